This design comes from an exercise in tuning for small area, a short achievable clock period and few clock cycles on the open sky130 flow, not from production work. Function was checked by simulation only, so behaviour that the tests miss may differ from the original. Runs are listed by start time; runs that overlapped did not see each other's results, and the first one shown may already differ from the original design. The series may have gaps, and a smaller design here may also do less where the tests do not look. Power figures rest on the tool's default switching activity, not on a simulated workload.

==> design/flow/design.v <==
module DecodeExecute(
    output [31:0] oldIR, oldA, oldB, oldPC,
    input [31:0] newIR, newA, newB, newPC,
    input clock, stall, reset);
    register_32 reg1(oldIR, newIR, clock, ~stall, reset);
    register_32 reg2(oldA, newA, clock, ~stall, reset);
    register_32 reg3(oldB, newB, clock, ~stall, reset);
    ProgramCounter programCounter(oldPC, newPC, clock, stall, reset);
endmodule
module FetchDecode(
    output [31:0] oldIR, oldPC,
    input [31:0] newIR, newPC,
    input clock, stall, reset);
    register_32 reg1(oldIR, newIR, clock, ~stall, reset);
    ProgramCounter programCounter(oldPC, newPC, clock, stall, reset);
endmodule
module MemoryWriteback(
    output [31:0] oldIR, oldO, oldD,
    output errorOut,
    input [31:0] newIR, newO, newD,
    input errorIn,
    input clock, stall, reset);
    register_32 regIR(oldIR, newIR, clock, ~stall, reset);
    register_32 regO(oldO, newO, clock, ~stall, reset);
    register_32 regD(oldD, newD, clock, ~stall, reset);
    dffe_ref regError(errorOut, errorIn, clock, ~stall, reset);
endmodule
module ProgramCounter(
    output [31:0] oldPC,
    input [31:0] newPC,
    input clock, stall, reset);
    register_32 reg1(oldPC, newPC, clock, ~stall, reset);
endmodule
module PCControl(
    output [31:0] nextPC,
    output branch,
    input [31:0] PCPlusOne, executePC, executeT, executeA, executeImmediate,
    input [4:0] executeOpcode,
    input neq, lt);
    wire [31:0] branchAddr, executePCPlusImmediate;
    wire adderOverflow;
    adder_32 adder(executePCPlusImmediate, adderOverflow, executePC, executeImmediate, 1'b0);
    assign nextPC = branch ? branchAddr : PCPlusOne;
    assign branchAddr = (executeOpcode == 5'b00001) || (executeOpcode == 5'b00011) || (executeOpcode == 5'b10110 && neq) ? executeT :
                        (executeOpcode == 5'b00010 && neq) || (executeOpcode == 5'b00110 && lt) ? executePCPlusImmediate :
                        (executeOpcode == 5'b00100) ? executeA :
                        32'd0;
    assign branch = (executeOpcode == 5'b00001) ||
                    (executeOpcode == 5'b00011) ||
                    (executeOpcode == 5'b00100) ||
                    (executeOpcode == 5'b10110 && neq) ||
                    (executeOpcode == 5'b00010 && neq) ||
                    (executeOpcode == 5'b00110 && lt);
endmodule
module ExecuteMemory(
    output [31:0] oldIR, oldO, oldB,
    output errorOut,
    input [31:0] newIR, newO, newB,
    input errorIn,
    input clock, stall, reset);
    register_32 regIR(oldIR, newIR, clock, ~stall, reset);
    register_32 regO(oldO, newO, clock, ~stall, reset);
    register_32 regB(oldB, newB, clock, ~stall, reset);
    dffe_ref regError(errorOut, errorIn, clock, ~stall, reset);
endmodule
module adder_32(
    output [31:0] sum,
    output overflow,
    input [31:0] A, B,
    input sub);
    wire [31:0] adderArgB, b_inverted;
    wire [3:0] carry;
    wire [3:0] PG, GG;
    wire [3:0] overflowBus;
    not_32 invertB(b_inverted, B);
    mux_2 add_sub_selector(adderArgB, sub, B, b_inverted);
    assign overflow = overflowBus[3];
    assign carry[0] = sub;
    adder_8 adder0(sum[7:0], PG[0], GG[0], overflowBus[0], A[7:0], adderArgB[7:0], carry[0]);
    adder_8 adder1(sum[15:8], PG[1], GG[1], overflowBus[1], A[15:8], adderArgB[15:8], carry[1]);
    adder_8 adder2(sum[23:16], PG[2], GG[2], overflowBus[2], A[23:16], adderArgB[23:16], carry[2]);
    adder_8 adder3(sum[31:24], PG[3], GG[3], overflowBus[3], A[31:24], adderArgB[31:24], carry[3]);
    cla_32 cla_32(carry, PG, GG);
endmodule
module adder_8(
    output [7:0] S,
    output PG, GG, overflow,
    input [7:0] a, b,
    input Cin);
    wire [7:0] carryWire;
    wire [7:0] P, G;
    xor carryOutXOR(overflow, carryWire[7], carryWire[6]);
    full_adder adder0(S[0], P[0], G[0], a[0], b[0], Cin);
    genvar i;
    for(i = 1; i < 8; i = i + 1) begin : adder_loop
        full_adder adder(S[i], P[i], G[i], a[i], b[i], carryWire[i - 1]);
    end
    cla_8 cla(PG, GG, carryWire, P, G, Cin);
endmodule
module alu(
    input [31:0] data_operandA, data_operandB,
    input [4:0] ctrl_ALUopcode, ctrl_shiftamt,
    output [31:0] data_result,
    output isNotEqual, isLessThan, overflow);
    wire [31:0] andWire, orWire, addWire, SLWire, SRWire, multWire, divWire;
    wire eq, multDone, divDone, startMult, startDiv;
    and_32 and_32(andWire, data_operandA, data_operandB);
    or_32 or_32(orWire, data_operandA, data_operandB);
    comparator_32 comparator_32(isLessThan, eq, data_operandA, data_operandB);
    not NEQNot(isNotEqual, eq);
    adder_32 adder_32(addWire, overflow, data_operandA, data_operandB, ctrl_ALUopcode[0]);
    shift_left SLL(SLWire, ctrl_shiftamt, data_operandA);
    shift_right SRA(SRWire, ctrl_shiftamt, data_operandA);
    alu_op alu_op(data_result, ctrl_ALUopcode[2:0], andWire, orWire, addWire, addWire, SLWire, SRWire);
endmodule
module alu_op(
    output [31:0] out,
    input [2:0] opcode,
    input [31:0] andData, orData, addData, subData, SLLData, SRAData);
    mux_8 mux(out, opcode, addData, subData, andData, orData, SLLData, SRAData, 32'b0, 32'b0);
endmodule
module and_32(
    output [31:0] result,
    input [31:0] a, b);
    genvar i;
    for(i = 0; i < 32; i = i + 1) begin : andGates
        and(result[i], a[i], b[i]);
    end
endmodule
module shift_left_1(
    output [31:0] out,
    input shift,
    input [31:0] in);
    wire [31:0] shifted;
    assign shifted[31:1] = in[30:0];
    assign shifted[0] = 1'b0;
    mux_2 mux(out, shift, in, shifted);
endmodule
module shift_left_16(
    output [31:0] out,
    input shift,
    input [31:0] in);
    wire [31:0] shifted;
    assign shifted[31:16] = in[15:0];
    assign shifted[15:0] = 1'b0;
    mux_2 mux(out, shift, in, shifted);
endmodule
module shift_left_2(
    output [31:0] out,
    input shift,
    input [31:0] in);
    wire [31:0] shifted;
    assign shifted[31:2] = in[29:0];
    assign shifted[1:0] = 1'b0;
    mux_2 mux(out, shift, in, shifted);
endmodule
module shift_left_4(
    output [31:0] out,
    input shift,
    input [31:0] in);
    wire [31:0] shifted;
    assign shifted[31:4] = in[27:0];
    assign shifted[3:0] = 1'b0;
    mux_2 mux(out, shift, in, shifted);
endmodule
module shift_left_8(
    output [31:0] out,
    input shift,
    input [31:0] in);
    wire [31:0] shifted;
    assign shifted[31:8] = in[23:0];
    assign shifted[7:0] = 1'b0;
    mux_2 mux(out, shift, in, shifted);
endmodule
module shift_right_1(
    output [31:0] out,
    input shift,
    input [31:0] in);
    wire [31:0] shifted;
    assign shifted[30:0] = in[31:1];
    assign shifted[31] = in[31];
    mux_2 mux(out, shift, in, shifted);
endmodule
module shift_right_16(
    output [31:0] out,
    input shift,
    input [31:0] in);
    wire [31:0] shifted;
    assign shifted[15:0] = in[31:16];
    genvar i;
    for(i = 16; i < 32; i = i + 1) begin
        assign shifted[i] = in[31];
    end
    mux_2 mux(out, shift, in, shifted);
endmodule
module shift_right_2(
    output [31:0] out,
    input shift,
    input [31:0] in);
    wire [31:0] shifted;
    assign shifted[29:0] = in[31:2];
    genvar i;
    for(i = 30; i < 32; i = i + 1) begin
        assign shifted[i] = in[31];
    end
    mux_2 mux(out, shift, in, shifted);
endmodule
module shift_right_4(
    output [31:0] out,
    input shift,
    input [31:0] in);
    wire [31:0] shifted;
    assign shifted[27:0] = in[31:4];
    genvar i;
    for(i = 28; i < 32; i = i + 1) begin
        assign shifted[i] = in[31];
    end
    mux_2 mux(out, shift, in, shifted);
endmodule
module shift_right_8(
    output [31:0] out,
    input shift,
    input [31:0] in);
    wire [31:0] shifted;
    assign shifted[23:0] = in[31:8];
    genvar i;
    for(i = 24; i < 32; i = i + 1) begin
        assign shifted[i] = in[31];
    end
    mux_2 mux(out, shift, in, shifted);
endmodule
module Bypass(
    output [1:0] ALU_A_bypass, ALU_B_bypass,
    output dmem_bypass,
    input [31:0] executeIR, memoryIR, writebackIR,
    input memoryException, writebackException);
    wire [4:0] executeRS1, executeRS2, memoryRD, writebackRD, memoryOpcode, writebackOpcode;
    wire [1:0] executeInsType;
    wire [31:0] executeT;
    wire memoryWrites, writebackWrites;
    DecodeControl executeSources(executeInsType, executeT, executeRS1, executeRS2, executeIR);
    assign memoryOpcode = memoryIR[31:27];
    assign writebackOpcode = writebackIR[31:27];
    assign memoryWrites = memoryException || memoryOpcode == 5'b00000 || memoryOpcode == 5'b00101 ||
                          memoryOpcode == 5'b01000 || memoryOpcode == 5'b00011 || memoryOpcode == 5'b10101;
    assign writebackWrites = writebackException || writebackOpcode == 5'b00000 || writebackOpcode == 5'b00101 ||
                             writebackOpcode == 5'b01000 || writebackOpcode == 5'b00011 || writebackOpcode == 5'b10101;
    assign memoryRD = memoryException ? 5'd30 : memoryOpcode == 5'b00011 ? 5'd31 : memoryOpcode == 5'b10101 ? 5'd30 : memoryIR[26:22];
    assign writebackRD = writebackException ? 5'd30 : writebackOpcode == 5'b00011 ? 5'd31 : writebackOpcode == 5'b10101 ? 5'd30 : writebackIR[26:22];
    assign ALU_A_bypass = (executeRS1 != 5'b0 && memoryWrites && executeRS1 == memoryRD) ? 2'b00 :
                          (executeRS1 != 5'b0 && writebackWrites && executeRS1 == writebackRD) ? 2'b01 : 2'b10;
    assign ALU_B_bypass = (executeRS2 != 5'b0 && memoryWrites && executeRS2 == memoryRD) ? 2'b00 :
                          (executeRS2 != 5'b0 && writebackWrites && executeRS2 == writebackRD) ? 2'b01 : 2'b10;
    assign dmem_bypass = memoryOpcode == 5'b00111 && memoryIR[26:22] != 5'b0 && writebackWrites && memoryIR[26:22] == writebackRD;
endmodule
module cla_32(
    output [3:0] carry,
    input [3:0] PG, GG);
    wire w1_0, w2_0, w2_1, w3_0, w3_1, w3_2, w4_0, w4_1, w4_2, w4_3;
    and andCarry1_0(w1_0, PG[0], carry[0]);
    or orCarry1_0(carry[1], GG[0], w1_0);
    and andCarry2_0(w2_0, PG[0], PG[1], carry[0]);
    and andCarry2_1(w2_1, GG[0], PG[1]);
    or orCarry2(carry[2], GG[1], w2_0, w2_1);
    and andCarry3_0(w3_0, PG[0], PG[1], PG[2], carry[0]);
    and andCarry3_1(w3_1, GG[0], PG[1], PG[2]);
    and andCarry3_2(w3_2, GG[1], PG[2]);
    or orCarry3(carry[3], GG[2], w3_0, w3_1, w3_2);
endmodule
module cla_8(
    output PG, GG,
    output [7:0] Cout,
    input [7:0] P, G,
    input Cin);
    wire w0_0, w1_0, w1_1, w2_0, w2_1, w2_2, w3_0, w3_1, w3_2, w3_3,
         w4_0, w4_1, w4_2, w4_3, w4_4, w5_0, w5_1, w5_2, w5_3, w5_4, w5_5,
         w6_0, w6_1, w6_2, w6_3, w6_4, w6_5, w6_6, w7_0, g0, g1, g2, g3,
         g4, g5, g6, wCout7;
    and andCOut0_0(w0_0, P[0], Cin);
    or orCOut0(Cout[0], G[0], w0_0);
    and andCOut1_0(w1_0, G[0], P[1]);
    and andCOut1_1(w1_1, P[0], P[1], Cin);
    or orCOut1(Cout[1], G[1], w1_0, w1_1);
    and andCOut2_0(w2_0, G[1], P[2]);
    and andCOut2_1(w2_1, G[0], P[1], P[2]);
    and andCOut2_2(w2_2, Cin, P[0], P[1], P[2]);
    or orCOut2(Cout[2], G[2], w2_0, w2_1, w2_2);
    and andCOut3_0(w3_0, G[2], P[3]);
    and andCOut3_1(w3_1, G[1], P[2], P[3]);
    and andCOut3_2(w3_2, G[0], P[1], P[2], P[3]);
    and andCOut3_3(w3_3, Cin, P[0], P[1], P[2], P[3]);
    or orCOut3(Cout[3], G[3], w3_0, w3_1, w3_2, w3_3);
    and andCOut4_0(w4_0, G[3], P[4]);
    and andCOut4_1(w4_1, G[2], P[3], P[4]);
    and andCOut4_2(w4_2, G[1], P[2], P[3], P[4]);
    and andCOut4_3(w4_3, G[0], P[1], P[2], P[3], P[4]);
    and andCOut4_4(w4_4, Cin, P[0], P[1], P[2], P[3], P[4]);
    or orCOut4(Cout[4], G[4], w4_0, w4_1, w4_2, w4_3, w4_4);
    and andCOut5_0(w5_0, G[4], P[5]);
    and andCOut5_1(w5_1, G[3], P[4], P[5]);
    and andCOut5_2(w5_2, G[2], P[3], P[4], P[5]);
    and andCOut5_3(w5_3, G[1], P[2], P[3], P[4], P[5]);
    and andCOut5_4(w5_4, G[0], P[1], P[2], P[3], P[4], P[5]);
    and andCOut5_5(w5_5, Cin, P[0], P[1], P[2], P[3], P[4], P[5]);
    or orCOut5(Cout[5], G[5], w5_0, w5_1, w5_2, w5_3, w5_4, w5_5);
    and andCOut6_0(w6_0, G[5], P[6]);
    and andCOut6_1(w6_1, G[4], P[5], P[6]);
    and andCOut6_2(w6_2, G[3], P[4], P[5], P[6]);
    and andCOut6_3(w6_3, G[2], P[3], P[4], P[5], P[6]);
    and andCOut6_4(w6_4, G[1], P[2], P[3], P[4], P[5], P[6]);
    and andCOut6_5(w6_5, G[0], P[1], P[2], P[3], P[4], P[5], P[6]);
    and andCOut6_6(w6_6, Cin, P[0], P[1], P[2], P[3], P[4], P[5], P[6]);
    or orCOut6(Cout[6], G[6], w6_0, w6_1, w6_2, w6_3, w6_4, w6_5, w6_6);
    and andCOut7_0(wCout7, Cin, PG);
    or orCOut7(Cout[7], GG, wCout7);
    and andPG(PG, P[7], P[6], P[5], P[4], P[3], P[2], P[1], P[0]);
    and andGG1(g6, G[6], P[7]);
    and andGG2(g5, G[5], P[6], P[7]);
    and andGG3(g4, G[4], P[5], P[6], P[7]);
    and andGG4(g3, G[3], P[4], P[5], P[6], P[7]);
    and andGG5(g2, G[2], P[3], P[4], P[5], P[6], P[7]);
    and andGG6(g1, G[1], P[2], P[3], P[4], P[5], P[6], P[7]);
    and andGG7(g0, G[0], P[1], P[2], P[3], P[4], P[5], P[6], P[7]);
    or combinedGG(GG, G[7], g0, g1, g2, g3, g4, g5, g6);
endmodule
module comparator_2(
    output LT, EQ,
    input LT_in, EQ_in,
    input [1:0] a, b);
    wire eq0, eq1, eq2, lt0, lt1, lt2, lt3, lt4;
    wire notA1Wire, notA0Wire, notB1Wire, notB0Wire;
    not notA1(notA1Wire, a[1]);
    not notA0(notA0Wire, a[0]);
    not notB1(notB1Wire, b[1]);
    not notB0(notB0Wire, b[0]);
    xnor xnor0(eq0, a[0], b[0]);
    xnor xnor1(eq1, a[1], b[1]);
    and EQAnd(EQ, eq0, eq1, EQ_in);
    and and0(lt0, notA1Wire, notA0Wire, notB1Wire, b[0]);
    and and1(lt1, notA1Wire, b[1]);
    and and2(lt2, a[1], notA0Wire, b[1], b[0]);
    or LTOr(lt3, lt0, lt1, lt2);
    and LTAnd(lt4, lt3, EQ_in);
    or LTOr2(LT, lt4, LT_in);
endmodule
module comparator_32(
    output LT, EQ,
    input [31:0] a, b);
    wire LT3, EQ3, LT2, EQ2, LT1, EQ1, LT_in, LT_chain_output, EQ_in, a32InverseWire, b32InverseWire, forceGTWire;
    not a32Inverse(a32InverseWire, a[31]);
    not b32Inverse(b32InverseWire, b[31]);
    and forceLT(LT_in, a[31], b32InverseWire);
    and forceGT(forceGTWire, b[31], a32InverseWire);
    assign EQ_in = 1;
    comparator_8 comp3(LT3, EQ3, LT_in, EQ_in, a[31:24], b[31:24]);
    comparator_8 comp2(LT2, EQ2, LT3, EQ3, a[23:16], b[23:16]);
    comparator_8 comp1(LT1, EQ1, LT2, EQ2, a[15:8], b[15:8]);
    comparator_8 comp0(LT_chain_output, EQ, LT1, EQ1, a[7:0], b[7:0]);
    mux_2_1 mux(LT, forceGTWire, LT_chain_output, 1'b0);
endmodule
module comparator_8(
    output LT, EQ,
    input LT_in, EQ_in,
    input [7:0] a, b);
    wire LT3, EQ3, LT2, EQ2, LT1, EQ1;
    comparator_2 comp3(LT3, EQ3, LT_in, EQ_in, a[7:6], b[7:6]);
    comparator_2 comp2(LT2, EQ2, LT3, EQ3, a[5:4], b[5:4]);
    comparator_2 comp1(LT1, EQ1, LT2, EQ2, a[3:2], b[3:2]);
    comparator_2 comp0(LT, EQ, LT1, EQ1, a[1:0], b[1:0]);
endmodule
module DecodeControl(
    output [1:0] insType,
    output [31:0] decodeT,
    output [4:0] ctrl_readRegA, ctrl_readRegB,
    input [31:0] ins);
    wire [4:0] rs1, rs2;
    TypeDetector typeDetector(insType, ins);
    assign decodeT[26:0] = insType == 2'b10 ? ins[26:0] : 27'b0;
    assign decodeT[31:27] = 5'b0;
    mux_4_5 select_rs1(rs1, insType, ins[21:17], ins[21:17], 5'b0, ins[26:22]);
    mux_4_5 select_rs2(rs2, insType, ins[16:12], ins[26:22], 5'b0, 5'b0);
    assign ctrl_readRegA = ins[31:27] == 5'b10101 ? 5'b0 : ins[31:27] == 5'b10110 ? 5'd30 : ins[31:27] == 5'b00110 || ins[31:27] == 5'b00010 ? rs2 : rs1;
    assign ctrl_readRegB = ins[31:27] == 5'b10110 ? 5'b0 : ins[31:27] == 5'b00110 || ins[31:27] == 5'b00010 ? rs1 : rs2;
endmodule
module decoder_32(
    output [31:0] out,
    input enable,
    input [4:0] select);
    assign out = enable << select;
endmodule
module dffe_ref(q, d, clk, en, clr);
   input d, clk, en, clr;
   wire clr;
   output q;
   reg q;
   always @(posedge clk or posedge clr) begin
       if (clr) begin
           q <= 1'b0;
       end else if (en) begin
           q <= d;
       end
   end
endmodule
module Exception(
    output [31:0] exceptionData,
    input [31:0] ins,
    input error);
    wire [4:0] op, aluOp;
    wire [1:0] insType;
    TypeDetector typeDetector(insType, ins);
    assign aluOp = ins[6:2];
    assign op = ins[31:27];
    assign exceptionData = error ? insType == 2'd0 && aluOp == 5'b00000 ? 32'd1 :
                                   insType == 2'd0 && aluOp == 5'b00001 ? 32'd3 :
                                   insType == 2'd0 && aluOp == 5'b00110 ? 32'd4 :
                                   insType == 2'd0 && aluOp == 5'b00111 ? 32'd5 :
                                   op == 5'b00101 ? 32'd2 :
                                   32'd0 : 32'd0;
endmodule
module ExecuteControl(
    output [1:0] insType,
    output [4:0] aluOpCode, shiftAmt,
    output aluBSelector0, aluBSelector1, startMult, startDiv,
    input [31:0] ins,
    input clock, multDivDone);
    TypeDetector typeDetector(insType, ins);
    assign aluOpCode = insType == 2'b00 ? ins[6:2] : 5'b0;
    assign aluBSelector0 = (insType == 2'b01) && (ins[31:27] != 5'b00010 && ins[31:27] != 5'b00110);
    assign aluBSelector1 = ins[31:27] == 5'b10101;
    assign shiftAmt = ins[11:7];
    assign startMult = insType == 2'b00 && aluOpCode == 5'b00110;
    assign startDiv = insType == 2'b00 && aluOpCode == 5'b00111;
endmodule
module SignExtender_16(
    output [31:0] out,
    input [16:0] in);
    assign out[31:17] = in[16] ? {15{1'b1}} : 15'b0;
    assign out[16:0] = in;
endmodule
module full_adder(
    output S, P, G,
    input A, B, Cin);
    wire w1, w2, w3;
    xor sumOut(S, A, B, Cin);
    and AND1(w1, A, B);
    and AND2(w2, A, Cin);
    and AND3(w3, B, Cin);
    and gen(G, A, B);
    or prop(P, A, B);
endmodule
module Interlock(
    output stall,
    input [31:0] decodeIR, executeIR);
    wire [4:0] decodeRS1, decodeRS2, executeRD, decodeOpcode, executeOpcode;
    wire [1:0] decodeInsType;
    wire [31:0] decodeT;
    DecodeControl decodeSources(decodeInsType, decodeT, decodeRS1, decodeRS2, decodeIR);
    assign executeRD = executeIR[26:22];
    assign decodeOpcode = decodeIR[31:27];
    assign executeOpcode = executeIR[31:27];
    assign stall = (executeOpcode == 5'b01000) && (executeRD != 5'b0) &&
                   ((decodeRS1 == executeRD) || ((decodeRS2 == executeRD) && decodeOpcode != 5'b00111));
endmodule
module MemoryControl(
    output [1:0] insType,
    output writeEnable,
    input [31:0] ins);
    wire [4:0] opcode;
    TypeDetector typeDetector(insType, ins);
    assign opcode = ins[31:27];
    assign writeEnable = opcode == 5'b00111;
endmodule
module MultDivStall(
    output stall,
    input [31:0] ins,
    input operationDone);
    wire [4:0] aluOpCode;
    wire [1:0] insType;
    TypeDetector insTypeDetector(insType, ins);
    assign aluOpCode = ins[6:2];
    assign stall = (insType == 2'b00) && (aluOpCode[4:1] == 4'b0011) && ~operationDone;
endmodule
module multdiv(
	data_operandA, data_operandB,
	ctrl_MULT, ctrl_DIV,
	clock, reset,
	data_result, data_exception, data_resultRDY);
    input [31:0] data_operandA, data_operandB;
    input ctrl_MULT, ctrl_DIV, clock, reset;
    output [31:0] data_result;
    output data_exception, data_resultRDY;
    reg busy, done, isDiv, negate;
    reg [5:0] count;
    reg [31:0] divisorReg;      
    reg [63:0] acc;             
    reg [31:0] resultReg;
    reg exceptionReg;
    wire [31:0] absA = data_operandA[31] ? (~data_operandA + 32'd1) : data_operandA;
    wire [31:0] absB = data_operandB[31] ? (~data_operandB + 32'd1) : data_operandB;
    wire [32:0] multSum = {1'b0, acc[63:32]} + (acc[0] ? {1'b0, divisorReg} : 33'd0);
    wire [63:0] divShift = {acc[62:0], 1'b0};
    wire [32:0] divDiff = {1'b0, divShift[63:32]} - {1'b0, divisorReg};
    wire [63:0] magProduct = acc;
    wire [63:0] signedProduct = negate ? (~magProduct + 64'd1) : magProduct;
    wire [31:0] quotient = negate ? (~acc[31:0] + 32'd1) : acc[31:0];
    wire multOverflow = (signedProduct[63:31] != {33{1'b0}}) && (signedProduct[63:31] != {33{1'b1}});
    always @(posedge clock or posedge reset) begin
        if (reset) begin
            busy <= 1'b0;
            done <= 1'b0;
            isDiv <= 1'b0;
            negate <= 1'b0;
            count <= 6'd0;
            divisorReg <= 32'd0;
            acc <= 64'd0;
            resultReg <= 32'd0;
            exceptionReg <= 1'b0;
        end else if (done) begin
            done <= 1'b0;
        end else if (busy) begin
            if (count == 6'd32) begin
                busy <= 1'b0;
                done <= 1'b1;
                if (isDiv) begin
                    resultReg <= (divisorReg == 32'd0) ? 32'd0 : quotient;
                    exceptionReg <= divisorReg == 32'd0;
                end else begin
                    resultReg <= signedProduct[31:0];
                    exceptionReg <= multOverflow;
                end
            end else begin
                count <= count + 6'd1;
                if (isDiv) begin
                    if (!divDiff[32])
                        acc <= {divDiff[31:0], divShift[31:1], 1'b1};
                    else
                        acc <= divShift;
                end else begin
                    acc <= {multSum, acc[31:1]};
                end
            end
        end else if (ctrl_MULT | ctrl_DIV) begin
            busy <= 1'b1;
            isDiv <= ctrl_DIV;
            negate <= data_operandA[31] ^ data_operandB[31];
            count <= 6'd0;
            divisorReg <= absB;
            acc <= {32'd0, absA};
        end
    end
    assign data_result = resultReg;
    assign data_exception = exceptionReg;
    assign data_resultRDY = done;
endmodule
module mux_2(out, select, in0, in1);
    output [31:0] out;
    input select;
    input [31:0] in0, in1;
    assign out = select ? in1 : in0;
endmodule
module mux_2_1(out, select, in0, in1);
    output out;
    input select;
    input in0, in1;
    assign out = select ? in1 : in0;
endmodule
module mux_2_5(out, select, in0, in1);
    output [4:0] out;
    input select;
    input [4:0] in0, in1;
    assign out = select ? in1 : in0;
endmodule
module mux_4(out, select, in0, in1, in2, in3);
    output [31:0] out;
    input [1:0] select;
    input [31:0] in0, in1, in2, in3;
    wire [31:0] w1, w2;
    mux_2 mux0_top(.out(w1), .select(select[0]), .in0(in0), .in1(in1));
    mux_2 mux0_bot(.out(w2), .select(select[0]), .in0(in2), .in1(in3));
    mux_2 mux1(.out(out), .select(select[1]), .in0(w1), .in1(w2));
endmodule
module mux_4_5(out, select, in0, in1, in2, in3);
    output [4:0] out;
    input [1:0] select;
    input [4:0] in0, in1, in2, in3;
    wire [4:0] w1, w2;
    mux_2_5 mux0_top(.out(w1), .select(select[0]), .in0(in0), .in1(in1));
    mux_2_5 mux0_bot(.out(w2), .select(select[0]), .in0(in2), .in1(in3));
    mux_2_5 mux1(.out(out), .select(select[1]), .in0(w1), .in1(w2));
endmodule
module mux_8(out, select, in0, in1, in2, in3, in4, in5, in6, in7);
    input [2:0] select;
    input [31:0] in0, in1, in2, in3, in4, in5, in6, in7;
    output [31:0] out;
    wire [31:0] w1, w2;
    mux_4 mux0_top(w1, select[1:0], in0, in1, in2, in3);
    mux_4 mux0_bottom(w2, select[1:0], in4, in5, in6, in7);
    mux_2 mux1(out, select[2], w1, w2);
endmodule
module not_32(
    output [31:0] result,
    input [31:0] in);
    genvar i;
    for(i = 0; i < 32; i = i + 1) begin : gen_loop
        not(result[i], in[i]);
    end
endmodule
module or_32(
    output [31:0] result,
    input [31:0] a, b);
    genvar i;
    for(i = 0; i < 32; i = i + 1) begin : gen_loop
        or(result[i], a[i], b[i]);
    end
endmodule
module processor(
    clock,                           
    reset,                           
    address_imem,                    
    q_imem,                          
    address_dmem,                    
    data,                            
    wren,                            
    q_dmem,                          
    ctrl_writeEnable,                
    ctrl_writeReg,                   
    ctrl_readRegA,                   
    ctrl_readRegB,                   
    data_writeReg,                   
    data_readRegA,                   
    data_readRegB                    
    );
	input clock, reset;
    output [31:0] address_imem;
	input [31:0] q_imem;
	output [31:0] address_dmem, data;
	output wren;
	input [31:0] q_dmem;
	output ctrl_writeEnable;
	output [4:0] ctrl_writeReg, ctrl_readRegA, ctrl_readRegB;
	output [31:0] data_writeReg;
	input [31:0] data_readRegA, data_readRegB;
    wire overflow1, multDivStall, stallPC, stallFD, stallDX, stallXM, stallMW;
    wire interlockStall;
    MultDivStall multDivStallModule(multDivStall, executeIR, multDivDone);
    assign stallPC = multDivStall || interlockStall;
    assign stallFD = multDivStall || interlockStall;
    assign stallDX = multDivStall;
    assign stallXM = multDivStall;
    assign stallMW = multDivStall;
    Interlock interlock(interlockStall, decodeIR, executeIR);
    wire [1:0] ALU_A_bypass, ALU_B_bypass;
    wire dmem_bypass;
    Bypass bypass(ALU_A_bypass, ALU_B_bypass, dmem_bypass, executeIR, memoryIR, writebackIR, memoryErrorOut, writebackErrorOut);
    wire [31:0] PC, nextPC, PCPlusOne;
    wire branch, PCOverflow;
    ProgramCounter programCounter(PC, nextPC, clock, stallPC, reset);
    PCControl programCountController(nextPC, branch, PCPlusOne, executePC, executeT, aluAInput, executeImmediate, executeOpcode, aluNEQ, aluLT);
    adder_32 PCAdder(PCPlusOne, PCOverflow, PC, 32'd1, 1'b0);
    assign address_imem = PC;
    wire [31:0] decodeIR, decodePC, decodeIRIn, decodeT;
    wire [1:0] decodeInsType;
    assign decodeIRIn = branch ? 32'b0 : q_imem;
    FetchDecode fetchDecodeLatch(decodeIR, decodePC, decodeIRIn, PCPlusOne, clock, stallFD, reset);
    DecodeControl decodeController(decodeInsType, decodeT, ctrl_readRegA, ctrl_readRegB, decodeIR);
    wire [31:0] executeIR, executeA, executeB, executePC, aluBInput, executeImmediate, aluOut, executeIRIn, executeT;
    wire [4:0] aluOpCode, shiftAmt, executeOpcode;
    wire [1:0] executeInsType;
    wire aluBSelector0, aluBSelector1, aluOverflow, aluNEQ, aluLT;
    assign executeT[26:0] = executeIR[26:0];
    assign executeT[31:27] = 5'b0;
    assign executeOpcode = executeIR[31:27];
    assign executeIRIn = interlockStall || branch ? 32'b0 : decodeIR;
    DecodeExecute decodeExecuteLatch(executeIR, executeA, executeB, executePC, executeIRIn, data_readRegA, data_readRegB, decodePC, clock, stallDX, reset);
    ExecuteControl executeController(executeInsType, aluOpCode, shiftAmt, aluBSelector0, aluBSelector1, startMult, startDiv, executeIR, clock, multDivDone);
    SignExtender_16 signExtenderExecuteImm(executeImmediate, executeIR[16:0]);
    wire [31:0] aluAInput, aluB;
    assign aluAInput = ALU_A_bypass[1] ? executeA : ALU_A_bypass[0] ? data_writeReg : memoryO;
    assign aluB = ALU_B_bypass[1] ? executeB : ALU_B_bypass[0] ? data_writeReg : memoryO;
    assign aluBInput = aluBSelector1 ? executeT : aluBSelector0 ? executeImmediate : aluB;
    alu mainALU(aluAInput, aluBInput, aluOpCode, shiftAmt, aluOut, aluNEQ, aluLT, aluOverflow);
    wire [31:0] memoryIn, multDivResult;
    wire startMult, startDiv, multDivError, multDivDone;
    multdiv mainMultDiv(aluAInput, aluB, startMult, startDiv, clock, reset, multDivResult, multDivError, multDivDone);
    wire [31:0] memoryIR, memoryO, memoryB;
    wire memoryErrorIn, memoryErrorOut;
    wire [1:0] memoryInsType;
    ExecuteMemory executeMemoryLatch(memoryIR, memoryO, memoryB, memoryErrorOut, executeIR, memoryIn, aluB, memoryErrorIn, clock, stallXM, reset);
    MemoryControl memoryController(memoryInsType, wren, memoryIR);
    assign address_dmem = memoryO;
    assign data = dmem_bypass ? data_writeReg : memoryB;
    assign memoryErrorIn = (multDivError && multDivDone) | (aluOverflow && executeIR != 32'd0 && ((executeInsType == 2'b00 && aluOpCode[4:1] == 4'b0000) || executeOpcode == 5'b00101));
    assign memoryIn = memoryErrorIn ? exceptionData : (executeInsType == 2'b00 && aluOpCode[4:1] == 4'b0011) ? multDivResult : executeOpcode == 5'b00011 ? executePC : aluOut;
    wire [31:0] exceptionData;
    Exception exceptionLogic(exceptionData, executeIR, memoryErrorIn);
    wire [31:0] writebackIR, writebackO, writebackD, writebackData;
    wire [4:0] rd, j1WriteReg;
    wire [1:0] writebackInsType;
    wire writebackDataSelector, writebackErrorOut;
    MemoryWriteback memoryWritebackLatch(writebackIR, writebackO, writebackD, writebackErrorOut, memoryIR, memoryO, q_dmem, memoryErrorOut, clock, stallMW, reset);
    WritebackControl writebackController(writebackInsType, writebackDataSelector, ctrl_writeEnable, writebackIR, 1'b0, 1'b0);
    assign j1WriteReg = writebackIR[31:27] == 5'b00011 ? 5'd31 : 5'd30;
    mux_4_5 select_rd(rd, writebackInsType, writebackIR[26:22], writebackIR[26:22], j1WriteReg, writebackIR[26:22]);
    assign data_writeReg = writebackDataSelector ? writebackD : writebackO;
    assign ctrl_writeReg = writebackErrorOut ? 5'd30 : rd;
endmodule
module regfile (
	clock,
	ctrl_writeEnable, ctrl_reset, ctrl_writeReg,
	ctrl_readRegA, ctrl_readRegB, data_writeReg,
	data_readRegA, data_readRegB);
	input clock, ctrl_writeEnable, ctrl_reset;
	input [4:0] ctrl_writeReg, ctrl_readRegA, ctrl_readRegB;
	input [31:0] data_writeReg;
	output [31:0] data_readRegA, data_readRegB;
    wire [31:0] regOut[31:0];
    wire [31:0] selectWriteRegDecoded;
    wire [31:0] storedA, storedB;
    decoder_32 selectWriteReg(selectWriteRegDecoded, ctrl_writeEnable, ctrl_writeReg);
    genvar i;
    for (i = 0; i < 32; i = i + 1) begin : registers
        if(i == 0) begin
            assign regOut[i] = 32'd0;
        end else begin
            register_32 reg32(regOut[i], data_writeReg, clock, selectWriteRegDecoded[i], ctrl_reset);
        end
    end
    assign storedA = regOut[ctrl_readRegA];
    assign storedB = regOut[ctrl_readRegB];
    assign data_readRegA = (ctrl_writeEnable && ctrl_writeReg != 5'd0 && ctrl_writeReg == ctrl_readRegA) ? data_writeReg : storedA;
    assign data_readRegB = (ctrl_writeEnable && ctrl_writeReg != 5'd0 && ctrl_writeReg == ctrl_readRegB) ? data_writeReg : storedB;
endmodule
    module register_32(
        output [31:0] out,
        input [31:0] data,
        input clock, enable, reset);
        dffe_ref dffe_reg[31:0] (out, data, clock, enable, reset);
    endmodule
module shift_left(
    output [31:0] out,
    input [4:0] shiftAmt,
    input [31:0] in);
    wire [31:0] shifted_16, shifted_8, shifted_4, shifted_2;
    shift_left_16 shift16(shifted_16, shiftAmt[4], in);
    shift_left_8 shift8(shifted_8, shiftAmt[3], shifted_16);
    shift_left_4 shift4(shifted_4, shiftAmt[2], shifted_8);
    shift_left_2 shift2(shifted_2, shiftAmt[1], shifted_4);
    shift_left_1 shift1(out, shiftAmt[0], shifted_2);
endmodule
module shift_right(
    output [31:0] out,
    input [4:0] shiftAmt,
    input [31:0] in);
    wire [31:0] shifted_16, shifted_8, shifted_4, shifted_2;
    shift_right_16 shift16(shifted_16, shiftAmt[4], in);
    shift_right_8 shift8(shifted_8, shiftAmt[3], shifted_16);
    shift_right_4 shift4(shifted_4, shiftAmt[2], shifted_8);
    shift_right_2 shift2(shifted_2, shiftAmt[1], shifted_4);
    shift_right_1 shift1(out, shiftAmt[0], shifted_2);
endmodule
module TypeDetector(
    output [1:0] insType,
    input [31:0] ins);
    wire [4:0] opcode;
    wire r_type, i_type, j1_type, j2_type;
    assign opcode = ins[31:27];
    assign insType = r_type ? 2'b00 : i_type ? 2'b01 : j1_type ? 2'b10 : j2_type ? 2'b11 : 2'b00;
    assign r_type = opcode == 5'b00000;
    assign i_type = opcode == 5'b00101 || opcode == 5'b00111 ||
                        opcode == 5'b01000 || opcode == 5'b00010 ||
                        opcode == 5'b00110 || opcode == 5'b10001;
    assign j1_type = opcode == 5'b00001 || opcode == 5'b00011 ||
                     opcode == 5'b10110 || opcode == 5'b10101;
    assign j2_type = opcode == 5'b00100;
endmodule
module WritebackControl(
    output [1:0] insType,
    output dataSelector, writeEnable,
    input [31:0] ins,
    input swStall, timeWriteEnable);
    wire [4:0] op;
    TypeDetector typeDetector(insType, ins);
    assign op = ins[31:27];
    assign dataSelector = op == 5'b01000;
    assign writeEnable = op == 5'b00000 || op == 5'b00101 ||
                         op == 5'b01000 || op == 5'b00011 ||
                         op == 5'b10101 || swStall || timeWriteEnable;
endmodule
module ece350_cpu(
    input         clock,
    input         reset,
    output [31:0] address_imem,
    input  [31:0] q_imem,
    output [31:0] address_dmem,
    output [31:0] data,
    output        wren,
    input  [31:0] q_dmem);
    wire rwe;
    wire [4:0] rd, rs1, rs2;
    wire [31:0] rData, regA, regB;
    processor CPU(.clock(clock), .reset(reset),
        .address_imem(address_imem), .q_imem(q_imem),
        .ctrl_writeEnable(rwe), .ctrl_writeReg(rd),
        .ctrl_readRegA(rs1), .ctrl_readRegB(rs2),
        .data_writeReg(rData), .data_readRegA(regA), .data_readRegB(regB),
        .wren(wren), .address_dmem(address_dmem),
        .data(data), .q_dmem(q_dmem));
    regfile RegisterFile(.clock(clock),
        .ctrl_writeEnable(rwe), .ctrl_reset(reset),
        .ctrl_writeReg(rd),
        .ctrl_readRegA(rs1), .ctrl_readRegB(rs2),
        .data_writeReg(rData), .data_readRegA(regA), .data_readRegB(regB));
endmodule
==> design/flow/run.sh <==
#!/bin/bash
# synth_recipe.tcl (not shown) runs the flow's synth.tcl, then flattens the netlist and writes it again
# the make line also repeats each setting of config.mk as NAME=value (left out here)
make -C /OpenROAD-flow-scripts/flow DESIGN_CONFIG=/design/flow/config.mk WORK_HOME=/design/flow/orfs CLKGATE_MAP_FILE= SYNTH_SCRIPT=/design/flow/synth_recipe.tcl finish
==> design/flow/config.mk <==
export PLATFORM = sky130hd
export DESIGN_NAME = ece350_cpu
export DESIGN_NICKNAME = ece350_cpu
export VERILOG_FILES = /design/flow/design.v
export SDC_FILE = /design/flow/constraint.sdc
export NUM_CORES = 4
export LEC_CHECK = 0
export CAP_MARGIN = 20
export CORE_MARGIN = 2
export CORE_UTILIZATION = 40
export SLEW_MARGIN = 20
==> design/flow/constraint.sdc <==
create_clock -name core_clock -period 11.0 [get_ports {clock}]
set_input_delay 2.2000 -clock core_clock [delete_from_list [all_inputs] [get_ports {clock}]]
set_output_delay 2.2000 -clock core_clock [all_outputs]
set_load 0.01 [all_outputs]
==> results.py, run 1 <==
metrics = {
    "route": {
        "firstDrtPassIters": 9,
        "wl_um": 491000,
        "antenna_left": 0,
        "viasPerCell": 6.83,
        "wl_per_cell_um": 37.4,
        "first_iter_violations": 14500,
        "drc": 0,
        "vias": 89600,
    },
    "sta": {
        "finalClockSkew_ps": 101,
        "tns_ps": 0,
        "rsz0062_at_grt": "no",
        "period_share_pct": 94.0,
        "drv_slew": 0,
        "max_freq_mhz": 96.7,
        "setup_viol_count_final": 0,
        "period_needed_ps": 10340,
        "hold_viol": 0,
        "relSlewSlack_pct": 15.3,
        "tightest_slew_ps": 1260,
    },
    "floorplan": {
        "die-area_um2": 227000,
        "die-height_um": 477,
        "placementRows": 173,
        "core_area_um2": 222000,
        "ios": 163,
        "die_x_um": 477,
        "initial_utilization_pct": 40.2,
    },
    "cells_and_area": {
        "num-nets-final": 10400,
        "mostFrequentLayoutCells": "1,682 x nand2_1, 1,500 x dfrtp_1, 1,369 x o21ai_0",
        "syn_to_final_growth_pct": 12.8,
        "layout_commonest_cell": "nand2_1",
        "layout-drive-gt1-share_pct": 10.1,
        "instances_no_fill": 13100,
    },
    "worst_setup_path": {
        "slowest_delay_ps": 730,
        "crit_family": "simple AND/OR/NAND/NOR gates",
        "worst_setup_path_start_kind": "flop",
        "arrival_ps": 11140,
        "cp_slowest_cell": "a311o_1",
        "cp-end-kind": "flop",
        "critPathBufInv": 1,
        "cp.required_ps": 11810,
        "critPathMaxFanout": 58,
        "path_class": "reg2reg",
    },
    "cts": {
        "post-cts-setup-buffers": 0,
        "cts_buffers": 173,
        "ctsHoldBuffers": 0,
        "insertion_delay_ps": 880,
        "max-clock-path-buffers": 3,
        "cts_tree": "built",
        "post_cts_resized": 0,
        "h-tree-depth": 4,
        "cts_root_buf": "clkbuf_16",
        "cts_sinks": 1505,
        "path_clk_slew_ps": 60,
    },
    "global_route": {
        "grt_usage_pct": 41.8,
        "antenna_found_initial": 53,
        "grt_pass1_vias": 85000,
        "grt_max_degree": 170,
        "grt-ovfl-total": 0,
        "grt_first_pass_wirelength_um": 678000,
    },
    "logic_synthesis": {
        "synthSimpleGateAreaFrac_pct": 15.2,
        "synth-xor-area-share_pct": 2.92,
        "ys_seq_area_share_pct": 42.1,
        "syn_inst": 10200,
        "synth_edf_count": 0,
        "synth_compound_area_share_pct": 26.8,
        "yosys_warnings": 3,
        "synthAdderAreaFrac_pct": 4.40,
        "yosysUniqueCellTypes": 121,
        "syn_area_um2": 89400,
        "yosys_register_bits": 1505,
        "avgSynthCellArea_um2": 8.75,
        "synth_top_family_by_area": "compound AO/OA/AOI/OAI gates",
        "synthArstFlopShare_pct": 100,
        "synth.mux.area_fraction_pct": 3.02,
        "synthFlopType": "dfrtp_1",
    },
    "placed_design": {
        "portBuffers": 162,
        "post-place-cells": 12800,
        "place.gp.congestion": 1.02,
        "dp_hpwl_um": 326000,
    },
    "flow_run": {
        "cap_violations": 0,
    },
    "power": {
        "p_leak_nw": 42.9,
        "peakVddDrop_v": 0.000199,
        "power-per-cell-area_nw_per_um2": 387,
    },
    "run_status": {
        "status": "no timing/DRC/antenna violations",
    },
    "hold_path": {
        "hold_class": "reg2reg",
    },
}
==> state kept, by name, summed over array words and instances (netlist names), 6 cells and up <==
| name | flops |
|---|---|
| RegisterFile.registers.genblk1.reg32.dffe.q | 992 |
| CPU.mainMultDiv.acc | 64 |
| CPU.decodeExecuteLatch.programCounter.reg1.dffe.q | 32 |
| CPU.decodeExecuteLatch.reg1.dffe.q | 32 |
| CPU.decodeExecuteLatch.reg2.dffe.q | 32 |
| CPU.decodeExecuteLatch.reg3.dffe.q | 32 |
| CPU.executeMemoryLatch.regB.dffe.q | 32 |
| CPU.executeMemoryLatch.regO.dffe.q | 32 |
| CPU.fetchDecodeLatch.programCounter.reg1.dffe.q | 32 |
| CPU.fetchDecodeLatch.reg1.dffe.q | 32 |
| CPU.mainMultDiv.divisorReg | 32 |
| CPU.mainMultDiv.resultReg | 32 |
| CPU.memoryWritebackLatch.regD.dffe.q | 32 |
| CPU.memoryWritebackLatch.regO.dffe.q | 32 |
| CPU.programCounter.reg1.dffe.q | 32 |
| CPU.executeMemoryLatch.regIR.dffe.q | 10 |
| CPU.memoryWritebackLatch.regIR.dffe.q | 10 |
| CPU.mainMultDiv.count | 6 |
==> final timing paths <==
path | start | end | slack, ps | cells after the start
worst max register to register | CPU.decodeExecuteLatch.reg1.dffe_reg[29].q$_DFFE_PP0N_ | CPU.programCounter.reg1.dffe_reg[25].q$_DFFE_PP0N_ | 660 | 30
worst max-delay path | CPU.decodeExecuteLatch.reg1.dffe_reg[29].q$_DFFE_PP0N_ | CPU.programCounter.reg1.dffe_reg[25].q$_DFFE_PP0N_ | 660 | 30
max in group asynchronous | reset | async pin | 6950 | 4
worst min-delay path | flop | flop | 470 | 2
min in group asynchronous | reset | CPU.mainMultDiv.acc[56]$_DFFE_PP0P_ | 1820 | 2
worst min register to register | flop | flop | 470 | 2
==> routing by layer <==
layer  part of all wire [%]  GRT usage, %  vias to the layer above
met5                  0.066         0.336                        -
met4                    8.9          29.6                       38
met3                     12          13.4                     2187
met2                     40          59.0                     6637
met1                     38          53.8                    43900
li1                       -             -                    36800
==> Yosys cell counts (39+ instances only) <==
cell type | number | area share [%]
o211ai_1 | 50 | 0.42
o21a_1 | 55 | 0.46
ha_1 | 300 | 4.2
a21oi_1 | 378 | 2.1
a221oi_1 | 345 | 3.4
nand3_1 | 203 | 1.1
a22o_1 | 365 | 3.6
nand2_1 | 1714 | 7.2
nor4_1 | 73 | 0.51
nand4_1 | 141 | 0.99
a222oi_1 | 91 | 1.0
xnor2_1 | 201 | 2.0
o221ai_1 | 54 | 0.53
clkbuf_1 | 715 | 3.0
buf_1 | 66 | 0.28
a22oi_1 | 323 | 2.7
xor2_1 | 97 | 0.95
nor2_1 | 582 | 2.4
dfrtp_1 | 1505 | 42
o31ai_1 | 39 | 0.33
nor3_1 | 112 | 0.63
o21ai_0 | 1370 | 7.7
mux2_2 | 93 | 1.2
buf_4 | 78 | 0.66
mux2i_1 | 114 | 1.3
inv_1 | 274 | 1.2
a31oi_1 | 99 | 0.69
a211oi_1 | 41 | 0.34
==> metrics by stage <==
| step | power [mW] | util, % | cell area (um^2) | hold slack, ps | setup WS [ps] |
|---|---|---|---|---|---|
| 6_report | 39.0 | 45.4 | 101000 | 473 | 664 |
| 5_1_grt | 40.2 | 45.4 | 101000 | 476 | 157 |
| 4_1_cts | 37.9 | 45.3 | 101000 | 474 | 803 |
| 3_5_place_dp | 31.7 | 42.6 | 94700 | 460 | 851 |
| 3_3_place_gp | 31.5 | 42.6 | 94700 | 453 | 922 |
| 2_1_floorplan | 21.6 | - | 89400 | 438 | -12040 |
==> power breakdown <==
group          internal, mW  leakage [nW]  switching, mW
registers              7.52          20.1           2.45
logic                  6.71          19.9           16.1
clock network          3.56          2.93           2.65
==> worst register-to-register path: cells and delay by family, from the launching register on <==
family	cells	cell delay, ps
buf+inv	1	690
simple gates	15	4590
compound gates	13	4000
flops	1	670
fa+ha+maj	1	350
==> final cells by class <==
type                            count  area, um^2
Fill cell                       21700      121000
Multi-Input combinational cell   7508       48000
Sequential cell                  1505       37700
Clock buffer                      256        5080
Timing Repair Buffer              506        4350
Tap cell                         2975        3720
Inverter                          285        1070
Clock inverter                     61         937
Antenna cell                       15        37.5
==> kinds of logic after synthesis <==
| group | count (synthesis) |
|---|---|
| AOI/OAI and AO/OA | 3553 |
| xor gates and xnor gates | 298 |
| adders and majority gates | 309 |
| buffers and inverters | 1197 |
| DFF | 1505 |
| muxes | 231 |
| and+or+nand+nor | 3117 |
Testbench counts, summed over its fixed seeds: cycles 121,605.
==> run 2, diff against run 1 <==
==> design/flow/design.v (replaced) <==
module ece350_cpu(
    input         clock,
    input         reset,
    output [31:0] address_imem,
    input  [31:0] q_imem,
    output [31:0] address_dmem,
    output [31:0] data,
    output        wren,
    input  [31:0] q_dmem);
    reg  [31:0] pc;
    reg         xAdd, xSub, xAnd, xOr, xSll, xSra, xMul, xDiv;
    reg         xLw, xSw, xBne, xBlt, xBex, xPassB, xOvfEn, xAddi, xPred, xWen;
    reg  [4:0]  xRd, xSh;
    reg  [31:0] xA, xB, xC;
    reg  [32*32-1:0] rf;      
    reg  [31:1] valid;
    wire [31:0] bOp   = xSub ? ~xB : xB;
    wire [31:0] sum   = xA + bOp + {31'd0, xSub};
    wire        ovf   = xOvfEn & (xA[31] == bOp[31]) & (sum[31] != xA[31]);
    wire [31:0] shl   = xA << xSh;
    wire [63:0] shr64 = {{32{xA[31]}}, xA} >> xSh;
    wire [31:0] shr   = shr64[31:0];
    wire [31:0] alu   = xAnd ? (xA & xB) :
                        xOr  ? (xA | xB) :
                        xSll ? shl :
                        xSra ? shr : sum;
    wire        neq   = xA != xB;
    wire        lt    = (xB[31] != xA[31]) ? xB[31] : (xB[30:0] < xA[30:0]);    
    wire        taken = (xBne & neq) | (xBlt & lt) | (xBex & (xB != 32'd0));
    wire        mispred = (xBne | xBlt | xBex) & (taken ^ xPred);
    wire        mdRun;             
    wire        mdDone;            
    wire [31:0] mdRes;
    wire        mdExc;
    muldiv MD(.clock(clock), .reset(reset), .mul(xMul), .div(xDiv),
        .a(xA), .b(xB), .run(mdRun), .done(mdDone), .result(mdRes), .exc(mdExc));
    wire        stall = mdRun;
    wire        exc   = ovf | mdExc;
    wire [31:0] excCode = xMul ? 32'd4 : xDiv ? 32'd5 : xAddi ? 32'd2 : xSub ? 32'd3 : 32'd1;
    wire [31:0] res   = exc ? excCode :
                        xLw ? q_dmem :
                        xPassB ? xB :
                        (xMul | xDiv) ? mdRes : alu;
    wire        wen   = ~stall & (exc | xWen);
    wire [4:0]  waddr = exc ? 5'd30 : xRd;
    assign address_dmem = sum;
    assign data = xC;
    assign wren = xSw;
    genvar i;
    generate
        for (i = 1; i < 32; i = i + 1) begin : regs
            always @(posedge clock)
                if (wen && waddr == i)
                    rf[32*i +: 32] <= res;
        end
    endgenerate
    always @(posedge clock or posedge reset)
        if (reset)
            valid <= 31'd0;
        else if (wen && waddr != 5'd0)
            valid[waddr] <= 1'b1;
    wire [31:0] ins = q_imem;
    wire [4:0]  op  = ins[31:27];
    wire isR    = op == 5'b00000;
    wire isJ    = op == 5'b00001;
    wire isBne  = op == 5'b00010;
    wire isJal  = op == 5'b00011;
    wire isJr   = op == 5'b00100;
    wire isAddi = op == 5'b00101;
    wire isBlt  = op == 5'b00110;
    wire isSw   = op == 5'b00111;
    wire isLw   = op == 5'b01000;
    wire isSetx = op == 5'b10101;
    wire isBex  = op == 5'b10110;
    wire [4:0] aluop = ins[6:2];
    wire [31:0] imm = {{15{ins[16]}}, ins[16:0]};
    wire [31:0] T   = {5'd0, ins[26:0]};
    wire [4:0] aP = ins[21:17];
    wire [4:0] aQ = isR ? ins[16:12] : isBex ? 5'd30 : ins[26:22];
    reg  [31:0] rfP, rfQ;
    integer k;
    always @(*) begin
        rfP = 32'd0;
        rfQ = 32'd0;
        for (k = 1; k < 32; k = k + 1) begin
            rfP = rfP | ({32{valid[k] && aP == k}} & rf[32*k +: 32]);
            rfQ = rfQ | ({32{valid[k] && aQ == k}} & rf[32*k +: 32]);
        end
    end
    wire byP = exc ? (aP == 5'd30) : (xWen && aP == xRd);
    wire byQ = exc ? (aQ == 5'd30) : (xWen && aQ == xRd);
    wire [31:0] valP = byP ? res : rfP;
    wire [31:0] valQ = byQ ? res : rfQ;
    wire [31:0] pcp1 = pc + 32'd1;
    wire [31:0] tgt  = pcp1 + imm;
    wire        cond = isBne | isBlt;
    wire        pred = (cond & ins[16]) | isBex;
    wire [31:0] altPC = (cond & ~ins[16]) ? tgt : pcp1;
    wire [31:0] nextPC = mispred ? xC :
                         (isJ | isJal | isBex) ? T :
                         isJr ? valQ :
                         (cond & ins[16]) ? tgt : pcp1;
    wire useImm = isAddi | isLw | isSw;
    wire [31:0] bIn = useImm ? imm : isJal ? pcp1 : isSetx ? T : valQ;
    wire [31:0] cIn = isSw ? valQ : altPC;
    wire [4:0] rdIn = isJal ? 5'd31 : isSetx ? 5'd30 : ins[26:22];
    wire wenIn = (isR | isAddi | isLw | isJal | isSetx) && rdIn != 5'd0;
    always @(posedge clock or posedge reset) begin
        if (reset)
            pc <= 32'd0;
        else if (!stall)
            pc <= nextPC;
    end
    always @(posedge clock or posedge reset) begin
        if (reset) begin
            {xAdd, xSub, xAnd, xOr, xSll, xSra, xMul, xDiv} <= 8'd0;
            {xLw, xSw, xBne, xBlt, xBex, xPassB, xOvfEn, xAddi, xPred, xWen} <= 10'd0;
        end else if (!stall) begin
            if (mispred) begin
                {xAdd, xSub, xAnd, xOr, xSll, xSra, xMul, xDiv} <= 8'd0;
                {xLw, xSw, xBne, xBlt, xBex, xPassB, xOvfEn, xAddi, xPred, xWen} <= 10'd0;
            end else begin
                xAdd   <= (isR & aluop == 5'd0) | useImm;
                xSub   <= isR & aluop == 5'd1;
                xAnd   <= isR & aluop == 5'd2;
                xOr    <= isR & aluop == 5'd3;
                xSll   <= isR & aluop == 5'd4;
                xSra   <= isR & aluop == 5'd5;
                xMul   <= isR & aluop == 5'd6;
                xDiv   <= isR & aluop == 5'd7;
                xLw    <= isLw;
                xSw    <= isSw;
                xBne   <= isBne;
                xBlt   <= isBlt;
                xBex   <= isBex;
                xPassB <= isJal | isSetx;
                xOvfEn <= (isR & (aluop == 5'd0 | aluop == 5'd1)) | isAddi;
                xAddi  <= isAddi;
                xPred  <= pred;
                xWen   <= wenIn;
            end
        end
    end
    always @(posedge clock)
        if (!stall)
            xRd <= rdIn;
    always @(posedge clock) begin
        xSh <= ins[11:7];
        xA  <= valP;
        xB  <= bIn;
        xC  <= cIn;
    end
    assign address_imem = pc;
endmodule
module muldiv(
    input         clock, reset,
    input         mul, div,
    input  [31:0] a, b,
    output        run, done,
    output [31:0] result,
    output        exc);
    localparam IDLE = 3'd0, SETUP = 3'd1, MUL = 3'd2, DIVA = 3'd3, DIVB = 3'd4, DONE = 3'd5;
    reg  [2:0]  state;
    reg  [31:0] R, Q;
    reg  [32:0] D;
    reg         neg, isDiv, big, dbig;
    reg  [5:0]  cnt;
    wire [31:0] absA = a[31] ? -a : a;
    wire [31:0] absB = b[31] ? -b : b;
    wire        aZero = a == 32'd0;
    wire        bZero = b == 32'd0;
    wire        start = (mul | div) & (state == IDLE);
    wire        trivial = aZero | bZero;
    wire [31:0] tr, td;
    assign tr[31] = R[31];
    assign td[31] = D[31];
    genvar t;
    generate
        for (t = 0; t < 31; t = t + 1) begin : therm
            assign tr[t] = tr[t+1] | R[t];
            assign td[t] = td[t+1] | D[t];
        end
    endgenerate
    wire        rLtD = |(td & ~tr);    
    wire [30:0] ovfPair;
    generate
        for (t = 1; t < 32; t = t + 1) begin : pairs
            assign ovfPair[t-1] = tr[t] & td[32-t];
        end
    endgenerate
    wire        setupDone = (state == SETUP) & (|ovfPair);
    wire [32:0] dOp = (state == DIVB) ? {1'b0, D[32:1]} : D;
    wire        sub = (state != MUL);
    wire [33:0] addRes = {2'b0, R} + {1'b0, sub ? ~dOp : dOp} + {33'd0, sub};
    wire        geq = sub & addRes[33];    
    wire [31:0] v    = isDiv ? Q : R;
    wire [31:0] vNeg = neg ? -v : v;
    wire        mulOvf = big | (R[31] & ~(neg & R[30:0] == 31'd0));
    wire        divZero = (state == DIVA) & (cnt == 6'd0) & ~geq;
    assign done   = (start & trivial) | setupDone | divZero | (state == DONE);
    assign run    = (mul | div) & ~done;
    assign result = (state == DONE) ? vNeg : 32'd0;
    assign exc    = (state == DONE) ? (~isDiv & mulOvf) :
                    (state == SETUP) ? setupDone :
                    (start & div & bZero);
    always @(posedge clock or posedge reset) begin
        if (reset)
            state <= IDLE;
        else case (state)
            IDLE:  if (start & ~trivial) state <= div ? DIVA : SETUP;
            SETUP: state <= setupDone ? IDLE : MUL;
            MUL:   if (Q[31:1] == 31'd0) state <= DONE;
            DIVA:  if (divZero) state <= IDLE;
                   else if (~geq) state <= DIVB;
            DIVB:  if (cnt == 6'd1) state <= DONE;
            default: state <= IDLE;
        endcase
    end
    always @(posedge clock) begin
        case (state)
            IDLE: begin
                neg   <= a[31] ^ b[31];
                isDiv <= div;
                big   <= 1'b0;
                dbig  <= 1'b0;
                cnt   <= 6'd0;
                R     <= absA;
                D     <= {1'b0, absB};
                Q     <= 32'd0;
            end
            SETUP: begin
                R <= 32'd0;
                Q <= rLtD ? R : D[31:0];
                D <= {1'b0, rLtD ? D[31:0] : R};
            end
            MUL: begin
                if (Q[0]) begin
                    R   <= addRes[31:0];
                    big <= big | addRes[32] | dbig | D[32];
                end
                D    <= {D[31:0], 1'b0};
                dbig <= dbig | D[32];
                Q    <= {1'b0, Q[31:1]};
            end
            DIVA: begin
                if (geq) begin
                    D   <= {D[31:0], 1'b0};
                    cnt <= cnt + 6'd1;
                end
            end
            DIVB: begin
                D   <= dOp;
                cnt <= cnt - 6'd1;
                if (geq) begin
                    R <= addRes[31:0];
                    Q <= {Q[30:0], 1'b1};
                end else
                    Q <= {Q[30:0], 1'b0};
            end
            default: ;
        endcase
    end
endmodule
--- a/design/flow/config.mk
+++ b/design/flow/config.mk
@@ -9,3 +9,4 @@
 export CORE_MARGIN = 2
-export CORE_UTILIZATION = 40
+export CORE_UTILIZATION = 35
+export SETUP_SLACK_MARGIN = 5
 export SLEW_MARGIN = 20
==> results.py, run 2 <==
metrics = {
    "run_status": {
        "status": "no timing/DRC/antenna violations",
    },
    "cells_and_area": {
        "layout-drive-gt1-share_pct": 17.8,
        "largest_reg_flops": 992,
        "syn_to_final_growth_pct": 20.4,
        "num-nets-final": 7201,
        "mostFrequentLayoutCells": "1,104 x edfxtp_1, 427 x nand2_1, 369 x nor2_1",
        "instances_no_fill": 9860,
        "layout_commonest_cell": "edfxtp_1",
        "top_register": "rf",
        "largest_registers": "rf x992, MD.D x33",
    },
    "route": {
        "wl_per_cell_um": 43.1,
        "first_iter_violations": 15000,
        "firstDrtPassIters": 15,
        "viasPerCell": 7.29,
        "drc": 0,
        "wl_um": 425000,
        "antenna_left": 0,
        "vias": 71800,
    },
    "hold_path": {
        "min_path_cells": 1,
        "hold_path_end": "valid[6]$_DFFE_PP0P_",
        "hold_class": "reg2reg",
        "hp-start": "valid[6]$_DFFE_PP0P_",
    },
    "logic_synthesis": {
        "ys_seq_area_share_pct": 50.8,
        "synth_common_cells": "1,104 x edfxtp_1, 449 x nand2_1, 423 x nor2_1",
        "synth_compound_area_share_pct": 22.8,
        "syn_inst": 6694,
        "yosys_warnings": 2,
        "synthAdderAreaFrac_pct": 3.59,
        "yosysTopAreaCellShare_pct": 45.2,
        "synthTopCellsByArea": "edfxtp_1 45%, ha_1 3.5%, a22oi_1 3.5%",
        "synth_edf_count": 1104,
        "synth-xor-area-share_pct": 3.34,
        "avgSynthCellArea_um2": 11.0,
        "syn_area_um2": 73400,
        "synthFlopType": "edfxtp_1",
        "synthSimpleGateAreaFrac_pct": 11.4,
        "yosysMostFrequentCell": "edfxtp_1",
        "yosys_register_bits": 1288,
        "yosys.area.top_type": "edfxtp_1",
        "synthArstFlopShare_pct": 6.44,
        "synth.mux.area_fraction_pct": 4.29,
        "synth_top_family_by_area": "compound AO/OA/AOI/OAI gates",
        "yosysUniqueCellTypes": 105,
    },
    "worst_setup_path": {
        "path_class": "reg2out",
        "rr_startpoint": "xSub$_DFFE_PP0N_",
        "worst_setup_path_start_kind": "flop",
        "critPathMaxFanout": 6,
        "rrSetupSlack_ps": 4900,
        "crit_start": "xSub$_DFFE_PP0N_",
        "cp.required_ps": 8800,
        "arrival_ps": 4210,
        "r2r.worst_path.cells": 31,
        "r2r_end": "valid[1]$_DFFE_PP0P_",
        "cp-end-kind": "output pin",
    },
    "cts": {
        "path_clk_slew_ps": 60,
        "cts_tree": "built",
        "cts_sinks": 1288,
        "ctsHoldBuffers": 0,
        "h-tree-depth": 4,
        "cts_buffers": 146,
        "cts_root_buf": "clkbuf_16",
        "max-clock-path-buffers": 3,
        "insertion_delay_ps": 890,
    },
    "sta": {
        "period_share_pct": 58.3,
        "tns_ps": 0,
        "finalClockSkew_ps": 123,
        "hold_viol": 0,
        "max_freq_mhz": 156,
        "setup_viol_count_final": 0,
        "period_needed_ps": 6410,
        "tightest_slew_ps": 1310,
        "rsz0062_at_grt": "yes",
        "drv_slew": 0,
        "relSlewSlack_pct": 12.2,
    },
    "placed_design": {
        "dp_hpwl_um": 276000,
        "portBuffers": 162,
        "post-place-cells": 9382,
        "place.gp.congestion": 1.04,
    },
    "flow_run": {
        "cap_violations": 0,
    },
    "global_route": {
        "grt_max_degree": 57,
        "antenna_found_initial": 25,
        "grt_first_pass_wirelength_um": 564000,
        "grt_pass1_vias": 65800,
        "grt_usage_pct": 38.2,
        "grt-ovfl-total": 0,
    },
    "floorplan": {
        "placementRows": 168,
        "core_area_um2": 209000,
        "die-area_um2": 213000,
        "initial_utilization_pct": 35.1,
        "ios": 163,
        "die_x_um": 462,
        "die-height_um": 462,
    },
    "power": {
        "p_leak_nw": 31.3,
        "power-per-cell-area_nw_per_um2": 222,
        "peakVddDrop_v": 0.000192,
    },
}
-- run 2: metrics by stage --
stage	setup slack (ps)	total power, mW	hold slack (ps)	area [um^2]	util (%)
finish	4590	19.6	491	88400	42.3
global route	4600	20.1	517	88300	42.3
CTS	4600	19.1	493	87200	41.7
detailed placement	2740	13.7	472	79100	37.8
global placement	2790	13.7	469	78900	37.8
floorplan	4870	10.6	434	73600	-
-- run 2: worst max-delay path: stages, from the launching register on --
cell and delay, ps:
dfrtp_2 490, buf_12 170, buf_16 160, buf_4 150, xor2_2 270, ha_2 390, nand3_1 100, nand2_1 60
a41o_1 250, and4_1 230, a211o_4 390, a21boi_4 220, xnor2_4 290, buf_6 190
-- run 2: worst max-delay path by stage --
stage	endpoint	slack, ps
global placement	pc[1]$_DFFE_PP0N_	2790
detailed placement	xB[13]$_DFF_P_	2740
global route	address_dmem[30]	4600
finish	address_dmem[30]	4590
floorplan	rf[288]$_DFFE_PP_	4870
CTS	address_dmem[30]	4600
-- run 2: layout make-up --
class	instances	area, um^2
multi-input cells	4684	35900
well taps	2805	3510
clock buffers	174	3850
flip-flops and latches	1288	37300
repair buffers	631	6090
fillers	19600	121000
inverters	175	672
clock inverters	84	1050
diodes	19	47.5
-- run 2: repair_timing --
action                                  4_1_cts  5_1_grt
gates cloned                                  6        5
resized for setup                           422      159
pin swaps                                   122       82
endpoints found under the setup margin     1211     1066
setup buffers                               147       41
-- run 2: logic make-up after synthesis --
kind of cell               count (synthesis)
AOI/OAI and AO/OA                       2274
xor gates and xnor gates                 280
adders and majority gates                209
buffers and inverters                    728
DFF                                     1288
muxes                                    225
and+or+nand+nor                         1690
-- run 2: per-layer routing --
metal  vias up  wire, um  global-route usage (%)
li1      27300         -                       -
met1     35300    147000                    46.2
met2      7336    172000                    54.5
met3      1927     65500                    15.9
met4        26     38800                    26.8
met5         -      1020                    3.10
-- run 2: power breakdown --
part / switching (mW) / leakage [nW] / internal (mW)
clock network: 2.27 / 2.36 / 2.82
registers: 0.657 / 12.3 / 6.22
logic: 5.00 / 16.6 / 2.63
total: 7.93 / 31.3 / 11.7
Testbench counts for the RTL of run 2, summed over its fixed seeds: cycles 58,683.
==> run 3, diff against run 2 <==
--- a/design/flow/design.v
+++ b/design/flow/design.v
@@ -45,3 +45,3 @@
     wire [4:0]  waddr = exc ? 5'd30 : xRd;
-    assign address_dmem = sum;
+    assign address_dmem = xA + xB;
     assign data = xC;
@@ -63,13 +63,14 @@
     wire [4:0]  op  = ins[31:27];
-    wire isR    = op == 5'b00000;
-    wire isJ    = op == 5'b00001;
-    wire isBne  = op == 5'b00010;
-    wire isJal  = op == 5'b00011;
-    wire isJr   = op == 5'b00100;
-    wire isAddi = op == 5'b00101;
-    wire isBlt  = op == 5'b00110;
-    wire isSw   = op == 5'b00111;
-    wire isLw   = op == 5'b01000;
-    wire isSetx = op == 5'b10101;
-    wire isBex  = op == 5'b10110;
+    wire lowOp  = ~op[4] & ~op[3];
+    wire isR    = lowOp & op[2:0] == 3'b000;
+    wire isJ    = op[2:0] == 3'b001;
+    wire isBne  = op[2:0] == 3'b010;
+    wire isJal  = op[2:0] == 3'b011;
+    wire isJr   = op[2:0] == 3'b100;
+    wire isAddi = lowOp & op[2:0] == 3'b101;
+    wire isBlt  = lowOp & op[2:0] == 3'b110;
+    wire isSw   = op[2:0] == 3'b111;
+    wire isLw   = op[3];
+    wire isSetx = op[4] & op[0];
+    wire isBex  = op[4] & ~op[0];
     wire [4:0] aluop = ins[6:2];
@@ -78,3 +79,3 @@
     wire [4:0] aP = ins[21:17];
-    wire [4:0] aQ = isR ? ins[16:12] : isBex ? 5'd30 : ins[26:22];
+    wire [4:0] aQ = op[4] ? 5'd30 : (op[2:0] == 3'b000) ? ins[16:12] : ins[26:22];
     reg  [31:0] rfP, rfQ;
@@ -191,2 +192,9 @@
     wire        setupDone = (state == SETUP) & (|ovfPair);
+    wire [26:0] far;
+    generate
+        for (t = 0; t < 27; t = t + 1) begin : farBits
+            assign far[t] = td[t] & ~td[t+1] & tr[t+5];
+        end
+    endgenerate
+    wire        step4 = |far;
     wire [32:0] dOp = (state == DIVB) ? {1'b0, D[32:1]} : D;
@@ -245,3 +253,6 @@
             DIVA: begin
-                if (geq) begin
+                if (step4) begin
+                    D   <= {D[28:0], 4'd0};
+                    cnt <= cnt + 6'd4;
+                end else if (geq) begin
                     D   <= {D[31:0], 1'b0};
--- a/design/flow/config.mk
+++ b/design/flow/config.mk
@@ -9,3 +9,3 @@
 export CORE_MARGIN = 2
-export CORE_UTILIZATION = 35
+export CORE_UTILIZATION = 30
 export SETUP_SLACK_MARGIN = 5
==> results.py, run 3 <==
metrics = {
    "worst_setup_path": {
        "arrival_ps": 4370,
        "critPathMaxFanout": 15,
        "r2r_end": "rf[603]$_DFFE_PP_",
        "crit_chain": "buf_4, inv_1, ha_1, o21ai_2, a211oi_2, o31a_1, a31oi_1, nor3_2, a21oi_2, a2111oi_2, o21a_1, o21ai_2, o311ai_1, buf_2",
        "cp-end-kind": "output pin",
        "crit_family": "compound AO/OA/AOI/OAI gates",
        "cp_slowest_cell": "ha_1",
        "rr_startpoint": "MD.state[0]$_DFFE_PP0P_",
        "r2r.worst_path.cells": 18,
        "rrSetupSlack_ps": 5070,
        "path_class": "reg2out",
        "worst_setup_path_start_kind": "flop",
        "cp.required_ps": 8800,
        "critPathBufInv": 3,
        "cpMostUsedCell": "o21ai_2",
        "slowest_delay_ps": 570,
    },
    "placed_design": {
        "dp_slack_ps": 2480,
        "post-place-cells": 10300,
        "place.gp.congestion": 1.04,
        "portBuffers": 162,
        "dp_hpwl_um": 289000,
    },
    "hold_path": {
        "hp-start": "xC[11]$_DFF_P_",
        "hold_path_end": "pc[11]$_DFFE_PP0N_",
        "hold_class": "reg2reg",
        "min_path_cells": 2,
    },
    "sta": {
        "relSlewSlack_pct": -2.09,
        "tightest_slew_ps": 1510,
        "hold_viol": 0,
        "tns_ps": 0,
        "hold_ws_ps": 498,
        "period_needed_ps": 6570,
        "layout_setup_ws_ps": 4430,
        "rsz0062_at_grt": "yes",
        "setup_viol_count_final": 0,
        "period_share_pct": 59.7,
        "finalClockSkew_ps": 82.7,
        "max_freq_mhz": 152,
        "drv_slew": 2,
    },
    "cts": {
        "path_clk_slew_ps": 70,
        "max-clock-path-buffers": 3,
        "cts_buffers": 144,
        "cts_sinks": 1288,
        "h-tree-depth": 4,
        "cts_tree": "built",
        "cts_root_buf": "clkbuf_16",
        "insertion_delay_ps": 860,
    },
    "logic_synthesis": {
        "yosysUniqueCellTypes": 116,
        "syn_inst": 7106,
        "ys_seq_area_share_pct": 49.5,
        "yosys_warnings": 2,
        "yosys_register_bits": 1288,
        "avgSynthCellArea_um2": 10.6,
        "syn_area_um2": 75200,
        "synthArstFlopShare_pct": 6.44,
        "yosysMostFrequentCell": "edfxtp_1",
        "synthFlopType": "edfxtp_1",
        "yosys.area.top_type": "edfxtp_1",
        "synth_common_cells": "1,104 x edfxtp_1, 504 x nand2_1, 488 x nor2_1",
        "yosysTopAreaCellShare_pct": 44.1,
        "synthTopCellsByArea": "edfxtp_1 44%, a22oi_1 4.0%, ha_1 3.5%",
        "synth_edf_count": 1104,
    },
    "flow_run": {
        "cap_violations": 1,
    },
    "cells_and_area": {
        "top_register": "rf",
        "fillCellCount": 24600,
        "multiInputGateArea_um2": 36700,
        "layout_commonest_cell": "edfxtp_1",
        "largest_registers": "rf x992, MD.D x33",
        "num-nets-final": 7636,
        "instances_no_fill": 10800,
        "largest_reg_flops": 992,
        "mostFrequentLayoutCells": "1,104 x edfxtp_1, 500 x nand2_1, 442 x nor2_1",
        "syn_to_final_growth_pct": 19.6,
        "seq_area_um2": 37300,
        "layout-drive-gt1-share_pct": 16.4,
    },
    "power": {
        "peakVddDrop_v": 0.000124,
        "pwr-share-clk_pct": 22.8,
        "p_sw_share_pct": 43.3,
        "seqPwrFrac_pct": 33.3,
        "finalPower_mw": 21.9,
        "p_int_mw": 12.4,
        "p_leak_nw": 31.4,
        "p_switching_mw": 9.49,
        "pwr-share-comb_pct": 43.9,
        "power-per-cell-area_nw_per_um2": 244,
    },
    "global_route": {
        "grt-ovfl-total": 0,
        "grt_first_pass_wirelength_um": 595000,
        "grt_max_degree": 64,
        "grt_usage_pct": 33.3,
        "grt_pass1_vias": 69200,
        "antenna_found_initial": 31,
    },
    "floorplan": {
        "initial_utilization_pct": 30.2,
        "die_x_um": 505,
        "core_area_um2": 249000,
        "die-height_um": 505,
        "ios": 163,
        "placementRows": 183,
        "die-area_um2": 255000,
    },
    "route": {
        "wl_per_cell_um": 41.4,
        "first_iter_violations": 16600,
        "antenna_left": 0,
        "vias": 75100,
        "viasPerCell": 6.94,
        "wl_um": 448000,
        "drc": 0,
        "firstDrtPassIters": 11,
    },
    "run_status": {
        "failed_checks": "max-capacitance violations, max-slew violations",
        "status": "failed layout checks",
    },
}
## run 3: repair_timing
item | CTS | global route
resized for setup | 292 | 133
pin swaps | 52 | 63
hold buffers | 0 | 0
setup buffers | 121 | 65
gates cloned | 4 | 3
endpoints found under the setup margin | 1305 | 1187
## run 3: kinds of logic (layout without fill, tap and decap cells)
logic type      after synthesis  after routing  share of synthesized area (%)
compound gates             2466           2467                           23.4
simple gates               1884           1889                           12.3
flops                      1288           1288                           49.5
buf+inv                     765           1125                           3.97
xor+xnor                    286            286                           3.33
fa+ha+maj                   214            214                           3.60
mux                         203            203                           3.90
other cells                   0             22                              0
## run 3: how the worst max path moves through the flow
stage	cells after the start	end	slack, ps	startpoint
after global placement	17	xB[27]$_DFF_P_	2560	q_imem[27]
after CTS	17	address_dmem[30]	4490	xA[1]$_DFF_P_
after detailed placement	17	xB[27]$_DFF_P_	2480	q_imem[27]
after global routing	16	address_dmem[30]	4350	xB[1]$_DFF_P_
after floorplan	26	rf[640]$_DFFE_PP_	4700	MD.state[1]$_DFFE_PP0P_
final	14	address_dmem[30]	4430	xA[4]$_DFF_P_
## run 3: final cells by class
| class | count | area share (%) |
|---|---|---|
| Clock inverter | 79 | 1.02 |
| Inverter | 193 | 0.880 |
| Clock buffer | 183 | 4.39 |
| Tap cell | 3330 | 4.63 |
| Multi-Input combinational cell | 5059 | 40.8 |
| Timing Repair Buffer | 670 | 6.79 |
| Antenna cell | 22 | 0.0612 |
| Sequential cell | 1288 | 41.5 |
## run 3: per-stage QoR
step	util, %	cell area (um^2)
after floorplan	-	75300
after global placement	32.8	81800
after detailed placement	32.9	81900
after CTS	35.6	88800
after global routing	36.1	89900
final	36.1	90000
## run 3: worst min-delay path: stages, from the launching register on
cell and delay, ps:
dfxtp_1 330, nand2_1 60, a31oi_1 70
## run 3: power by group through the flow
stage,logic (mW),registers (mW),clock network (mW)
after detailed placement,8.60,7.38,0
final,9.64,7.30,4.99
after global routing,9.96,7.30,5.18
after floorplan,5.07,6.94,0
after global placement,8.53,7.38,0
after CTS,9.00,7.25,4.97
## run 3: per-layer routing
| metal | share of wire, % | vias to the layer above | global-route usage [%] |
|---|---|---|---|
| met3 | 16 | 2064 | 13.3 |
| met2 | 40 | 7691 | 47.6 |
| met5 | 0.053 | - | 0 |
| met1 | 35 | 36700 | 41.2 |
| met4 | 8.7 | 26 | 22.4 |
| li1 | - | 28700 | - |
Testbench counts for the RTL of run 3, summed over its fixed seeds: cycles 57,663.
==> run 4, diff against run 3 <==
--- a/design/flow/design.v
+++ b/design/flow/design.v
@@ -19,11 +19,19 @@
     wire        ovf   = xOvfEn & (xA[31] == bOp[31]) & (sum[31] != xA[31]);
-    wire [31:0] shl   = xA << xSh;
-    wire [63:0] shr64 = {{32{xA[31]}}, xA} >> xSh;
-    wire [31:0] shr   = shr64[31:0];
+    function [31:0] rev;
+        input [31:0] x;
+        integer j;
+        begin
+            for (j = 0; j < 32; j = j + 1)
+                rev[j] = x[31 - j];
+        end
+    endfunction
+    wire [31:0] shIn  = xSll ? rev(xA) : xA;
+    wire [63:0] shr64 = {{32{xSra & xA[31]}}, shIn} >> xSh;
+    wire [31:0] shOut = xSll ? rev(shr64[31:0]) : shr64[31:0];
     wire [31:0] alu   = xAnd ? (xA & xB) :
                         xOr  ? (xA | xB) :
-                        xSll ? shl :
-                        xSra ? shr : sum;
+                        (xSll | xSra) ? shOut : sum;
     wire        neq   = xA != xB;
-    wire        lt    = (xB[31] != xA[31]) ? xB[31] : (xB[30:0] < xA[30:0]);    
+    wire        subNeg = sum[31] ^ ((xA[31] != xB[31]) & (sum[31] != xA[31]));
+    wire        lt    = ~subNeg & neq;
     wire        taken = (xBne & neq) | (xBlt & lt) | (xBex & (xB != 32'd0));
@@ -124,3 +132,3 @@
                 xAdd   <= (isR & aluop == 5'd0) | useImm;
-                xSub   <= isR & aluop == 5'd1;
+                xSub   <= (isR & aluop == 5'd1) | isBlt;
                 xAnd   <= isR & aluop == 5'd2;
--- a/design/flow/config.mk
+++ b/design/flow/config.mk
@@ -8,4 +8,7 @@
 export CAP_MARGIN = 20
+export CELL_PAD_IN_SITES_DETAIL_PLACEMENT = 1
+export CELL_PAD_IN_SITES_GLOBAL_PLACEMENT = 1
 export CORE_MARGIN = 2
 export CORE_UTILIZATION = 30
+export PLACE_DENSITY = 0.45
 export SETUP_SLACK_MARGIN = 5
==> results.py, run 4 <==
metrics = {
    "logic_synthesis": {
        "synthFlopType": "edfxtp_1",
        "avgSynthCellArea_um2": 10.7,
        "yosys.area.top_type": "edfxtp_1",
        "synthTopCellsByArea": "edfxtp_1 44%, a22oi_1 3.4%, ha_1 2.9%",
        "yosysMostFrequentCell": "edfxtp_1",
        "yosys_warnings": 2,
        "ys_seq_area_share_pct": 49.5,
        "syn_inst": 7020,
        "yosys_register_bits": 1288,
        "yosysTopAreaCellShare_pct": 44.1,
        "synth_edf_count": 1104,
        "syn_area_um2": 75200,
        "synthArstFlopShare_pct": 6.44,
        "yosysUniqueCellTypes": 107,
        "synth_common_cells": "1,104 x edfxtp_1, 511 x nand2_1, 448 x clkbuf_1",
    },
    "sta": {
        "setup_viol_count_final": 0,
        "max_freq_mhz": 151,
        "relSlewSlack_pct": 10.4,
        "tns_ps": 0,
        "hold_viol": 0,
        "drv_slew": 0,
        "tightest_slew_ps": 1330,
        "period_share_pct": 60.2,
        "finalClockSkew_ps": 81.1,
        "period_needed_ps": 6620,
        "rsz0062_at_grt": "yes",
    },
    "worst_setup_path": {
        "rrSetupSlack_ps": 4990,
        "cp-end-kind": "output pin",
        "cp_slowest_cell": "or4_4",
        "r2r_end": "xB[24]$_DFF_P_",
        "crit_family": "compound AO/OA/AOI/OAI gates",
        "worst_setup_path_start_kind": "flop",
        "path_class": "reg2out",
        "slowest_delay_ps": 450,
        "r2r.worst_path.cells": 18,
        "crit_chain": "buf_12, clkinvlp_4, ha_4, a21o_1, a2111oi_4, nor2b_2, a31oi_4, nand4_1, o211ai_1, o21ai_2, or4_4, a311o_1, a21oi_2, xnor2_2, buf_2",
        "rr_startpoint": "xA[0]$_DFF_P_",
        "cp.required_ps": 8800,
        "critPathBufInv": 3,
        "arrival_ps": 4420,
        "critPathMaxFanout": 3,
    },
    "power": {
        "p_int_mw": 12.9,
        "p_leak_nw": 32.2,
        "p_sw_share_pct": 43.5,
        "seqPwrFrac_pct": 32.1,
        "pwr-share-clk_pct": 24.0,
        "peakVddDrop_v": 0.000157,
        "p_switching_mw": 9.93,
        "finalPower_mw": 22.8,
        "pwr-share-comb_pct": 43.9,
        "power-per-cell-area_nw_per_um2": 248,
    },
    "cells_and_area": {
        "instances_no_fill": 10900,
        "layout_commonest_cell": "edfxtp_1",
        "num-nets-final": 7640,
        "top_register": "rf",
        "largest_reg_flops": 992,
        "mostFrequentLayoutCells": "1,104 x edfxtp_1, 503 x nand2_1, 500 x buf_4",
        "fillCellCount": 27200,
        "syn_to_final_growth_pct": 22.2,
        "post-route-util_pct": 36.9,
        "layout-drive-gt1-share_pct": 18.7,
        "largest_registers": "rf x992, MD.D x33",
    },
    "cts": {
        "insertion_delay_ps": 870,
        "max-clock-path-buffers": 3,
        "cts_tree": "built",
        "h-tree-depth": 4,
        "cts_sinks": 1288,
        "cts_root_buf": "clkbuf_16",
        "cts_buffers": 159,
        "path_clk_slew_ps": 60,
    },
    "floorplan": {
        "placementRows": 183,
        "die_x_um": 505,
        "die-area_um2": 255000,
        "die-height_um": 505,
        "initial_utilization_pct": 30.2,
        "ios": 163,
        "core_area_um2": 249000,
    },
    "route": {
        "firstDrtPassIters": 10,
        "drc": 0,
        "first_iter_violations": 10900,
        "wl_um": 498000,
        "vias": 73900,
        "antenna_left": 0,
        "viasPerCell": 6.79,
        "wl_per_cell_um": 45.8,
    },
    "global_route": {
        "antenna_found_initial": 40,
        "grt_max_degree": 72,
        "grt_usage_pct": 37.5,
        "grt-ovfl-total": 0,
        "grt_first_pass_wirelength_um": 659000,
        "grt_pass1_vias": 72100,
    },
    "hold_path": {
        "hp-start": "valid[30]$_DFFE_PP0P_",
        "hold_class": "reg2reg",
        "hold_path_end": "valid[30]$_DFFE_PP0P_",
        "min_path_cells": 1,
    },
    "placed_design": {
        "dp_hpwl_um": 337000,
        "portBuffers": 162,
        "post-place-cells": 10300,
        "place.gp.congestion": 0.965,
    },
    "flow_run": {
        "cap_violations": 0,
    },
    "run_status": {
        "status": "no timing/DRC/antenna violations",
    },
}
==> run 4: cell count changes after synthesis, sizes merged, moves of 53 or more <==
| cell | previous run | this run |
|---|---|---|
| nand3 | 207 | 154 |
| o21ai | 377 | 316 |
| a22oi | 400 | 339 |
| a21oi | 450 | 353 |
| a22o | 182 | 248 |
| nor2 | 490 | 411 |
==> run 4: power by group through the flow <==
stage / combinational (mW) / sequential (mW) / clock, mW
after global routing: 10.5 / 7.34 / 5.70
after detailed placement: 8.91 / 7.50 / 0
after CTS: 9.55 / 7.33 / 5.53
after global placement: 8.86 / 7.51 / 0
final: 10.0 / 7.32 / 5.48
after floorplan: 5.00 / 6.94 / 0
==> run 4: logic make-up after synthesis <==
kind of cell	count (synthesis)	share of synthesized area, %
compound gates	2450	24.0
simple gates	1877	12.5
flops	1288	49.5
buf+inv	732	3.76
xor+xnor	260	3.03
mux	232	4.20
fa+ha+maj	181	3.05
==> run 4: worst max-delay path by stage <==
stage | cells after the start | slack, ps | endpoint | start
floorplan | 22 | 4760 | rf[640]$_DFFE_PP_ | MD.state[0]$_DFFE_PP0P_
detailed placement | 14 | 2440 | xB[21]$_DFF_P_ | q_imem[29]
global route | 15 | 4240 | address_dmem[29] | xA[8]$_DFF_P_
finish | 15 | 4380 | address_dmem[29] | xA[8]$_DFF_P_
CTS | 15 | 4360 | address_dmem[29] | xA[8]$_DFF_P_
global placement | 14 | 2680 | pc[21]$_DFFE_PP0N_ | q_imem[29]
==> run 4: what timing repair did <==
item	4_1_cts	5_1_grt
cloned	2	5
hold buffers	0	0
buffers inserted	157	78
endpoints found under the setup margin	1356	791
gates resized for setup	474	107
pin swaps	73	50
==> run 4: cell type report <==
cell class / count / area, um^2 / area share (%)
tap: 3330 / 4170 / 4.53
clock buffer: 189 / 4150 / 4.52
timing repair buffer: 756 / 6970 / 7.58
sequential: 1288 / 37300 / 40.6
clock inverter: 102 / 1220 / 1.33
inverter: 187 / 767 / 0.834
multi-input combinational: 5001 / 37300 / 40.5
antenna: 23 / 57.6 / 0.0626
==> run 4: worst reg2reg max path, cell delays in order, from the launching register on <==
cell and delay [ps]:
dfxtp_2 340, buf_12 150, buf_4 350, mux2_2 280, inv_1 60, fa_1 410
nor2b_1 200, o2111a_1 290, o311ai_0 150, buf_4 190, a31oi_1 650, or3_1 220
nor4b_1 60, o41ai_1 1060, a221oi_1 400, a22oi_2 550, buf_4 220, a21oi_1 60
a221o_1 280
==> run 4: layer usage <==
layer / wire length, um / vias up / global-route usage, %
li1: - / 29000 / -
met1: 191000 / 38100 / 46.6
met2: 221000 / 5249 / 58.3
met3: 46300 / 1577 / 8.34
met4: 40400 / 10 / 25.0
met5: 67 / - / 0
==> run 4: through the flow <==
stage	setup slack (ps)	hold WS, ps	instance area, um^2
2_1_floorplan	4760	428	75300
3_3_place_gp	2680	448	82200
3_5_place_dp	2440	449	82300
4_1_cts	4360	463	90700
5_1_grt	4240	488	91900
6_report	4380	457	91900
Testbench counts for the RTL of run 4, summed over its fixed seeds: cycles 57,663.
==> run 5, diff against run 4 <==
==> design/flow/flow/run.sh (new file) <==
#!/bin/bash
set -euo pipefail
bash standard.sh SETUP_SLACK_MARGIN=6 finish > standard_flow.log 2>&1
==> design/flow/standard.sh (new file) <==
#!/bin/bash
# synth_recipe.tcl (not shown) runs the flow's synth.tcl, then flattens the netlist and writes it again
# the make line also repeats each setting of config.mk as NAME=value (left out here)
make -C /OpenROAD-flow-scripts/flow DESIGN_CONFIG=/design/flow/config.mk WORK_HOME=/design/flow/orfs CLKGATE_MAP_FILE= SYNTH_SCRIPT=/design/flow/synth_recipe.tcl "${@:-finish}"
--- a/design/flow/config.mk
+++ b/design/flow/config.mk
@@ -13,3 +13,2 @@
 export PLACE_DENSITY = 0.45
-export SETUP_SLACK_MARGIN = 5
 export SLEW_MARGIN = 20
removed: design/flow/run.sh
==> results.py, run 5 <==
metrics = {
    "sta": {
        "tns_ps": 0,
        "drv_slew": 0,
        "tightest_slew_ps": 1160,
        "period_share_pct": 60.0,
        "setup_viol_count_final": 0,
        "hold_viol": 0,
        "period_needed_ps": 6600,
        "layout_setup_ws_ps": 4400,
        "relSlewSlack_pct": 22.6,
        "max_freq_mhz": 151,
        "finalClockSkew_ps": 96.2,
        "hold_ws_ps": 471,
        "rsz0062_at_grt": "yes",
    },
    "route": {
        "wl_per_cell_um": 48.2,
        "antenna_left": 0,
        "wl_um": 555000,
        "viasPerCell": 6.88,
        "vias": 79200,
        "drc": 0,
        "firstDrtPassIters": 10,
        "first_iter_violations": 13100,
    },
    "worst_setup_path": {
        "path_class": "reg2out",
        "cp_slowest_cell": "dfxtp_4",
        "cp-end-kind": "output pin",
        "arrival_ps": 4400,
        "crit_chain": "inv_4, ha_4, a21o_1, a2111oi_4, nor2b_4, a31oi_4, nand4_1, o211ai_1, o21ai_2, or4_4, a311o_1, a21oi_2, xnor2_4, buf_6",
        "slowest_delay_ps": 490,
        "worst_setup_path_start_kind": "flop",
        "critPathMaxFanout": 4,
        "rrSetupSlack_ps": 5290,
        "cp.required_ps": 8800,
    },
    "logic_synthesis": {
        "yosys.area.top_type": "edfxtp_1",
        "yosysUniqueCellTypes": 107,
        "yosysTopAreaCellShare_pct": 44.1,
        "syn_area_um2": 75200,
        "yosys_warnings": 2,
        "avgSynthCellArea_um2": 10.7,
        "syn_inst": 7020,
        "yosys_register_bits": 1288,
        "synth_edf_count": 1104,
        "synthTopCellsByArea": "edfxtp_1 44%, a22oi_1 3.4%, ha_1 2.9%",
        "synth_common_cells": "1,104 x edfxtp_1, 511 x nand2_1, 448 x clkbuf_1",
        "synthFlopType": "edfxtp_1",
        "ys_seq_area_share_pct": 49.5,
        "synthArstFlopShare_pct": 6.44,
        "yosysMostFrequentCell": "edfxtp_1",
    },
    "cells_and_area": {
        "syn_to_final_growth_pct": 40.7,
        "largest_reg_flops": 992,
        "layout_commonest_cell": "edfxtp_1",
        "mostFrequentLayoutCells": "1,104 x edfxtp_1, 557 x buf_4, 481 x nand2_1",
        "layout-drive-gt1-share_pct": 30.1,
        "top_register": "rf",
        "largest_registers": "rf x992, MD.D x33",
        "fin_area_um2": 106000,
        "num-nets-final": 8284,
    },
    "floorplan": {
        "ios": 163,
        "core_area_um2": 249000,
        "initial_utilization_pct": 30.2,
        "die-height_um": 505,
        "placementRows": 183,
        "die-area_um2": 255000,
        "die_x_um": 505,
    },
    "cts": {
        "path_clk_slew_ps": 60,
        "cts_root_buf": "clkbuf_16",
        "cts_tree": "built",
        "h-tree-depth": 4,
        "cts_buffers": 158,
        "max-clock-path-buffers": 3,
        "insertion_delay_ps": 870,
        "cts_sinks": 1288,
    },
    "placed_design": {
        "dp_hpwl_um": 333000,
        "dp_slack_ps": 2500,
        "placed_cell_area_um2": 82800,
        "place.gp.congestion": 0.973,
        "portBuffers": 162,
    },
    "global_route": {
        "grt-ovfl-total": 0,
        "grt_first_pass_wirelength_um": 718000,
        "grt_usage_pct": 41.3,
        "antenna_found_initial": 35,
        "grt_max_degree": 59,
        "grt_pass1_vias": 75700,
    },
    "power": {
        "power-per-cell-area_nw_per_um2": 230,
        "peakVddDrop_v": 0.000177,
        "p_leak_nw": 38.2,
        "finalPower_mw": 24.4,
    },
    "flow_run": {
        "cap_violations": 0,
    },
    "run_status": {
        "status": "no timing/DRC/antenna violations",
    },
    "hold_path": {
        "hold_class": "reg2reg",
    },
}
==> run 5: changes by cell type in the layout (fill, tap and decap cells not counted), moves of 43 or more <==
cell	delta
buf_6	+216
buf_12	+191
buf_16	+85
buf_4	+57
buf_8	+56
o21ai_0	-52
a221oi_1	-43
==> run 5: kinds of logic after synthesis <==
| kind of cell | Yosys count | synth area share [%] |
|---|---|---|
| compound gates | 2450 | 24.0 |
| xor+xnor | 260 | 3.03 |
| fa+ha+maj | 181 | 3.05 |
| buf+inv | 732 | 3.76 |
| flops | 1288 | 49.5 |
| mux | 232 | 4.20 |
| simple gates | 1877 | 12.5 |
==> run 5: worst paths after layout <==
| path | from | end | depth (start not counted) |
|---|---|---|---|
| worst max-delay path | xA[8]$_DFF_P_ | address_dmem[29] | 14 |
| worst min-delay path | valid[30]$_DFFE_PP0P_ | valid[30]$_DFFE_PP0P_ | 1 |
| worst max register to register | MD.state[1]$_DFFE_PP0P_ | rf[1015]$_DFFE_PP_ | 30 |
| worst min register to register | valid[30]$_DFFE_PP0P_ | valid[30]$_DFFE_PP0P_ | 1 |
| max in group asynchronous | reset | xSll$_DFFE_PP0N_ | 3 |
| min in group asynchronous | reset | pc[15]$_DFFE_PP0N_ | 2 |
==> run 5: layer usage <==
layer	up-vias	wire length (um)	GRT usage, %
met3	2042	65200	12.1
met1	40400	202000	50.4
met4	30	52900	31.4
met2	6392	234000	61.2
li1	30400	-	-
met5	-	216	0
==> run 5: final cells by class <==
| type | instances | area (um^2) |
|---|---|---|
| diodes | 13 | 32.5 |
| clock buffers | 185 | 4090 |
| clock inverters | 107 | 1250 |
| fillers | 26300 | 143000 |
| inverters | 187 | 779 |
| multi-input cells | 5017 | 40700 |
| flip-flops and latches | 1288 | 37300 |
| well taps | 3330 | 4170 |
| repair buffers | 1384 | 17600 |
| repair inverters | 1 | 7.51 |
==> run 5: repair_timing <==
| action | 4_1_cts | 5_1_grt |
|---|---|---|
| gates cloned | 83 | 26 |
| buffers inserted | 624 | 184 |
| gates resized for setup | 1302 | 492 |
| setup endpoints to repair | 2241 | 1542 |
| hold buffers | 0 | 0 |
| pin swaps | 284 | 283 |
==> run 5: through the flow <==
| step | util, % | cells |
|---|---|---|
| floorplan | - | 7020 |
| CTS | 40.8 | 11300 |
| global placement | 33.2 | 10300 |
| finish | 42.5 | 11500 |
| global route | 42.5 | 11500 |
| detailed placement | 33.2 | 10300 |
==> run 5: worst max-delay path, delay by kind of cell, from the launching register on <==
family / cells / cell delay, ps
AO/OA/AOI/OAI: 7 / 1740
XOR/XNOR: 1 / 200
adder cells (fa/ha/maj): 1 / 250
buffers and inverters: 2 / 210
flip-flops: 1 / 490
AND/OR/NAND/NOR: 3 / 690
==> run 5: where the power goes <==
part           leakage (nW)  internal [mW]  switching, mW
registers              12.1           6.48          0.872
logic                  23.5           4.14           7.41
clock network          2.57           3.08           2.42
==> run 6, diff against run 5 <==
--- a/design/flow/design.v
+++ b/design/flow/design.v
@@ -87,3 +87,6 @@
     wire [4:0] aP = ins[21:17];
-    wire [4:0] aQ = op[4] ? 5'd30 : (op[2:0] == 3'b000) ? ins[16:12] : ins[26:22];
+    wire qRt  = ~op[4] & (op[2:0] == 3'b000);
+    wire qRd  = ~op[4] & (op[2:0] != 3'b000);
+    wire qR30 = op[4];
+    wire [4:0] aQ = qR30 ? 5'd30 : qRt ? ins[16:12] : ins[26:22];
     reg  [31:0] rfP, rfQ;
@@ -95,3 +98,3 @@
             rfP = rfP | ({32{valid[k] && aP == k}} & rf[32*k +: 32]);
-            rfQ = rfQ | ({32{valid[k] && aQ == k}} & rf[32*k +: 32]);
+            rfQ = rfQ | ({32{valid[k] && ((qRt && ins[16:12] == k) || (qRd && ins[26:22] == k) || (qR30 && k == 30))}} & rf[32*k +: 32]);
         end
==> design/flow/run.sh (new file) <==
#!/bin/bash
# synth_recipe.tcl (not shown) runs the flow's synth.tcl, then flattens the netlist and writes it again
# the make line also repeats each setting of config.mk as NAME=value (left out here)
make -C /OpenROAD-flow-scripts/flow DESIGN_CONFIG=/design/flow/config.mk WORK_HOME=/design/flow/orfs CLKGATE_MAP_FILE= SYNTH_SCRIPT=/design/flow/synth_recipe.tcl finish
==> design/flow/config.mk (replaced) <==
export PLATFORM = sky130hd
export DESIGN_NAME = ece350_cpu
export DESIGN_NICKNAME = ece350_cpu
export VERILOG_FILES = /design/flow/design.v
export SDC_FILE = /design/flow/constraint.sdc
export NUM_CORES = 4
export LEC_CHECK = 0
export CAP_MARGIN = 20
export CORE_MARGIN = 2
export CORE_UTILIZATION = 35
export SETUP_SLACK_MARGIN = 5
export SLEW_MARGIN = 20
removed: design/flow/flow/run.sh
removed: design/flow/standard.sh
==> results.py, run 6 <==
metrics = {
    "cells_and_area": {
        "syn_to_final_growth_pct": 19.6,
        "num-nets-final": 7535,
        "mostFrequentLayoutCells": "1,104 x edfxtp_1, 447 x nand2_1, 397 x buf_4",
        "seq_area_um2": 37300,
        "fillCellCount": 19900,
        "largest_reg_flops": 992,
        "top_register": "rf",
        "layout-drive-gt1-share_pct": 16.5,
        "layout_commonest_cell": "edfxtp_1",
        "largest_registers": "rf x992, MD.D x33",
        "multiInputGateArea_um2": 36700,
    },
    "route": {
        "wl_per_cell_um": 42.7,
        "viasPerCell": 7.43,
        "first_iter_violations": 17400,
        "drc": 0,
        "wl_um": 438000,
        "firstDrtPassIters": 13,
        "antenna_left": 0,
        "vias": 76200,
    },
    "power": {
        "p_switching_mw": 11.1,
        "pwr-share-clk_pct": 20.5,
        "pwr-share-comb_pct": 47.3,
        "p_leak_nw": 31.3,
        "power-per-cell-area_nw_per_um2": 277,
        "p_int_mw": 13.7,
        "peakVddDrop_v": 0.000172,
        "seqPwrFrac_pct": 32.3,
        "p_sw_share_pct": 44.8,
    },
    "logic_synthesis": {
        "yosys_warnings": 2,
        "syn_area_um2": 75000,
        "synthFlopType": "edfxtp_1",
        "ys_seq_area_share_pct": 49.7,
        "avgSynthCellArea_um2": 10.6,
        "yosys.area.top_type": "edfxtp_1",
        "synth_edf_count": 1104,
        "synthArstFlopShare_pct": 6.44,
        "yosys_register_bits": 1288,
        "yosysTopAreaCellShare_pct": 44.2,
        "synth_common_cells": "1,104 x edfxtp_1, 509 x clkbuf_1, 462 x nand2_1",
        "yosysUniqueCellTypes": 97,
        "synthTopCellsByArea": "edfxtp_1 44%, a22oi_1 3.6%, a221oi_1 3.6%",
        "syn_inst": 7041,
        "yosysMostFrequentCell": "edfxtp_1",
    },
    "floorplan": {
        "die-area_um2": 218000,
        "core_area_um2": 213000,
        "placementRows": 169,
        "initial_utilization_pct": 35.3,
        "die_x_um": 467,
        "die-height_um": 467,
        "ios": 163,
    },
    "global_route": {
        "antenna_found_initial": 29,
        "grt_usage_pct": 38.5,
        "grt.busiest_layer": "met2",
        "gr-usage-met1_pct": 47.8,
        "grt_first_pass_wirelength_um": 585000,
        "grt-ovfl-total": 0,
        "grtUsageMet3_pct": 15.9,
        "grt_pass1_vias": 69300,
        "met2_usage_pct": 54.3,
        "grt_max_degree": 71,
    },
    "worst_setup_path": {
        "worst_setup_path_start_kind": "flop",
        "cp-end-kind": "output pin",
        "critPathMaxFanout": 5,
        "path_class": "reg2out",
        "arrival_ps": 4290,
        "cp.required_ps": 8800,
    },
    "sta": {
        "tightest_slew_ps": 1310,
        "tns_ps": 0,
        "finalClockSkew_ps": 80.1,
        "hold_viol": 0,
        "period_needed_ps": 6490,
        "setup_viol_count_final": 0,
        "drv_slew": 0,
        "relSlewSlack_pct": 11.9,
        "max_freq_mhz": 154,
        "period_share_pct": 59.0,
        "rsz0062_at_grt": "yes",
        "hold_ws_ps": 512,
    },
    "cts": {
        "h-tree-depth": 4,
        "cts_tree": "built",
        "path_clk_slew_ps": 70,
        "cts_root_buf": "clkbuf_16",
        "ctsHoldBuffers": 0,
        "cts_buffers": 143,
        "cts_sinks": 1288,
        "max-clock-path-buffers": 3,
        "insertion_delay_ps": 850,
    },
    "flow_run": {
        "cap_violations": 0,
    },
    "run_status": {
        "status": "no timing/DRC/antenna violations",
    },
    "placed_design": {
        "place.gp.congestion": 1.05,
        "dp_hpwl_um": 280000,
        "portBuffers": 162,
    },
    "hold_path": {
        "hold_class": "reg2reg",
    },
}
## run 6: changes by cell type in the layout (fill, tap and decap cells not counted), sizes merged, moves of 49 or more
cell / change
a221oi: +56
buf: -698
o22ai: +55
nand3: +55
nand2: -49
o21ai: -52
nand4: +59
## run 6: stage by stage
stage               area (um^2)  utilization, %  setup WS [ps]  instances  total power [mW]
finish                    89600            42.2           4510      10200              24.8
global route              89600            42.1           4440      10200              25.3
CTS                       88700            41.8           4460      10200              23.9
detailed placement        81200            38.2           3060       9751              18.4
global placement          81100            38.2           3020       9749              18.3
floorplan                 75300               -           4930       7041              13.7
## run 6: cells by family (layout without fill, tap and decap cells)
group | count (synthesis) | count (layout) | share of synthesized area, %
multiplexers | 209 | 209 | 3.92
flip-flops | 1288 | 1288 | 49.7
AND/OR/NAND/NOR | 1884 | 1887 | 12.5
XOR/XNOR | 282 | 282 | 3.29
buffers and inverters | 777 | 1134 | 3.94
AO/OA/AOI/OAI | 2420 | 2420 | 23.5
adder cells (fa/ha/maj) | 181 | 181 | 3.06
other | 0 | 27 | 0
## run 6: layer usage
metal / wire [um] / share of wire (%)
met5: 424 / 0.097
met4: 38400 / 8.8
met3: 69400 / 16
met2: 176000 / 40
met1: 153000 / 35
## run 6: what timing repair did
| item | 4_1_cts | 5_1_grt |
|---|---|---|
| setup endpoints to repair | 1746 | 647 |
| gates cloned | 12 | 1 |
| pin swaps | 109 | 75 |
| gates resized for setup | 318 | 129 |
| setup buffers | 160 | 39 |
## run 6: final cells by class
| class | count | area share, % |
|---|---|---|
| diodes | 27 | 0.0754 |
| clock buffers | 171 | 4.17 |
| clock inverters | 87 | 1.26 |
| inverters | 202 | 0.891 |
| multi-input cells | 4979 | 41.0 |
| flip-flops and latches | 1288 | 41.6 |
| well taps | 2821 | 3.94 |
| repair buffers | 674 | 7.09 |
## run 6: critical path, stage by stage, from the launching register on
cell	delay, ps
dfxtp_1	360
buf_12	140
clkinvlp_4	150
ha_4	350
nand2_1	60
o211ai_1	330
nor3_2	90
o31ai_2	360
o41ai_2	100
buf_4	160
o21a_1	180
nor2_2	160
o41ai_2	100
buf_4	150
o21a_1	190
o21ai_2	170
a21oi_2	90
xnor2_1	140
buf_2	150
## run 6: power groups by stage
stage,clock [mW],sequential (mW),combinational (mW)
after global routing,5.24,7.99,12.1
after CTS,5.05,7.91,10.9
after detailed placement,0,8.11,10.3
final,5.07,7.99,11.7
after floorplan,0,7.54,6.12
after global placement,0,8.11,10.2
## run 6: path summary, 6_finish.rpt
kind	startpoint	end	slack, ps	cells after the start
max	xA[3]$_DFF_P_	address_dmem[31]	4510	18
min	xSw$_DFFE_PP0N_	xSw$_DFFE_PP0N_	510	2
max reg2reg	MD.R[30]$_DFFE_PP_	valid[10]$_DFFE_PP0P_	4680	22
min reg2reg	xSw$_DFFE_PP0N_	xSw$_DFFE_PP0N_	510	2
max in group asynchronous	reset	MD.state[1]$_DFFE_PP0P_	7790	3
min in group asynchronous	reset	pc[29]$_DFFE_PP0N_	1780	2
Testbench counts for the RTL of run 6, summed over its fixed seeds: cycles 57,663.
==> run 7, diff against run 6 <==
--- a/design/flow/design.v
+++ b/design/flow/design.v
@@ -53,5 +53,18 @@
     wire [4:0]  waddr = exc ? 5'd30 : xRd;
-    assign address_dmem = xA + xB;
+    wire [11:0] dAddr = xA[11:0] + xB[11:0];
+    assign address_dmem = {20'd0, dAddr};
     assign data = xC;
     assign wren = xSw;
+    reg         wWen;
+    reg  [4:0]  wAddr;
+    reg  [31:0] wRes;
+    always @(posedge clock or posedge reset)
+        if (reset)
+            wWen <= 1'b0;
+        else
+            wWen <= wen;
+    always @(posedge clock) begin
+        wAddr <= waddr;
+        wRes  <= res;
+    end
     genvar i;
@@ -60,4 +73,4 @@
             always @(posedge clock)
-                if (wen && waddr == i)
-                    rf[32*i +: 32] <= res;
+                if (wWen && wAddr == i)
+                    rf[32*i +: 32] <= wRes;
         end
@@ -67,4 +80,10 @@
             valid <= 31'd0;
-        else if (wen && waddr != 5'd0)
-            valid[waddr] <= 1'b1;
+        else if (wWen && wAddr != 5'd0)
+            valid[wAddr] <= 1'b1;
+    wire [31:1] readable;
+    generate
+        for (i = 1; i < 32; i = i + 1) begin : rdbl
+            assign readable[i] = valid[i] & ~(wWen && wAddr == i);
+        end
+    endgenerate
     wire [31:0] ins = q_imem;
@@ -97,5 +116,7 @@
         for (k = 1; k < 32; k = k + 1) begin
-            rfP = rfP | ({32{valid[k] && aP == k}} & rf[32*k +: 32]);
-            rfQ = rfQ | ({32{valid[k] && ((qRt && ins[16:12] == k) || (qRd && ins[26:22] == k) || (qR30 && k == 30))}} & rf[32*k +: 32]);
-        end
+            rfP = rfP | ({32{readable[k] && aP == k}} & rf[32*k +: 32]);
+            rfQ = rfQ | ({32{readable[k] && ((qRt && ins[16:12] == k) || (qRd && ins[26:22] == k) || (qR30 && k == 30))}} & rf[32*k +: 32]);
+        end
+        rfP = rfP | ({32{wWen && aP == wAddr}} & wRes);
+        rfQ = rfQ | ({32{wWen && ((qRt && ins[16:12] == wAddr) || (qRd && ins[26:22] == wAddr) || (qR30 && wAddr == 5'd30))}} & wRes);
     end
@@ -108,4 +129,4 @@
     wire        cond = isBne | isBlt;
-    wire        pred = (cond & ins[16]) | isBex;
-    wire [31:0] altPC = (cond & ~ins[16]) ? tgt : pcp1;
+    wire        pred = cond | isBex;
+    wire [31:0] altPC = pcp1;
     wire [31:0] nextPC = mispred ? xC :
@@ -113,3 +134,3 @@
                          isJr ? valQ :
-                         (cond & ins[16]) ? tgt : pcp1;
+                         cond ? tgt : pcp1;
     wire useImm = isAddi | isLw | isSw;
==> design/flow/flow/run.sh (new file) <==
#!/bin/bash
set -euo pipefail
bash standard.sh MATCH_CELL_FOOTPRINT=0 SETUP_SLACK_MARGIN=5.5 finish > standard_flow.log 2>&1
==> design/flow/standard.sh (new file) <==
#!/bin/bash
# synth_recipe.tcl (not shown) runs the flow's synth.tcl, then flattens the netlist and writes it again
# the make line also repeats each setting of config.mk as NAME=value (left out here)
make -C /OpenROAD-flow-scripts/flow DESIGN_CONFIG=/design/flow/config.mk WORK_HOME=/design/flow/orfs CLKGATE_MAP_FILE= SYNTH_SCRIPT=/design/flow/synth_recipe.tcl "${@:-finish}"
--- a/design/flow/config.mk
+++ b/design/flow/config.mk
@@ -10,3 +10,2 @@
 export CORE_UTILIZATION = 35
-export SETUP_SLACK_MARGIN = 5
 export SLEW_MARGIN = 20
removed: design/flow/run.sh
==> results.py, run 7 <==
metrics = {
    "placed_design": {
        "dp_hpwl_um": 297000,
        "placed_cell_area_um2": 83300,
        "portBuffers": 142,
        "dp_slack_ps": 2690,
        "post-place-cells": 10100,
        "place.gp.congestion": 1.05,
    },
    "global_route": {
        "grt_first_pass_wirelength_um": 613000,
        "grt-ovfl-total": 0,
        "antenna_found_initial": 32,
        "grt_pass1_vias": 71300,
        "grt_max_degree": 79,
        "grt_usage_pct": 39.3,
    },
    "floorplan": {
        "die-area_um2": 225000,
        "placementRows": 172,
        "initial_utilization_pct": 35.2,
        "die_x_um": 474,
        "core_area_um2": 220000,
        "ios": 163,
        "die-height_um": 474,
    },
    "route": {
        "viasPerCell": 7.36,
        "wl_um": 461000,
        "vias": 77100,
        "first_iter_violations": 18000,
        "drc": 0,
        "firstDrtPassIters": 14,
        "antenna_left": 0,
        "wl_per_cell_um": 44.0,
    },
    "power": {
        "p_sw_share_pct": 43.3,
        "seqPwrFrac_pct": 35.2,
        "p_switching_mw": 9.86,
        "p_int_mw": 12.9,
        "finalPower_mw": 22.8,
        "power-per-cell-area_nw_per_um2": 250,
        "pwr-share-clk_pct": 23.6,
        "pwr-share-comb_pct": 41.2,
        "peakVddDrop_v": 0.000187,
        "p_leak_nw": 31.8,
    },
    "worst_setup_path": {
        "critPathMaxFanout": 24,
        "arrival_ps": 6430,
        "rrSetupSlack_ps": 5460,
        "cp.required_ps": 11770,
        "cp-end-kind": "flop",
        "rr_startpoint": "wAddr[0]$_SDFF_PN0_",
        "crit_start": "q_imem[19]",
        "r2r.worst_path.cells": 12,
        "r2r_end": "xA[7]$_DFF_P_",
        "worst_setup_path_start_kind": "input pin",
        "path_class": "in2reg",
    },
    "cells_and_area": {
        "seq_area_um2": 38100,
        "fin_area_um2": 91100,
        "largest_registers": "rf x992, MD.D x33",
        "instances_no_fill": 10500,
        "multiInputGateArea_um2": 38000,
        "fillCellCount": 20800,
        "top_register": "rf",
        "post-route-util_pct": 41.5,
        "layout-drive-gt1-share_pct": 15.4,
        "mostFrequentLayoutCells": "1,104 x edfxtp_1, 481 x a22oi_1, 425 x nand2_1",
        "layout_commonest_cell": "edfxtp_1",
        "num-nets-final": 7637,
        "largest_reg_flops": 992,
        "syn_to_final_growth_pct": 17.7,
    },
    "sta": {
        "period_needed_ps": 5650,
        "hold_ws_ps": 473,
        "hold_viol": 0,
        "setup_viol_count_final": 0,
        "max_freq_mhz": 177,
        "relSlewSlack_pct": 18.1,
        "drv_slew": 0,
        "period_share_pct": 51.4,
        "finalClockSkew_ps": 61.5,
        "layout_setup_ws_ps": 5350,
        "tightest_slew_ps": 1220,
        "tns_ps": 0,
        "rsz0062_at_grt": "yes",
    },
    "logic_synthesis": {
        "yosys.area.top_type": "edfxtp_1",
        "yosysUniqueCellTypes": 103,
        "avgSynthCellArea_um2": 10.7,
        "yosysTopAreaCellShare_pct": 42.8,
        "yosys_warnings": 2,
        "yosys_register_bits": 1326,
        "synthFlopType": "edfxtp_1",
        "syn_area_um2": 77400,
        "synth_common_cells": "1,104 x edfxtp_1, 481 x a22oi_1, 454 x clkbuf_1",
        "syn_inst": 7205,
        "ys_seq_area_share_pct": 49.1,
        "synthArstFlopShare_pct": 6.33,
        "synthTopCellsByArea": "edfxtp_1 43%, a22oi_1 4.7%, dfxtp_1 3.6%",
        "synth_edf_count": 1104,
        "yosysMostFrequentCell": "edfxtp_1",
    },
    "hold_path": {
        "hold_class": "reg2reg",
        "min_path_cells": 1,
        "hold_path_end": "valid[25]$_DFFE_PP0P_",
        "hp-start": "valid[25]$_DFFE_PP0P_",
    },
    "cts": {
        "cts_root_buf": "clkbuf_16",
        "h-tree-depth": 4,
        "max-clock-path-buffers": 3,
        "ctsHoldBuffers": 0,
        "cts_sinks": 1326,
        "cts_buffers": 147,
        "cts_tree": "built",
        "path_clk_slew_ps": 60,
        "insertion_delay_ps": 850,
    },
    "run_status": {
        "status": "no timing/DRC/antenna violations",
    },
    "flow_run": {
        "cap_violations": 0,
    },
}
## run 7: cell families (layout without fill, tap and decap cells)
logic type | count (synthesis) | count (layout) | synth area share [%]
AO/OA/AOI/OAI | 2617 | 2617 | 24.9
AND/OR/NAND/NOR | 1781 | 1784 | 11.7
flip-flops | 1326 | 1326 | 49.1
buffers and inverters | 799 | 1084 | 4.07
XOR/XNOR | 256 | 256 | 2.90
multiplexers | 243 | 243 | 4.33
adder cells (fa/ha/maj) | 182 | 182 | 2.98
other | 1 | 27 | 0.00484
## run 7: power by group through the flow
stage	clock (mW)	combinational (mW)	sequential (mW)
floorplan	0	4.85	7.47
global placement	0	8.51	8.02
detailed placement	0	8.55	8.01
CTS	5.37	8.80	7.93
global route	5.57	9.63	8.03
finish	5.37	9.39	8.01
## run 7: how the worst max path moves through the flow
stage | endpoint | slack [ps] | depth (start not counted)
global route | address_dmem[11] | 5310 | 15
floorplan | pc[25]$_DFFE_PP0N_ | 5420 | 15
detailed placement | pc[6]$_DFFE_PP0N_ | 2690 | 14
finish | xA[28]$_DFF_P_ | 5350 | 11
CTS | pc[6]$_DFFE_PP0N_ | 5420 | 14
global placement | pc[6]$_DFFE_PP0N_ | 2750 | 14
## run 7: layer usage
| metal | track usage [%] | wire, um |
|---|---|---|
| met1 | 48.6 | 162000 |
| met2 | 55.8 | 186000 |
| met3 | 16.3 | 70600 |
| met4 | 26.4 | 41600 |
| met5 | 0.606 | 423 |
## run 7: critical path, cell delays in order
cell and delay, ps:
clkdlybuf4s50_1 860, or3b_2 760, nor4b_4 580, buf_4 360, buf_6 480, a22o_1 200
a221oi_1 60, nand4_1 180, a2111oi_1 90, a21oi_2 470, a21o_1 130
## run 7: repair_timing
item	CTS	global route
setup endpoints to repair	257	184
cloned	3	3
gates resized for setup	255	127
setup buffers	80	51
pin swaps	40	31
## run 7: area by class of cell
type | instances | area share (%)
clock inverters | 90 | 1.39
clock buffers | 182 | 4.33
inverters | 213 | 0.897
well taps | 2958 | 4.06
multi-input cells | 5102 | 41.7
flip-flops and latches | 1326 | 41.8
diodes | 7 | 0.0192
repair buffers | 599 | 5.83
Testbench counts for the RTL of run 7, summed over its fixed seeds: cycles 57,574.

## static timing again, ports no longer ideal
The results above use ideal ports. As a check the final layouts listed here were re-extracted and re-timed, cells and wires unchanged. Step 1 (the two cells are an assumption about what drives the block):
set clk [get_ports {clock}]
set_driving_cell -lib_cell sky130_fd_sc_hd__clkbuf_16 $clk
set_driving_cell -lib_cell sky130_fd_sc_hd__buf_2 [delete_from_list [all_inputs] $clk]
Step 2 also shifts input and output timing later by t, the mid clock arrival at the registers, as if the neighbouring blocks saw the same clock. Slacks: no drivers / after step 1 / after step 2; pairs: no drivers / after step 1.
| run | t (ns) | slack for setup (ns) | worst hold slack (ns) | worst slew at a driven data input, ns |
|---|---|---|---|---|
| run 1 | 0.929 | 0.664 / 0.664 / 0.664 | 0.473 / 0.473 / 0.473 | 0.09 |
| run 2 | 0.912 | 4.586 / 4.503 / 3.984 | 0.491 / 0.491 / 0.491 | 0.11 |
| run 3 | 0.904 | 4.433 / 4.349 / 4.076 | 0.498 / 0.498 / 0.498 | 0.12 |
| run 4 | 0.917 | 4.380 / 4.287 / 3.987 | 0.457 / 0.457 / 0.457 | 0.05 |
| run 5 | 0.933 | 4.397 / 4.290 / 4.336 | 0.471 / 0.471 / 0.471 | 0.05 |
| run 6 | 0.892 | 4.507 / 4.425 / 3.938 | 0.512 / 0.512 / 0.512 | 0.10 |
| run 7 | 0.905 | 5.347 / 5.370 / 4.492 | 0.473 / 0.473 / 0.473 | 0.09 |
The setup slack of run 7, which loses most, moves by +0.023 ns with the drivers and by -0.855 ns with both steps.
